Background: an optimization exercise with open tools, aiming at a short achievable clock period and few clock cycles. Do not read the settings as production practice.
RTL that was checked went through simulation tests only; none was proved equivalent to the original.
The runs stand in the order in which they began. Some may have run side by side, so a run need not build on the results above it, and the first need not be the original design.
Not every run is shown, and edits may drop behaviour that the tests do not exercise.
No functional check of the RTL was part of run 5.
Power is estimated from default activity; no workload was simulated.

`run.sh`:
```
#!/bin/bash
# synth_recipe.tcl (not shown) runs the flow's synth.tcl, then flattens the netlist and writes it again
# the make line also repeats each setting of config.mk as NAME=value (left out here)
make -C /OpenROAD-flow-scripts/flow DESIGN_CONFIG=/design/flow/config.mk WORK_HOME=/design/flow/orfs CLKGATE_MAP_FILE= SYNTH_SCRIPT=/design/flow/synth_recipe.tcl finish
```
`config.mk`:
```
export PLATFORM = sky130hd
export DESIGN_NAME = cpu
export DESIGN_NICKNAME = cpu
export VERILOG_FILES = /design/flow/design.v
export SDC_FILE = /design/flow/constraint.sdc
export NUM_CORES = 4
export LEC_CHECK = 0
export ABC_CLOCK_PERIOD_IN_PS = 7000
export CAP_MARGIN = 20
export CORE_MARGIN = 2
export CORE_UTILIZATION = 35
export PLACE_DENSITY = 0.55
export SETUP_SLACK_MARGIN = 0.5
export SLEW_MARGIN = 20
```
`constraint.sdc`:
```
create_clock -name core_clock -period 13.0 [get_ports {clk}]
set_input_delay 2.6000 -clock core_clock [delete_from_list [all_inputs] [get_ports {clk}]]
set_output_delay 2.6000 -clock core_clock [all_outputs]
set_load 0.01 [all_outputs]
```
`design.v`:
```
`timescale 1ns / 1ps
module alu(a,b,alucontrol,zeroflag,aluresult);
input [31:0] a,b;
input [3:0] alucontrol;
output zeroflag;
output reg [31:0] aluresult;
localparam [3:0] 
          AND = 4'b0000,
          OR  = 4'b0001,
          ADD = 4'b0010,
          SUB = 4'b0110;
always @(*)
begin
    case(alucontrol)
        AND: aluresult = a & b;
        OR : aluresult = a | b;
        ADD: aluresult = a + b;
        SUB: aluresult = a - b;
        default : aluresult = 32'bx;
     endcase
end
assign zeroflag = (aluresult == 32'b0)? 1'b1 : 1'b0;
endmodule
`timescale 1ns / 1ps
module alucontrol(aluop,funct3,funct7_5,alu_control);
input [1:0] aluop;
input [2:0] funct3;
input funct7_5;
output reg [3:0] alu_control;
wire [3:0] funct;
assign funct = {funct7_5,funct3};
localparam [1:0]
            lw_sw_operation = 2'b00,
            beq_operation = 2'b01,
            R_operation = 2'b10;
localparam [3:0] 
            add = 4'b0000,
            sub = 4'b1000,
            AND = 4'b0111,
            OR = 4'b0110;
always @(*)
    case(aluop)
        lw_sw_operation : 
            alu_control = 4'b0010;
         beq_operation :
            alu_control = 4'b0110;
          R_operation :
            begin
                case(funct)
                    add:
                        alu_control = 4'b0010;
                    sub: 
                        alu_control = 4'b0110;
                    AND:
                        alu_control = 4'b0000;
                    OR:
                        alu_control = 4'b0001;
                     default:
                        alu_control = 4'b0010;
                endcase
            end  
          default :
            alu_control = 4'b0010;
     endcase
endmodule
`timescale 1ns / 1ps
module control_unit(opcode,immsel,aluop,regwrite_en,alusrc,MemtoReg,MemRead,MemWrite,Branch);
input [6:0] opcode;
output reg [1:0] immsel,aluop;
output reg regwrite_en,alusrc,MemtoReg,MemRead,MemWrite,Branch;
localparam [6:0]
            R_operation = 7'b0110011,
            lw_operation = 7'b0000011,
            sw_operation = 7'b0100011,
            beq_operation = 7'b1100011;
always @(*)
begin
    case(opcode)
        R_operation :
            begin
            immsel = 2'bxx;
            aluop =  2'b10;
            alusrc = 1'b0;
            MemtoReg = 1'b0;
            regwrite_en = 1'b1;
            MemRead = 1'b0;
            MemWrite = 1'b0;
            Branch = 1'b0;
            end
       lw_operation :
            begin
            immsel = 2'b00;
            aluop =  2'b00;
            alusrc = 1'b1;
            MemtoReg = 1'b1;
            regwrite_en = 1'b1;
            MemRead = 1'b1;
            MemWrite = 1'b0;
            Branch = 1'b0;
            end
       sw_operation:
            begin
            immsel = 2'b01;
            aluop =  2'b00;
            alusrc = 1'b1;
            MemtoReg = 1'bx;
            regwrite_en = 1'b0;
            MemRead = 1'b0;
            MemWrite = 1'b1;
            Branch = 1'b0;
            end
       beq_operation:
            begin
            immsel = 2'b10;
            aluop =  2'b01;
            alusrc = 1'b0;
            MemtoReg = 1'bx;
            regwrite_en = 1'b0;
            MemRead = 1'b0;
            MemWrite = 1'b0;
            Branch = 1'b1;
            end
        default:
            begin
            immsel = 2'bxx;
            aluop =  2'b10;
            alusrc = 1'b0;
            MemtoReg = 1'b0;
            regwrite_en = 1'b1;
            MemRead = 1'b0;
            MemWrite = 1'b0;
            Branch = 1'b0;
            end
    endcase
end
endmodule
`timescale 1ns / 1ps
module imm_gen(instr,imm_sel,imm);
input [31:0] instr;
input [1:0] imm_sel;
output [31:0] imm;
reg [11:0] immediate;
wire [31:0] sign_extended_imm;
 assign  sign_extended_imm = $signed(immediate);
localparam [1:0]
            lw_operation = 2'b00,
            sw_operation = 2'b01,
            beq_operation = 2'b10;
always @(*)
    case (imm_sel)
        lw_operation : 
            immediate <= instr[31:20];
        sw_operation :
            immediate <= {instr[31:25],instr[11:7]};
        beq_operation :
            immediate <= {instr[31],instr[7],instr[30:25],instr[11:8]};
         default:
            immediate <= 12'bx;
    endcase
 assign  imm  = sign_extended_imm;
endmodule
`timescale 1ns / 1ps
module program_counter(clk,reset,pc_in,pc_out);
input [31:0] pc_in;
input clk,reset;
output reg [31:0] pc_out;
always @ (posedge clk, posedge reset)
    if(reset)
    begin
        pc_out = 32'b0;
    end
    else
        begin
            pc_out = pc_in;
        end
endmodule
`timescale 1ns / 1ps
    module register_file(clk,reset,read_address_port_a,read_address_port_b,write_address,write_data,write_enable,read_data_port_a,read_data_port_b,r1,r2,r3,r4,r5,r10);
    input clk,reset;
    output wire [31:0] r1,r2,r3,r4,r5,r10;
    input [4:0] read_address_port_a;
    output [31:0] read_data_port_a;
    input [4:0] read_address_port_b;
    output  [31:0] read_data_port_b;
    input [31:0] write_data;
    input [4:0] write_address;
    input write_enable;
    reg [31:0] reg_file [31:0];
    integer i;
    always @(posedge clk, posedge reset)
    begin
        if(reset)
            begin
            for(i =0; i<32; i=i+1)
                reg_file[i] = {27'b0,i}; 
            end
        else
            begin
            if(write_enable)
                begin
                    reg_file[write_address] = write_data;
                end
            end
    end
    assign r1 = reg_file[1];
    assign r2 = reg_file[2];
    assign r3 = reg_file[3];
    assign r4 = reg_file[4];
    assign r5 = reg_file[5];
    assign r10 = reg_file[10];
    assign read_data_port_a = (read_address_port_a==5'b0)? 32'b0 : reg_file[read_address_port_a];
    assign read_data_port_b = (read_address_port_b==5'b0)? 32'b0 : reg_file[read_address_port_b];
    endmodule
`timescale 1ns / 1ps
module cpu(clk,reset,imem_addr,imem_rdata,dmem_addr,dmem_wdata,dmem_we,dmem_rdata,r1,r2,r3,r4,r5,r10);
input clk,reset;
output [31:0] imem_addr;
input  [31:0] imem_rdata;
output [31:0] dmem_addr,dmem_wdata;
output dmem_we;
input  [31:0] dmem_rdata;
output [31:0] r1,r2,r3,r4,r5,r10;
wire [31:0] pc_in,pc_out,imm,data_memory_read,instruction,final_result,data_a,data_b,b,aluresult;
wire pc_src,zeroflag;
wire [3:0] alucontrol;
wire branch,MemtoReg,MemRead,MemWrite,Regwrite,alusrc;
wire [1:0] aluop,immsel;
wire [4:0] rs1,rs2,rdd;
wire [31:0] shifted_imm;
assign shifted_imm = imm << 1;
assign pc_in = (pc_src)  ? (pc_out + shifted_imm ) : (pc_out + 4);
program_counter pc(.clk(clk),
                   .reset(reset),
                   .pc_in(pc_in),
                   .pc_out(pc_out));
assign imem_addr = pc_out;
assign instruction = imem_rdata;
register_file registers(.clk(clk),
                        .reset(reset),
                        .read_address_port_a(instruction[19:15]),
                        .read_address_port_b(instruction[24:20]),
                        .write_address(instruction[11:7]),
                        .write_data(final_result),
                        .write_enable(Regwrite),
                        .read_data_port_a(data_a),
                        .read_data_port_b(data_b),
                        .r1(r1),
                        .r2(r2),
                        .r3(r3),
                        .r4(r4),
                        .r5(r5),
                        .r10(r10));
assign rs1 = instruction[19:15];
assign rs2 = instruction[24:20];
assign rdd = instruction[11:7];
control_unit  main_control_unit(.opcode(instruction[6:0]),
                               .immsel(immsel),
                               .aluop(aluop),
                               .regwrite_en(Regwrite),
                               .alusrc(alusrc),
                               .MemtoReg(MemtoReg),
                               .MemRead(MemRead),
                               .MemWrite(MemWrite),
                               .Branch(branch));
imm_gen IMM_GEN(.instr(instruction),
                .imm_sel(immsel),
                .imm(imm));
alucontrol ALU_CONTROL_UNIT(.aluop(aluop),
                            .funct3(instruction[14:12]),
                            .funct7_5(instruction[30]),
                            .alu_control(alucontrol));
assign b = (alusrc)? imm : data_b;
alu ALU(.a(data_a),
        .b(b),
        .alucontrol(alucontrol),
        .zeroflag(zeroflag),
        .aluresult(aluresult));
assign pc_src = branch & zeroflag;
assign dmem_addr = aluresult;
assign dmem_wdata = data_b;
assign dmem_we = MemWrite;
assign data_memory_read = dmem_rdata;
assign final_result = (MemtoReg) ? data_memory_read : aluresult;
endmodule
```
==> results of run 1 <==
[logic make-up (layout without fill, tap and decap cells)]
logic type      Yosys count  in the layout  share of synthesized area
other cells               1             23                  0.0000656
simple gates           2562           2562                      0.219
buf+inv                 662            992                     0.0492
flops                  1023           1023                      0.450
mux                     104            104                     0.0192
xor+xnor                101            101                     0.0155
compound gates         2088           2088                      0.231
fa+ha+maj                75             75                     0.0165
[layout by cell type (no fill, tap or decap), types with 36 or more instances in the layout]
master / count
nand2_1: 1156
mux2_2: 36
inv_1: 59
a21oi_1: 160
xnor2_1: 61
nand4_1: 161
buf_4: 343
nor2_1: 118
a221oi_1: 50
nor2_4: 36
a2111oi_0: 102
nor4_1: 36
clkdlybuf4s50_1: 343
ha_1: 67
nand3_1: 332
xor2_1: 40
dfstp_2: 80
mux2i_1: 39
a22oi_1: 395
and3_1: 394
nor3_1: 56
o21ai_0: 1031
a22o_1: 52
dfrtp_1: 943
clkbuf_16: 118
[report_power, final]
part	internal (W)	total (W)	switching [W]
logic	0.00236	0.00687	0.00450
clock network	0.00212	0.00366	0.00154
registers	0.00462	0.00665	0.00203
[final cells by class]
class	count	area, µm²
Clock buffer	157	3290
Multi-Input combinational cell	4931	29400
Fill cell	16200	93700
Antenna cell	22	55.1
Sequential cell	1023	25700
Timing Repair Buffer	712	6400
Clock inverter	63	901
Tap cell	2175	2720
Inverter	60	229
[per-layer routing]
| metal | vias up | track usage |
|---|---|---|
| li1 | 24700 | - |
| met1 | 30000 | 0.546 |
| met2 | 5101 | 0.584 |
| met3 | 1404 | 0.174 |
| met4 | 26 | 0.249 |
| met5 | - | 0 |
[how the worst max path moves through the flow]
stage | to | slack [ns]
finish | dmem_addr[30] | 0.75
floorplan | pc.pc_out[10] | -3.63
detailed placement | dmem_addr[31] | 0.11
CTS | dmem_addr[31] | 0.51
global placement | dmem_addr[31] | -0.01
global route | dmem_addr[30] | 0.53
[worst max-delay path: cells and delay by family]
family	cells	cell delay, ns
compound gates	13	2.99
buf+inv	7	2.08
simple gates	8	1.41
fa+ha+maj	1	0.34
xor+xnor	1	0.16
[state kept, by name, summed over array words and instances (netlist names)]
register,count
registers.reg_file,992
pc.pc_out,31
[what timing repair did]
action / in CTS / in global routing
setup buffers: 0 / 6
pin swaps: 0 / 3
resized for setup: 3 / 34
setup endpoints to repair: 9 / 15
[stage by stage]
| step | util | std cells | instance area [µm²] | hold slack [ns] |
|---|---|---|---|---|
| final | 0.423 | 9143 | 68700 | 0.501 |
| after floorplan | - | 6616 | 57100 | 0.455 |
| after global placement | 0.396 | 8894 | 64200 | 0.478 |
| after detailed placement | 0.396 | 8894 | 64200 | 0.484 |
| after CTS | 0.421 | 9114 | 68400 | 0.499 |
| after global routing | 0.423 | 9123 | 68700 | 0.515 |
==> results.yml, run 1 <==
run_status:
  status: "timing/DRC/antenna clean"
timing:
  fin_setup_tns_ns: 0
  fin_crit_sh: 0.942
  drv_slew: 0
  slew-limit-headroom: 0.0736
  grt_setup_unrepaired: "no"
  setup_violations: 0
  hold_viol_final: 0
  fin_crit_ns: 12.25
  clock-skew-final_ns: 0.0635
  fin_ws_ns: 0.754
  fmax_mhz: 81.7
  worst_pin_slew_ns: 1.38
critical_path:
  path_common_cell: "buf_4"
  end_kind: "output port"
  worstPathArrival_ns: 9.65
  slowest_delay_ns: 0.56
  path_class: "in2out"
  r2r-start: "registers.reg_file[16][3]"
  r2r_slack_ns: 4.89
  crit_fanout: 18
  r2r_cells: 27
  start_kind: "input port"
  startpoint: "imem_rdata[24]"
  required_ns: 10.40
  cp_slowest_cell: "clkdlybuf4s50_1"
  worstReg2RegEnd: "pc.pc_out[27]"
clock_network:
  cts_num_sinks: 1023
  clock_latency_ns: 0.81
  cts_buffers: 117
  clockBufferDepth: 3
  cts_tree: "built"
  hold_buffers: 0
  cts.clk_slew.worst_paths_ns: 0.06
  htreeDepth: 3
  cts-root-buf: "clkbuf_16"
yosys:
  synthCells: 6616
  yosysUniqueCellTypes: 108
  ys_seq_area_frac: 0.450
  syn_area_per_cell_um2: 8.64
  syn-num-nets: 6752
  yosysTopAreaCell: "dfrtp_1"
  synth_top_area_frac: 0.413
  synth-main-ff-cell: "dfrtp_1"
  yosysMostFrequentCell: "nand2_1"
  ys_warn_count: 7
  synth_area_um2: 57100
  synth-edff-count: 0
  async_reset_ff_frac: 1.00
  synth_seq_cells: 1023
  synthTopCellsByArea: "dfrtp_1, o21ai_0, nand2_1"
  synth_common_cells: "nand2_1, o21ai_0, dfrtp_1"
floorplan:
  die_w_um: 408
  coreArea_um2: 162000
  io_pins: 355
  die_area_um2: 167000
  row_count: 148
  initial_utilization: 0.352
  chipHeight_um: 408
placed_design:
  dp_hpwl_um: 246000
  dp_slack_ns: 0.106
  gp_congestion: 1.05
  portBuffers: 353
global_routing:
  overflow: 0
  grt_max_degree: 178
  first_global_vias: 57000
  antenna_found_initial: 34
  grt_pass1_wl_um: 491000
  grt.total_usage: 0.422
drt:
  dr_wl_met3_um: 51300
  drt_iter0_drc: 10400
  viasPerCell: 6.70
  drt-met1-wl_um: 140000
  ant_nets: 0
  drc: 0
  wl_met2_um: 144000
  drt_wl_total_um: 362000
  firstDrtPassIters: 7
  top_layer: "met5"
  via_count: 61200
  post_drt_wl_per_cell_um: 39.6
cells_and_area:
  syn2layout_area_growth_pct: 20.2
  layout-drive-gt1-share: 0.132
  nNetsFinal: 6981
job:
  cap_violations: 0
min_path:
  min_path_type: "reg2reg"
  holdCritStartpoint: "registers.reg_file[26][1]"
  whs_path_depth: 2
  hold_end: "registers.reg_file[26][1]"
power:
  p_leak_nw: 30.4
  total_power_w: 0.0172
  vdd_drop_max_uv: 326
  power.density_nw_per_um2: 250
Testbench counts, summed over its fixed seeds: cycles 12,961.
==> inputs of run 2 (changes only) <==
==> design.v (replaced) <==
`timescale 1ns / 1ps
module cpu(clk,reset,imem_addr,imem_rdata,dmem_addr,dmem_wdata,dmem_we,dmem_rdata,r1,r2,r3,r4,r5,r10);
input clk,reset;
output [31:0] imem_addr;
input  [31:0] imem_rdata;
output [31:0] dmem_addr,dmem_wdata;
output dmem_we;
input  [31:0] dmem_rdata;
output [31:0] r1,r2,r3,r4,r5,r10;
function automatic sum_eq;
    input [31:0] x, y, v;
    input cin;
    reg [31:0] c;
    begin
        c = {((x[30:0] & y[30:0]) | ((x[30:0] ^ y[30:0]) & ~v[30:0])), cin};
        sum_eq = ((x ^ y ^ v) == c[31:0]);
    end
endfunction
reg  [31:1] pc_f;                
reg  [31:0] ir_d;                
reg  [31:1] pc_d;
reg         v_d;
reg  [31:0] opa_e, opb_e, sd_e;  
reg         fwa_e, fwb_e, fws_e; 
reg  [1:0]  op_e;                
reg  [4:0]  rd_e;
reg         wr_e, ld_e, st_e;
reg  [31:0] res_m, sd_m;
reg  [4:0]  rd_m;
reg         wr_m, ld_m, st_m;
reg  [31:0] rf [1:31];
reg         bv   [0:7];
reg  [6:0]  btag [0:7];
reg  [31:1] btgt [0:7];
assign imem_addr  = {pc_f, 1'b0};
assign dmem_addr  = res_m;
assign dmem_wdata = sd_m;
assign dmem_we    = st_m;
assign r1 = rf[1];
assign r2 = rf[2];
assign r3 = rf[3];
assign r4 = rf[4];
assign r5 = rf[5];
assign r10 = rf[10];
wire [31:0] wb_data = ld_m ? dmem_rdata : res_m;
integer i;
always @(posedge clk or posedge reset)
    if (reset) begin
        for (i = 1; i < 32; i = i + 1) rf[i] <= i;
    end else if (wr_m) begin
        rf[rd_m] <= wb_data;
    end
wire [31:0] a_e = fwa_e ? res_m : opa_e;
wire [31:0] b_e = fwb_e ? res_m : opb_e;
wire [31:0] s_e = fws_e ? res_m : sd_e;
reg  [31:0] alu_e;
always @(*)
    case (op_e)
        2'd0: alu_e = a_e + b_e;
        2'd1: alu_e = a_e - b_e;
        2'd2: alu_e = a_e & b_e;
        default: alu_e = a_e | b_e;
    endcase
function automatic ex_eq;
    input [31:0] v;
    begin
        case (op_e)
            2'd0: ex_eq = sum_eq(a_e, b_e, v, 1'b0);
            2'd1: ex_eq = sum_eq(a_e, ~b_e, v, 1'b1);
            2'd2: ex_eq = ((a_e & b_e) == v);
            default: ex_eq = ((a_e | b_e) == v);
        endcase
    end
endfunction
always @(posedge clk or posedge reset)
    if (reset) begin
        wr_m <= 1'b0;
        ld_m <= 1'b0;
        st_m <= 1'b0;
    end else begin
        wr_m <= wr_e;
        ld_m <= ld_e;
        st_m <= st_e;
    end
always @(posedge clk) begin
    res_m <= alu_e;
    sd_m  <= s_e;
    rd_m  <= rd_e;
end
wire [6:0] opc = ir_d[6:0];
wire is_lw  = (opc == 7'b0000011);
wire is_sw  = (opc == 7'b0100011);
wire is_beq = (opc == 7'b1100011);
wire is_alu = ~(is_lw | is_sw | is_beq);
wire [4:0] rs1 = ir_d[19:15];
wire [4:0] rs2 = ir_d[24:20];
wire [4:0] rd  = ir_d[11:7];
wire [3:0] funct = {ir_d[30], ir_d[14:12]};
wire [1:0] aluop = ~is_alu ? 2'd0 :
                   (funct == 4'b1000) ? 2'd1 :
                   (funct == 4'b0111) ? 2'd2 :
                   (funct == 4'b0110) ? 2'd3 : 2'd0;
wire [31:0] imm_i = {{20{ir_d[31]}}, ir_d[31:20]};
wire [31:0] imm_s = {{20{ir_d[31]}}, ir_d[31:25], ir_d[11:7]};
wire [31:1] off_b = {{19{ir_d[31]}}, ir_d[31], ir_d[7], ir_d[30:25], ir_d[11:8]};
wire [31:0] rf1 = (rs1 == 5'd0) ? 32'd0 : rf[rs1];
wire [31:0] rf2 = (rs2 == 5'd0) ? 32'd0 : rf[rs2];
wire e1 = wr_e && (rd_e == rs1);
wire e2 = wr_e && (rd_e == rs2);
wire m1 = wr_m && (rd_m == rs1);
wire m2 = wr_m && (rd_m == rs2);
wire use2 = ~is_lw;
wire same = (rs1 == rs2);
wire stall_ld  = ld_e && (e1 || (use2 && e2));
wire stall_beq = is_beq && !same && ((m1 && !e1 && ld_m) || (m2 && !e2 && ld_m));
wire stall = v_d && (stall_ld || stall_beq);
wire [31:0] va = m1 ? wb_data : rf1;
wire [31:0] vb = m2 ? wb_data : rf2;
wire [31:0] ca = m1 ? res_m : rf1;
wire [31:0] cb = m2 ? res_m : rf2;
wire beq_eq = same ? 1'b1 :
              e1   ? ex_eq(cb) :
              e2   ? ex_eq(ca) :
              (ca == cb);
wire taken = is_beq && beq_eq;
wire [31:1] tgt_d = pc_d + off_b;
wire [31:1] seq_d = pc_d + 31'd2;
wire [31:1] npc_d = taken ? tgt_d : seq_d;
wire ok_t = sum_eq({pc_d, 1'b0}, {off_b, 1'b0}, {pc_f, 1'b0}, 1'b0);
wire ok_n = sum_eq({pc_d, 1'b0}, 32'd4, {pc_f, 1'b0}, 1'b0);
wire go  = v_d && !stall;
wire mis = go && (taken ? !ok_t : !ok_n);
wire [2:0] fidx = pc_f[4:2];
wire [6:0] ftag = {pc_f[1], pc_f[10:5]};
wire bhit = bv[fidx] && (btag[fidx] == ftag);
wire [31:1] pred_f = bhit ? btgt[fidx] : pc_f + 31'd2;
always @(posedge clk or posedge reset)
    if (reset) begin
        pc_f <= 31'd0;
        v_d  <= 1'b0;
    end else if (mis) begin
        pc_f <= npc_d;
        v_d  <= 1'b0;
    end else if (!stall) begin
        pc_f <= pred_f;
        v_d  <= 1'b1;
    end
always @(posedge clk)
    if (!stall && !mis) begin
        ir_d <= imem_rdata;
        pc_d <= pc_f;
    end
wire [2:0] didx = pc_d[4:2];
wire [6:0] dtag = {pc_d[1], pc_d[10:5]};
always @(posedge clk or posedge reset)
    if (reset) begin
        for (i = 0; i < 8; i = i + 1) bv[i] <= 1'b0;
    end else if (go && is_beq) begin
        if (taken) bv[didx] <= 1'b1;
        else if (btag[didx] == dtag) bv[didx] <= 1'b0;
    end
always @(posedge clk)
    if (go && is_beq && taken) begin
        btag[didx] <= dtag;
        btgt[didx] <= tgt_d;
    end
always @(posedge clk or posedge reset)
    if (reset) begin
        wr_e <= 1'b0;
        ld_e <= 1'b0;
        st_e <= 1'b0;
    end else begin
        wr_e <= go && (is_alu || is_lw) && (rd != 5'd0);
        ld_e <= go && is_lw;
        st_e <= go && is_sw;
    end
always @(posedge clk) begin
    opa_e <= va;
    opb_e <= is_lw ? imm_i : is_sw ? imm_s : vb;
    sd_e  <= vb;
    fwa_e <= e1;
    fwb_e <= e2 && !is_lw && !is_sw;
    fws_e <= e2;
    op_e  <= aluop;
    rd_e  <= rd;
end
endmodule
==> config.mk (replaced) <==
export PLATFORM = sky130hd
export DESIGN_NAME = cpu
export DESIGN_NICKNAME = cpu
export VERILOG_FILES = /design/flow/design.v
export SDC_FILE = /design/flow/constraint.sdc
export NUM_CORES = 4
export LEC_CHECK = 0
export ABC_CLOCK_PERIOD_IN_PS = 3000
export CAP_MARGIN = 20
export CORE_MARGIN = 2
export CORE_UTILIZATION = 35
export PLACE_DENSITY = 0.55
export SETUP_SLACK_MARGIN = 5
export SLEW_MARGIN = 20
==> run 2 against run 1 <==
Compared with the run above: sequential share of layout area is 2.2 points higher; still clean on timing, DRC and antenna; critical path type is now reg2reg; critical endpoint is now ir_d[27]; routed wire length up 33%; clock skew up 0.034 ns; critical path depth decreased by 9; non-clock buffer count increased by 34; worst hold slack worse by 0.14 ns; clock power increased by 52%; register-to-register slack hardly changed; combinational power increased to 2.7 times the previous value.
==> results.yml, run 2 <==
run_status:
  status: "timing/DRC/antenna clean"
global_routing:
  antenna_found_initial: 40
  first_global_vias: 77500
  grt_max_degree: 160
  grt_pass1_wl_um: 655000
  overflow: 0
  grt.total_usage: 0.373
drt:
  ant_nets: 0
  viasPerCell: 6.51
  drc: 0
  via_count: 82800
  drt_iter0_drc: 14400
  post_drt_wl_per_cell_um: 37.9
  firstDrtPassIters: 10
  drt_wl_total_um: 482000
placed_design:
  gp_congestion: 1.04
  portBuffers: 353
  dp.cells: 12300
  dp_slack_ns: 3.35
  dp_hpwl_um: 326000
critical_path:
  path_class: "reg2reg"
  end_kind: "register"
  start_kind: "register"
  crit_fanout: 43
  worstPathArrival_ns: 8.69
  required_ns: 13.57
yosys:
  yosysUniqueCellTypes: 98
  async_reset_ff_frac: 0.656
  synth_top_area_frac: 0.276
  synth-edff-count: 367
  syn_area_per_cell_um2: 9.57
  yosysTopAreaCell: "dfrtp_1"
  yosysMostFrequentCell: "dfrtp_1"
  synth_area_um2: 86800
  synth_seq_cells: 1583
  ys_warn_count: 3
  ys_seq_area_frac: 0.468
  syn-num-nets: 9463
  synthCells: 9073
  synth_common_cells: "dfrtp_1, nand3_1, nor2_1"
  synthTopCellsByArea: "dfrtp_1, edfxtp_1, nand3_1"
  synth-main-ff-cell: "dfrtp_1"
cells_and_area:
  final_cell_mix: "dfrtp_1, nand3_1, nor2_1"
  largest_register_ffs: 992
  regArea_um2: 40700
  final_cells: 12700
  syn2layout_area_growth_pct: 18.3
  multi_input_area_um2: 43900
  layout_commonest_cell: "dfrtp_1"
  nFillCells: 24000
  nNetsFinal: 9623
  layout-drive-gt1-share: 0.124
floorplan:
  row_count: 182
  die_w_um: 502
  initial_utilization: 0.352
  chipHeight_um: 502
  die_area_um2: 252000
  coreArea_um2: 246000
  io_pins: 355
power:
  pwr-share-clk: 0.159
  p_leak_nw: 40.0
  swShare: 0.507
  power.density_nw_per_um2: 341
  combPwrFrac: 0.535
  vdd_drop_max_uv: 206
  power_frac_seq: 0.306
  p_int_w: 0.0172
  p_sw_w: 0.0178
timing:
  fin_hold_ws_ns: 0.360
  drv_slew: 0
  fin_crit_sh: 0.624
  hold_viol_final: 0
  fin_crit_ns: 8.12
  clock-skew-final_ns: 0.0977
  fin_ws_ns: 4.88
  grt_setup_unrepaired: "no"
  slew-limit-headroom: 0.151
  worst_pin_slew_ns: 1.27
  fmax_mhz: 123
  setup_violations: 0
clock_network:
  cts.clk_slew.worst_paths_ns: 0.06
  htreeDepth: 4
  cts_num_sinks: 1583
  clock_latency_ns: 0.89
  cts-root-buf: "clkbuf_16"
  cts_tree: "built"
  clockBufferDepth: 3
  cts_buffers: 180
  hold_buffers: 0
min_path:
  min_path_type: "reg2reg"
job:
  cap_violations: 0
==> run 2: cell types whose count changed in the layout (fill, tap and decap cells not counted), moves of 154 or more <==
| cell | delta |
|---|---|
| fa_1 | +154 |
| dfxtp_1 | +172 |
| o21ai_0 | -495 |
| and3_1 | -202 |
| a21oi_1 | +623 |
| nand2_1 | -486 |
| edfxtp_1 | +367 |
| nand3_1 | +539 |
| nor2_1 | +727 |
| xnor2_1 | +183 |
==> run 2: worst paths after layout <==
kind | from | endpoint | slack, ns | cells past startpoint
setup / recovery | ir_d[23] | ir_d[27] | 4.88 | 21
hold / removal | st_e | st_m | 0.36 | 0
setup reg to reg | ir_d[23] | ir_d[27] | 4.88 | 21
hold reg to reg | st_e | st_m | 0.36 | 0
max in group asynchronous | reset | rf[7][3] | 8.40 | 5
min in group asynchronous | reset | rf[15][30] | 2.25 | 3
==> run 2: power by group through the flow <==
stage / registers (W) / clock network, W / logic, W
3_3_place_gp: 0.0106 / 0 / 0.0174
6_report: 0.0107 / 0.00556 / 0.0187
2_1_floorplan: 0.00898 / 0 / 0.0102
5_1_grt: 0.0107 / 0.00580 / 0.0196
3_5_place_dp: 0.0106 / 0 / 0.0176
4_1_cts: 0.0105 / 0.00561 / 0.0179
==> run 2: kinds of logic (layout without fill, tap and decap cells) <==
kind of cell / Yosys count / count (layout) / share of synthesized area
buf+inv: 952 / 1256 / 0.0441
compound gates: 2172 / 2172 / 0.154
other cells: 1 / 29 / 0.0000432
mux: 291 / 291 / 0.0471
simple gates: 3345 / 3355 / 0.186
flops: 1583 / 1583 / 0.468
fa+ha+maj: 324 / 324 / 0.0602
xor+xnor: 405 / 405 / 0.0408
==> run 2: through the flow <==
| stage | util | instance area (µm²) | setup TNS [ns] | total power, W |
|---|---|---|---|---|
| CTS | 0.414 | 102000 | 0 | 0.0341 |
| global placement | 0.385 | 94800 | 0 | 0.0280 |
| global route | 0.417 | 103000 | 0 | 0.0361 |
| finish | 0.417 | 103000 | 0 | 0.0350 |
| detailed placement | 0.385 | 95000 | 0 | 0.0281 |
| floorplan | - | 86900 | -3682.97 | 0.0191 |
==> run 2: area by class of cell <==
cell class | count | area share
Clock buffer | 237 | 0.0480
Antenna cell | 28 | 0.000682
Multi-Input combinational cell | 6548 | 0.427
Sequential cell | 1583 | 0.396
Timing Repair Buffer | 746 | 0.0668
Clock inverter | 99 | 0.0143
Tap cell | 3312 | 0.0404
Inverter | 174 | 0.00652
==> run 2: worst max-delay path: stages, from the launching register on <==
cell and delay [ns]:
edfxtp_1 0.54, buf_6 0.30, nor3b_4 0.72, buf_4 0.35, and2_1 0.18, buf_4 0.53
a22oi_1 0.19, nand3_1 0.13, or4_1 0.34, a32o_1 0.58, xor2_1 0.48, nand4_1 0.32
a2111oi_1 0.79, nand4_1 0.35, and3_1 0.35, o21ba_2 0.32, nor3_4 0.25, nor2_4 0.09
buf_12 0.20, nand2_8 0.17, clkinv_8 0.19, buf_16 0.25
==> run 2: layer usage <==
metal  global-route usage  routed length, µm
met1                0.491             189000
met2                0.529             197000
met3                0.118              58700
met4                0.231              37500
met5                    0                153
==> run 2: repair_timing <==
action	in CTS	in global routing
gates cloned	8	4
setup buffers	19	26
pin swaps	8	10
endpoints found under the setup margin	408	359
resized for setup	85	53
Testbench counts for the RTL of run 2, summed over its fixed seeds: cycles 13,963.
==> inputs of run 3 (changes only) <==
==> flow/run.sh (new file) <==
#!/bin/bash
set -euo pipefail
MARGIN=${MARGIN:-8.7}
bash standard.sh SETUP_SLACK_MARGIN=$MARGIN finish > flow_make.log 2>&1
==> standard.sh (new file) <==
#!/bin/bash
# synth_recipe.tcl (not shown) runs the flow's synth.tcl, then flattens the netlist and writes it again
# the make line also repeats each setting of config.mk as NAME=value (left out here)
make -C /OpenROAD-flow-scripts/flow DESIGN_CONFIG=/design/flow/config.mk WORK_HOME=/design/flow/orfs CLKGATE_MAP_FILE= SYNTH_SCRIPT=/design/flow/synth_recipe.tcl "${@:-finish}"
--- a/config.mk
+++ b/config.mk
@@ -12,3 +12,4 @@
 export PLACE_DENSITY = 0.55
 export SETUP_SLACK_MARGIN = 5
 export SLEW_MARGIN = 20
+export TNS_END_PERCENT = 100
removed: run.sh
==> run 3 against run 2 <==
Compared with the run above: core utilization up 5.1 points; highest routed layer unchanged; largest cell class unchanged; register-to-register slack better by 1.2 ns; synthesized area did not move; die area stayed put; via count increased by 7.9%; routed wire length up 11%; final cell count up 6.2%; still clean on timing, DRC and antenna; non-clock buffer count increased by 744; largest power group unchanged; clock power about the same.
==> results.yml, run 3 <==
power:
  power.density_nw_per_um2: 341
  vdd_drop_max_uv: 152
  p_leak_nw: 45.9
timing:
  fin_setup_tns_ns: 0
  hold_viol_final: 0
  fin_crit_sh: 0.533
  fin_crit_ns: 6.93
  fmax_mhz: 144
  worst_pin_slew_ns: 1.31
  slew-limit-headroom: 0.117
  clock-skew-final_ns: 0.100
  setup_violations: 0
  grt_setup_unrepaired: "yes"
  drv_slew: 0
floorplan:
  die_w_um: 502
  row_count: 182
  coreArea_um2: 246000
  chipHeight_um: 502
  die_area_um2: 252000
  io_pins: 355
  initial_utilization: 0.352
global_routing:
  antenna_found_initial: 59
  grt_pass1_wl_um: 712000
  overflow: 0
  first_global_vias: 83200
  grt.total_usage: 0.408
  grt_max_degree: 179
yosys:
  synthCells: 9073
  synth_area_um2: 86800
  synth_compound_area_frac: 0.154
  synth-xor-area-share: 0.0408
  synth-main-ff-cell: "dfrtp_1"
  synthMuxAreaShare: 0.0471
  ys_seq_area_frac: 0.468
  yosysMostFrequentCell: "dfrtp_1"
  yosysUniqueCellTypes: 98
  synthTopCellsByArea: "dfrtp_1, edfxtp_1, nand3_1"
  syn-num-nets: 9463
  synth_top_family_by_area: "simple AND/OR/NAND/NOR gates"
  synth-edff-count: 367
  yosysTopAreaCell: "dfrtp_1"
  async_reset_ff_frac: 0.656
  synth_common_cells: "dfrtp_1, nand3_1, nor2_1"
  ys_warn_count: 3
  synth_top_area_frac: 0.276
  synthSimpleGateAreaFrac: 0.186
  synthAdderAreaFrac: 0.0602
  syn_area_per_cell_um2: 9.57
  synth_seq_cells: 1583
clock_network:
  clock_latency_ns: 0.94
  cts_tree: "built"
  cts.clk_slew.worst_paths_ns: 0.07
  hold_buffers: 0
  cts_buffers: 181
  htreeDepth: 4
  cts_num_sinks: 1583
  cts-root-buf: "clkbuf_16"
  clockBufferDepth: 3
drt:
  drt_iter0_drc: 17100
  viasPerCell: 6.61
  firstDrtPassIters: 15
  ant_nets: 0
  drc: 0
  drt_wl_total_um: 534000
  via_count: 89300
  post_drt_wl_per_cell_um: 39.5
critical_path:
  required_ns: 13.80
  r2r-start: "ir_d[18]"
  path_class: "reg2reg"
  cp_slowest_cell: "a2111oi_0"
  slowest_delay_ns: 0.92
  worstPathArrival_ns: 7.73
  r2r_cells: 23
  crit_fanout: 36
  start_kind: "register"
  end_kind: "register"
  r2r_slack_ns: 6.07
  crit_chain: "buf_6 -> buf_12 -> nor3b_2 -> buf_12 -> and2_2 -> buf_4 -> a2111oi_0 -> nor4bb_1 -> a211oi_2 -> a21o_1 -> xnor2_1 -> nand4_1 -> a2111oi_0 -> nand4_1 -> and3_4 -> o21bai_4 -> buf_6 -> a21oi_4 -> nor2_4 -> buf_4 -> buf_6 -> nand2_8 -> mux2i_2"
  path_common_cell: "buf_6"
run_status:
  status: "timing/DRC/antenna clean"
placed_design:
  dp.cells: 12300
  portBuffers: 353
  gp_congestion: 1.06
  place_area_um2: 95100
  dp_hpwl_um: 326000
job:
  cap_violations: 0
min_path:
  holdCritStartpoint: "st_e"
  hold_end: "st_m"
  min_path_type: "reg2reg"
  whs_path_depth: 0
cells_and_area:
  layout_commonest_cell: "nand3_1"
  nNetsFinal: 10400
  final_cell_mix: "nand3_1, nor2_1, a21oi_1"
  syn2layout_area_growth_pct: 32.8
  final_cells: 13500
  largest_register_ffs: 992
  fin_util: 0.468
  final_area_um2: 115000
  layout-drive-gt1-share: 0.258
[run 3: changes by cell type in the layout (fill, tap and decap cells not counted), moves of 57 or more]
cell             change
dfrtp_1            -200
buf_4              +289
dfrtp_2            +196
buf_2               +57
clkdlybuf4s50_1    -288
dlygate4sd2_1      +116
buf_6              +268
buf_12             +111
[run 3: final cells by class]
class	count	area (µm²)
clock inverter	99	1390
tap	3312	4140
inverter	174	694
clock buffer	235	4980
multi-input combinational	6556	46400
timing repair inverter	1	16.3
antenna	62	155
sequential	1583	41100
fill	22900	131000
timing repair buffer	1490	16500
[run 3: timing repair]
action / 4_1_cts / 5_1_grt
gates cloned: 82 / 23
buffers inserted: 582 / 139
setup endpoints to repair: 1152 / 887
resized for setup: 1914 / 311
pin swaps: 178 / 117
[run 3: kinds of logic after synthesis]
group           count (synthesis)
simple gates                 3345
compound gates               2172
flops                        1583
buf+inv                       952
xor+xnor                      405
fa+ha+maj                     324
mux                           291
other cells                     1
[run 3: power breakdown]
part,switching (W),internal [W]
Clock,0.00239,0.00315
Sequential,0.00270,0.00761
Combinational,0.0145,0.00892
[run 3: metrics by stage]
step / hold WS (ns) / setup WS [ns] / power [W]
2_1_floorplan: 0.331 / -3.84 / 0.0192
3_3_place_gp: 0.347 / 2.58 / 0.0280
3_5_place_dp: 0.340 / 2.86 / 0.0281
4_1_cts: 0.352 / 6.53 / 0.0371
5_1_grt: 0.378 / 6.24 / 0.0403
6_report: 0.356 / 6.07 / 0.0393
[run 3: layer usage]
metal / part of all wire / up-vias / GRT usage / routed length (µm)
li1: - / 34900 / - / -
met1: 0.37 / 44100 / 0.510 / 198000
met2: 0.40 / 7806 / 0.563 / 212000
met3: 0.14 / 2457 / 0.172 / 73400
met4: 0.093 / 30 / 0.286 / 49500
met5: 0.0011 / - / 0.0176 / 598
[run 3: how the worst max path moves through the flow]
stage | endpoint | slack (ns) | cells after the start | from
4_1_cts | ir_d[24] | 6.53 | 27 | ir_d[24]
3_3_place_gp | ir_d[19] | 2.58 | 25 | ir_d[17]
5_1_grt | btgt[1][27] | 6.24 | 29 | ir_d[24]
2_1_floorplan | bv[0] | -3.84 | 1 | reset
3_5_place_dp | ir_d[17] | 2.86 | 25 | ir_d[22]
6_report | register | 6.07 | 23 | ir_d[18]
[run 3: critical path: cells and delay by family, from the launching register on]
family	cells	cell delay [ns]
muxes	1	0.36
xor gates and xnor gates	1	0.31
AOI/OAI and AO/OA	6	2.07
DFF	1	0.42
and+or+nand+nor	8	2.20
buffers and inverters	7	1.39
==> inputs of run 4 (changes only) <==
==> design.v (replaced) <==
`timescale 1ns / 1ps
module cpu(clk,reset,imem_addr,imem_rdata,dmem_addr,dmem_wdata,dmem_we,dmem_rdata,r1,r2,r3,r4,r5,r10);
input clk,reset;
output [31:0] imem_addr;
input  [31:0] imem_rdata;
output [31:0] dmem_addr,dmem_wdata;
output dmem_we;
input  [31:0] dmem_rdata;
output [31:0] r1,r2,r3,r4,r5,r10;
reg  [31:1] pc_f;                
reg  [31:0] ir_d;                
reg  [31:1] pc_d;
reg         pt_d;                
reg         v_d;
reg  [31:0] opa_e, opb_e, sd_e;  
reg         fal_e, fam_e;        
reg         fbl_e, fbm_e;        
reg         fsl_e, fsm_e;        
reg  [1:0]  op_e;                
reg  [4:0]  rd_e;
reg         wr_e, ld_e, st_e;
reg         br_e, pt_e;          
reg  [31:1] alt_e;               
reg  [31:0] res_m, sd_m;
reg  [4:0]  rd_m;
reg         wr_m, ld_m, st_m;
reg  [31:0] rf [1:31];
assign imem_addr  = {pc_f, 1'b0};
assign dmem_addr  = res_m;
assign dmem_wdata = sd_m;
assign dmem_we    = st_m;
assign r1 = rf[1];
assign r2 = rf[2];
assign r3 = rf[3];
assign r4 = rf[4];
assign r5 = rf[5];
assign r10 = rf[10];
wire [31:0] wb_data = ld_m ? dmem_rdata : res_m;
integer i;
always @(posedge clk or posedge reset)
    if (reset) begin
        for (i = 1; i < 32; i = i + 1) rf[i] <= i;
    end else if (wr_m) begin
        rf[rd_m] <= wb_data;
    end
wire [31:0] a_e = fal_e ? dmem_rdata : fam_e ? res_m : opa_e;
wire [31:0] b_e = fbl_e ? dmem_rdata : fbm_e ? res_m : opb_e;
wire [31:0] s_e = fsl_e ? dmem_rdata : fsm_e ? res_m : sd_e;
reg  [31:0] alu_e;
always @(*)
    case (op_e)
        2'd0: alu_e = a_e + b_e;
        2'd1: alu_e = a_e - b_e;
        2'd2: alu_e = a_e & b_e;
        default: alu_e = a_e | b_e;
    endcase
wire eq_e  = (a_e == b_e);
wire mis_e = br_e && (eq_e != pt_e);
always @(posedge clk or posedge reset)
    if (reset) begin
        wr_m <= 1'b0;
        ld_m <= 1'b0;
        st_m <= 1'b0;
    end else begin
        wr_m <= wr_e;
        ld_m <= ld_e;
        st_m <= st_e;
    end
always @(posedge clk) begin
    res_m <= alu_e;
    sd_m  <= s_e;
    rd_m  <= rd_e;
end
wire [6:0] opc = ir_d[6:0];
wire is_lw  = (opc == 7'b0000011);
wire is_sw  = (opc == 7'b0100011);
wire is_beq = (opc == 7'b1100011);
wire is_alu = ~(is_lw | is_sw | is_beq);
wire [4:0] rs1 = ir_d[19:15];
wire [4:0] rs2 = ir_d[24:20];
wire [4:0] rd  = ir_d[11:7];
wire [3:0] funct = {ir_d[30], ir_d[14:12]};
wire [1:0] aluop = ~is_alu ? 2'd0 :
                   (funct == 4'b1000) ? 2'd1 :
                   (funct == 4'b0111) ? 2'd2 :
                   (funct == 4'b0110) ? 2'd3 : 2'd0;
wire [31:0] imm_i = {{20{ir_d[31]}}, ir_d[31:20]};
wire [31:0] imm_s = {{20{ir_d[31]}}, ir_d[31:25], ir_d[11:7]};
wire [31:1] off_d = {{19{ir_d[31]}}, ir_d[31], ir_d[7], ir_d[30:25], ir_d[11:8]};
wire [31:0] rf1 = (rs1 == 5'd0) ? 32'd0 : rf[rs1];
wire [31:0] rf2 = (rs2 == 5'd0) ? 32'd0 : rf[rs2];
wire e1 = wr_e && (rd_e == rs1);
wire e2 = wr_e && (rd_e == rs2);
wire m1 = wr_m && (rd_m == rs1);
wire m2 = wr_m && (rd_m == rs2);
wire imm_b = is_lw || is_sw;
wire [31:0] va = m1 ? wb_data : rf1;
wire [31:0] vb = m2 ? wb_data : rf2;
wire go = v_d && !mis_e;
wire [31:1] tgt_d = pc_d + off_d;
wire [31:1] seq_d = pc_d + 31'd2;
always @(posedge clk or posedge reset)
    if (reset) begin
        wr_e <= 1'b0;
        ld_e <= 1'b0;
        st_e <= 1'b0;
        br_e <= 1'b0;
    end else begin
        wr_e <= go && !is_sw && !is_beq && (rd != 5'd0);
        ld_e <= go && is_lw;
        st_e <= go && is_sw;
        br_e <= go && is_beq;
    end
always @(posedge clk) begin
    opa_e <= va;
    opb_e <= is_lw ? imm_i : is_sw ? imm_s : vb;
    sd_e  <= vb;
    fal_e <= e1 && ld_e;
    fam_e <= e1 && !ld_e;
    fbl_e <= e2 && ld_e && !imm_b;
    fbm_e <= e2 && !ld_e && !imm_b;
    fsl_e <= e2 && ld_e;
    fsm_e <= e2 && !ld_e;
    op_e  <= aluop;
    rd_e  <= rd;
    pt_e  <= pt_d;
    alt_e <= pt_d ? seq_d : tgt_d;
end
wire [31:0] fi = imem_rdata;
wire        f_beq = (fi[6:0] == 7'b1100011);
wire        f_pt  = f_beq && ((fi[19:15] == fi[24:20]) || fi[31]);
wire [11:0] f_off = {fi[31], fi[7], fi[30:25], fi[11:8]};
wire [12:0] f_lo  = {1'b0, pc_f[12:1]} + {1'b0, f_off};
wire [31:13] f_hi  = pc_f[31:13];
wire [31:13] f_hip = pc_f[31:13] + 19'd1;
wire [31:13] f_him = pc_f[31:13] - 19'd1;
wire [31:13] f_th  = (f_lo[12] == f_off[11]) ? f_hi : f_lo[12] ? f_hip : f_him;
wire [31:1]  f_tgt = {f_th, f_lo[11:0]};
wire [31:1]  f_seq = pc_f + 31'd2;
always @(posedge clk or posedge reset)
    if (reset) begin
        pc_f <= 31'd0;
        v_d  <= 1'b0;
    end else begin
        pc_f <= mis_e ? alt_e : f_pt ? f_tgt : f_seq;
        v_d  <= !mis_e;
    end
always @(posedge clk) begin
    ir_d <= imem_rdata;
    pc_d <= pc_f;
    pt_d <= f_pt;
end
endmodule
==> flow/run.sh (replaced) <==
#!/bin/bash
set -euo pipefail
MARGIN=${MARGIN:-8.8}
bash standard.sh SETUP_SLACK_MARGIN=$MARGIN finish > flow_make.log 2>&1
--- a/config.mk
+++ b/config.mk
@@ -8,8 +8,8 @@
 export ABC_CLOCK_PERIOD_IN_PS = 3000
 export CAP_MARGIN = 20
 export CORE_MARGIN = 2
-export CORE_UTILIZATION = 35
-export PLACE_DENSITY = 0.55
+export CORE_UTILIZATION = 40
+export PLACE_DENSITY = 0.6
 export SETUP_SLACK_MARGIN = 5
 export SLEW_MARGIN = 20
-export TNS_END_PERCENT = 100
+export TNS_END_PERCENT = 10
==> run 4 against run 3 <==
Compared with the run above: sequential share of layout area increased by 3.4 points; synthesized area decreased by 24%; synthesized cell count decreased by 18%; final cell count decreased by 26%; sequential power decreased by 28%; highest routed layer unchanged; maximum frequency increased by 21%; worst hold slack got worse by 0.0010 ns; setup slack improved by 1.2 ns; clock skew decreased by 0.036 ns; non-clock buffer count decreased by 810; cell area decreased by 30%; routed wire length decreased by 37%.
==> results.yml, run 4 <==
power:
  power_frac_seq: 0.402
  p_leak_nw: 31.7
  p_sw_w: 0.00736
  vdd_drop_max_uv: 124
  power.density_nw_per_um2: 230
  p_int_w: 0.0111
  swShare: 0.398
  combPwrFrac: 0.357
  pwr-share-clk: 0.241
yosys:
  syn_area_per_cell_um2: 8.86
  synth_top_area_frac: 0.362
  synth-xor-area-share: 0.0205
  synth_top_family_by_area: "compound AO/OA/AOI/OAI gates"
  synthTopCellsByArea: "dfrtp_1, dfxtp_1, a22oi_1"
  yosysUniqueCellTypes: 85
  ys_seq_area_frac: 0.477
  synthSimpleGateAreaFrac: 0.143
  synthMuxAreaShare: 0.0271
  synth-edff-count: 0
  synth_compound_area_frac: 0.257
  async_reset_ff_frac: 0.790
  synthCells: 7429
  synthAdderAreaFrac: 0.0312
  ys_warn_count: 2
  synth_common_cells: "dfrtp_1, a21oi_1, nor2_1"
  synth_seq_cells: 1305
  yosysMostFrequentCell: "dfrtp_1"
  synth_area_um2: 65800
  syn-num-nets: 7656
  synth-main-ff-cell: "dfrtp_1"
  yosysTopAreaCell: "dfrtp_1"
placed_design:
  portBuffers: 353
  dp.cells: 9502
  gp_congestion: 0.997
  dp_hpwl_um: 204000
  dp_slack_ns: 5.41
clock_network:
  clockBufferDepth: 3
  clock_latency_ns: 0.83
  cts-root-buf: "clkbuf_16"
  htreeDepth: 4
  cts_num_sinks: 1305
  cts_buffers: 145
  cts_tree: "built"
  cts.clk_slew.worst_paths_ns: 0.06
timing:
  fin_crit_ns: 5.73
  slew-limit-headroom: 0.120
  clock-skew-final_ns: 0.0641
  setup_violations: 0
  drv_slew: 0
  worst_pin_slew_ns: 1.32
  grt_setup_unrepaired: "yes"
  fin_hold_ws_ns: 0.355
  fin_setup_tns_ns: 0
  hold_viol_final: 0
  fmax_mhz: 174
  fin_crit_sh: 0.441
  fin_ws_ns: 7.27
cells_and_area:
  layout-drive-gt1-share: 0.138
  fin_util: 0.493
  largest_register_ffs: 992
  syn2layout_area_growth_pct: 22.3
  layout_commonest_cell: "dfrtp_1"
  final_cell_mix: "dfrtp_1, a21oi_1, nor2_1"
  final_cells: 9943
  nNetsFinal: 7856
critical_path:
  start_kind: "input port"
  worstPathArrival_ns: 6.45
  crit_family: "compound AO/OA/AOI/OAI gates"
  path_class: "in2reg"
  required_ns: 13.72
  crit_fanout: 5
  path_common_cell: "a21o_1"
  crit_buf_inv: 3
  end_kind: "register"
  cp_slowest_cell: "fa_2"
  slowest_delay_ns: 0.34
  crit_chain: "buf_8 -> ha_4 -> fa_2 -> a21o_1 -> a21o_1 -> a21o_1 -> a22o_4 -> o41ai_4 -> buf_6 -> buf_6 -> ha_4 -> a21oi_4 -> nand4b_1 -> a21boi_2 -> a221o_1 -> a32oi_2 -> nor2b_4 -> xnor2_2 -> a211oi_2 -> o31ai_1"
floorplan:
  chipHeight_um: 410
  coreArea_um2: 163000
  row_count: 148
  initial_utilization: 0.403
  die_area_um2: 168000
  die_w_um: 410
  io_pins: 355
min_path:
  min_path_type: "reg2reg"
drt:
  drt_wl_total_um: 337000
  via_count: 67100
  ant_nets: 0
  drt_iter0_drc: 13000
  post_drt_wl_per_cell_um: 33.9
  drc: 0
  firstDrtPassIters: 12
  viasPerCell: 6.75
global_routing:
  overflow: 0
  first_global_vias: 63600
  grt_pass1_wl_um: 471000
  antenna_found_initial: 21
  grt.total_usage: 0.389
  grt_max_degree: 153
job:
  cap_violations: 0
run_status:
  status: "timing/DRC/antenna clean"
-- run 4: cell count changes in the layout (fill, tap and decap cells not counted), moves of 137 or more --
cell	previous run	this run
a22oi_1	313	646
buf_4	643	260
fa_1	139	2
and3_1	189	29
buf_6	286	36
edfxtp_1	367	0
dfrtp_1	754	950
dfrtp_2	197	0
nand3_1	864	92
xnor2_1	228	80
clkdlybuf4s50_1	65	314
-- run 4: final cells by class --
type | count | area [µm²]
clock inverters | 57 | 769
well taps | 2175 | 2720
diodes | 19 | 47.5
fillers | 15200 | 82700
inverters | 121 | 479
clock buffers | 210 | 4290
repair buffers | 680 | 6680
multi-input cells | 5376 | 34100
flip-flops and latches | 1305 | 31400
-- run 4: kinds of logic after synthesis --
| group | count (synthesis) |
|---|---|
| compound gates | 2701 |
| simple gates | 2186 |
| flops | 1305 |
| buf+inv | 748 |
| mux | 173 |
| fa+ha+maj | 161 |
| xor+xnor | 154 |
| other cells | 1 |
-- run 4: path summary, 6_finish.rpt --
path                               start         end  slack [ns]  depth (start not counted)
max reg2reg                     ir_d[15]    opa_e[0]        8.18                          9
max                        imem_rdata[8]    pc_f[26]        7.27                         20
min                                 st_e        st_m        0.35                          0
min in group asynchronous          reset    rf[1][9]        2.27                          2
max in group asynchronous          reset  rf[10][24]        8.53                          4
min reg2reg                         st_e        st_m        0.35                          0
-- run 4: timing repair --
item | CTS | global route
cloned | 9 | 0
buffers inserted | 107 | 32
resized for setup | 481 | 55
pin swaps | 149 | 52
setup endpoints to repair | 738 | 777
hold buffers | 0 | 0
-- run 4: metal layers --
layer	global-route usage	wire (µm)	up-vias
li1	-	-	27300
met3	0.168	50500	1879
met4	0.274	30700	14
met2	0.537	134000	5822
met5	0.0152	296	-
met1	0.484	122000	32000
-- run 4: power groups by stage --
| stage | clock network [W] | logic, W | registers (W) |
|---|---|---|---|
| detailed placement | 0 | 0.00559 | 0.00736 |
| finish | 0.00445 | 0.00660 | 0.00743 |
| floorplan | 0 | 0.00337 | 0.00679 |
| global route | 0.00462 | 0.00713 | 0.00754 |
| global placement | 0 | 0.00544 | 0.00734 |
| CTS | 0.00445 | 0.00630 | 0.00732 |
-- run 4: metrics by stage --
step | cell area [µm²] | power (W)
after CTS | 79800 | 0.0181
final | 80500 | 0.0185
after floorplan | 65800 | 0.0102
after detailed placement | 72100 | 0.0129
after global routing | 80400 | 0.0193
after global placement | 72000 | 0.0128
Testbench counts for the RTL of run 4, summed over its fixed seeds: cycles 13,523.
==> inputs of run 5 (changes only) <==
--- a/design.v
+++ b/design.v
@@ -11,10 +11,10 @@
 reg  [31:0] ir_d;                
 reg  [31:1] pc_d;
 reg         pt_d;                
+reg  [31:1] sa_d, sb_d;          
 reg         v_d;
 reg  [31:0] opa_e, opb_e, sd_e;  
-reg         fal_e, fam_e;        
-reg         fbl_e, fbm_e;        
+reg         fam_e, fbm_e;        
 reg         fsl_e, fsm_e;        
 reg  [1:0]  op_e;                
 reg  [4:0]  rd_e;
@@ -43,8 +43,8 @@
     end else if (wr_m) begin
         rf[rd_m] <= wb_data;
     end
-wire [31:0] a_e = fal_e ? dmem_rdata : fam_e ? res_m : opa_e;
-wire [31:0] b_e = fbl_e ? dmem_rdata : fbm_e ? res_m : opb_e;
+wire [31:0] a_e = fam_e ? res_m : opa_e;
+wire [31:0] b_e = fbm_e ? res_m : opb_e;
 wire [31:0] s_e = fsl_e ? dmem_rdata : fsm_e ? res_m : sd_e;
 reg  [31:0] alu_e;
 always @(*)
@@ -87,8 +87,15 @@
 wire [31:0] imm_i = {{20{ir_d[31]}}, ir_d[31:20]};
 wire [31:0] imm_s = {{20{ir_d[31]}}, ir_d[31:25], ir_d[11:7]};
 wire [31:1] off_d = {{19{ir_d[31]}}, ir_d[31], ir_d[7], ir_d[30:25], ir_d[11:8]};
-wire [31:0] rf1 = (rs1 == 5'd0) ? 32'd0 : rf[rs1];
-wire [31:0] rf2 = (rs2 == 5'd0) ? 32'd0 : rf[rs2];
+reg  [31:0] rf1, rf2;
+always @(*) begin
+    rf1 = 32'd0;
+    rf2 = 32'd0;
+    for (i = 1; i < 32; i = i + 1) begin
+        rf1 = rf1 | ({32{sa_d[i]}} & rf[i]);
+        rf2 = rf2 | ({32{sb_d[i]}} & rf[i]);
+    end
+end
 wire e1 = wr_e && (rd_e == rs1);
 wire e2 = wr_e && (rd_e == rs2);
 wire m1 = wr_m && (rd_m == rs1);
@@ -96,7 +103,8 @@
 wire imm_b = is_lw || is_sw;
 wire [31:0] va = m1 ? wb_data : rf1;
 wire [31:0] vb = m2 ? wb_data : rf2;
-wire go = v_d && !mis_e;
+wire stall = v_d && ld_e && (e1 || (e2 && !imm_b));
+wire go = v_d && !mis_e && !stall;
 wire [31:1] tgt_d = pc_d + off_d;
 wire [31:1] seq_d = pc_d + 31'd2;
 always @(posedge clk or posedge reset)
@@ -115,10 +123,8 @@
     opa_e <= va;
     opb_e <= is_lw ? imm_i : is_sw ? imm_s : vb;
     sd_e  <= vb;
-    fal_e <= e1 && ld_e;
-    fam_e <= e1 && !ld_e;
-    fbl_e <= e2 && ld_e && !imm_b;
-    fbm_e <= e2 && !ld_e && !imm_b;
+    fam_e <= e1;
+    fbm_e <= e2 && !imm_b;
     fsl_e <= e2 && ld_e;
     fsm_e <= e2 && !ld_e;
     op_e  <= aluop;
@@ -130,24 +136,44 @@
 wire        f_beq = (fi[6:0] == 7'b1100011);
 wire        f_pt  = f_beq && ((fi[19:15] == fi[24:20]) || fi[31]);
 wire [11:0] f_off = {fi[31], fi[7], fi[30:25], fi[11:8]};
-wire [12:0] f_lo  = {1'b0, pc_f[12:1]} + {1'b0, f_off};
-wire [31:13] f_hi  = pc_f[31:13];
-wire [31:13] f_hip = pc_f[31:13] + 19'd1;
-wire [31:13] f_him = pc_f[31:13] - 19'd1;
-wire [31:13] f_th  = (f_lo[12] == f_off[11]) ? f_hi : f_lo[12] ? f_hip : f_him;
+wire [12:0] f_lo;
+wire [31:13] f_hip, f_him;
+add12  u_add12 (.a(pc_f[12:1]), .b(f_off), .s(f_lo));
+incdec u_incdec(.x(pc_f[31:13]), .xp(f_hip), .xm(f_him));
+wire [31:13] f_th  = (f_lo[12] == f_off[11]) ? pc_f[31:13] : f_lo[12] ? f_hip : f_him;
 wire [31:1]  f_tgt = {f_th, f_lo[11:0]};
 wire [31:1]  f_seq = pc_f + 31'd2;
 always @(posedge clk or posedge reset)
     if (reset) begin
         pc_f <= 31'd0;
         v_d  <= 1'b0;
-    end else begin
-        pc_f <= mis_e ? alt_e : f_pt ? f_tgt : f_seq;
-        v_d  <= !mis_e;
+    end else if (mis_e) begin
+        pc_f <= alt_e;
+        v_d  <= 1'b0;
+    end else if (!stall) begin
+        pc_f <= f_pt ? f_tgt : f_seq;
+        v_d  <= 1'b1;
     end
-always @(posedge clk) begin
-    ir_d <= imem_rdata;
-    pc_d <= pc_f;
-    pt_d <= f_pt;
-end
+integer j;
+always @(posedge clk)
+    if (!stall) begin
+        ir_d <= imem_rdata;
+        pc_d <= pc_f;
+        pt_d <= f_pt;
+        for (j = 1; j < 32; j = j + 1) begin
+            sa_d[j] <= (fi[19:15] == j);
+            sb_d[j] <= (fi[24:20] == j);
+        end
+    end
 endmodule
+module add12(a, b, s);
+input  [11:0] a, b;
+output [12:0] s;
+assign s = {1'b0, a} + {1'b0, b};
+endmodule
+module incdec(x, xp, xm);
+input  [18:0] x;
+output [18:0] xp, xm;
+assign xp = x + 19'd1;
+assign xm = x - 19'd1;
+endmodule
==> flow/run.sh (replaced) <==
#!/bin/bash
set -euo pipefail
MARGIN=${MARGIN:-8.9}
bash standard.sh SETUP_SLACK_MARGIN=$MARGIN finish > flow_make.log 2>&1
==> config.mk (replaced) <==
export PLATFORM = sky130hd
export DESIGN_NAME = cpu
export DESIGN_NICKNAME = cpu
export VERILOG_FILES = /design/flow/design.v
export SDC_FILE = /design/flow/constraint.sdc
export NUM_CORES = 4
export LEC_CHECK = 0
export ABC_CLOCK_PERIOD_IN_PS = 2000
export CAP_MARGIN = 20
export CORE_MARGIN = 2
export CORE_UTILIZATION = 40
export PLACE_DENSITY = 0.6
export SETUP_SLACK_MARGIN = 5
export SLEW_MARGIN = 20
export SYNTH_HIERARCHICAL = 1
export TNS_END_PERCENT = 100
==> run 5 against run 4 <==
Compared with the run above: sequential cell count grew 60; clock power grew 2%; first-iteration DRC count shrank 12%; global-route usage shrank 1.3 points; maximum frequency grew 31%; critical path depth shrank 6.
==> results.yml, run 5 <==
run_status:
  status: "timing/DRC/antenna clean"
critical_path:
  crit_buf_inv: 3
  worstPathArrival_ns: 5.08
  r2r_cells: 15
  end_kind: "register"
  crit_fanout: 8
  start_kind: "input port"
  cp_slowest_cell: "fa_2"
  crit_chain: "buf_8 -> ha_4 -> fa_2 -> a211oi_4 -> o21ai_2 -> a31o_1 -> a31o_1 -> buf_12 -> xnor2_4 -> nand2_4 -> buf_12 -> nand3_4 -> o22ai_2 -> nor2_1"
  crit_family: "compound AO/OA/AOI/OAI gates"
  required_ns: 13.71
  slowest_delay_ns: 0.38
  r2r_slack_ns: 9.06
  worstReg2RegEnd: "res_m[24]"
  path_class: "in2reg"
  r2r-start: "fbm_e"
yosys:
  synthTopCellsByArea: "dfrtp_1, dfxtp_1, edfxtp_1"
  yosysUniqueCellTypes: 94
  synth_seq_cells: 1365
  ys_warn_count: 8
  synth_top_area_frac: 0.354
  synth-edff-count: 126
  synth_area_um2: 67300
  synthCells: 7114
  async_reset_ff_frac: 0.755
  synth-main-ff-cell: "dfrtp_1"
  syn_area_per_cell_um2: 9.45
  yosysMostFrequentCell: "dfrtp_1"
  syn-num-nets: 7325
  synthAdderAreaFrac: 0.0274
  synth_top_family_by_area: "compound AO/OA/AOI/OAI gates"
  synthSimpleGateAreaFrac: 0.130
  ys_seq_area_frac: 0.503
  synth_compound_area_frac: 0.245
  synthMuxAreaShare: 0.0353
  yosysTopAreaCell: "dfrtp_1"
  synth-xor-area-share: 0.0177
  synth_common_cells: "dfrtp_1, nor2_1, a21oi_1"
timing:
  hold_viol_final: 0
  worst_pin_slew_ns: 1.37
  clock-skew-final_ns: 0.0531
  fmax_mhz: 228
  setup_violations: 0
  drv_slew: 0
  fin_crit_ns: 4.38
  grt_setup_unrepaired: "yes"
  slew-limit-headroom: 0.0788
  fin_ws_ns: 8.62
  fin_crit_sh: 0.337
clock_network:
  cts.clk_slew.worst_paths_ns: 0.06
  cts_tree: "built"
  htreeDepth: 4
  cts-root-buf: "clkbuf_16"
  cts_buffers: 148
  clockBufferDepth: 3
  clock_latency_ns: 0.84
  cts_num_sinks: 1365
  hold_buffers: 0
cells_and_area:
  layout_commonest_cell: "nor2_1"
  nNetsFinal: 7674
  largest_register_ffs: 992
  final_cell_mix: "nor2_1, dfrtp_1, a21oi_1"
  final_area_um2: 81100
  layout-drive-gt1-share: 0.182
  syn2layout_area_growth_pct: 20.6
  fin_util: 0.486
min_path:
  whs_path_depth: 0
  min_path_type: "reg2reg"
  hold_end: "st_m"
  holdCritStartpoint: "st_e"
global_routing:
  grt_pass1_wl_um: 467000
  antenna_found_initial: 23
  grt.total_usage: 0.377
  overflow: 0
  grt_max_degree: 163
  first_global_vias: 62800
drt:
  drt_iter0_drc: 11500
  viasPerCell: 6.73
  firstDrtPassIters: 14
  via_count: 66000
  drt_wl_total_um: 335000
  post_drt_wl_per_cell_um: 34.1
  ant_nets: 0
  drc: 0
floorplan:
  die_area_um2: 171000
  initial_utilization: 0.403
  die_w_um: 414
  row_count: 150
  coreArea_um2: 167000
  io_pins: 355
  chipHeight_um: 414
placed_design:
  place_area_um2: 73600
  portBuffers: 353
  dp_hpwl_um: 196000
  dp_slack_ns: 6.78
  gp_congestion: 0.972
power:
  vdd_drop_max_uv: 158
  p_leak_nw: 33.2
  power.density_nw_per_um2: 220
  total_power_w: 0.0178
job:
  cap_violations: 0
==> run 5: worst max path at each step <==
stage | from | end | cells after the start
global route | imem_rdata[29] | pc_f[26] | 13
CTS | imem_rdata[8] | pc_f[17] | 14
floorplan | reset | br_e | 1
global placement | imem_rdata[24] | pc_f[26] | 11
finish | imem_rdata[8] | pc_f[26] | 14
detailed placement | imem_rdata[24] | pc_f[13] | 11
==> run 5: repair_timing <==
action,CTS,global route
gates resized for setup,1253,57
gates cloned,6,2
pin swaps,36,29
hold endpoints to repair,0,0
setup endpoints to repair,655,148
buffers inserted,225,12
==> run 5: metal layers <==
| layer | up-vias | GRT usage | wire [µm] | share of wire |
|---|---|---|---|---|
| li1 | 26900 | - | - | - |
| met1 | 31600 | 0.443 | 116000 | 0.35 |
| met2 | 5504 | 0.534 | 137000 | 0.41 |
| met3 | 1900 | 0.156 | 45900 | 0.14 |
| met4 | 26 | 0.310 | 35100 | 0.11 |
| met5 | - | 0.0128 | 337 | 0.0010 |
==> run 5: final cells by class <==
type,instances,area [µm²]
Multi-Input combinational cell,5022,31800
Inverter,123,473
Tap cell,2204,2760
Antenna cell,20,50.0
Sequential cell,1365,34100
Clock buffer,214,4380
Fill cell,15600,85900
Timing Repair Buffer,802,6640
Clock inverter,63,856
Timing Repair inverter,1,5.00
==> run 5: cell families (layout without fill, tap and decap cells) <==
kind of cell / count (synthesis) / in the layout
simple gates: 1992 / 1994
xor+xnor: 136 / 136
other cells: 1 / 21
mux: 236 / 236
compound gates: 2510 / 2510
fa+ha+maj: 145 / 145
buf+inv: 729 / 1203
flops: 1365 / 1365
==> run 5: through the flow <==
step	cells	setup TNS [ns]	hold WS, ns
global placement	9257	0	0.343
finish	9814	0	0.348
global route	9798	0	0.369
floorplan	7114	-3562.95	0.331
detailed placement	9264	0	0.335
CTS	9772	0	0.347
==> run 5: per-module statistics from Yosys (local to each module, per instance) <==
module	cells	copies in the design	flip-flops and latches
add12	82	1	0
cpu	6924	1	1365
incdec	108	1	0
==> run 5: where the power goes <==
part	switching, W	internal (W)	leakage (nW)
Combinational	0.00356	0.00231	16.3
Clock	0.00192	0.00264	2.55
Sequential	0.00147	0.00591	14.4
==> inputs of run 6 (changes only) <==
--- a/design.v
+++ b/design.v
@@ -15,12 +15,15 @@
 reg         v_d;
 reg  [31:0] opa_e, opb_e, sd_e;  
 reg         fam_e, fbm_e;        
+reg         fal_e, fbl_e;        
 reg         fsl_e, fsm_e;        
 reg  [1:0]  op_e;                
 reg  [4:0]  rd_e;
 reg         wr_e, ld_e, st_e;
 reg         br_e, pt_e;          
 reg  [31:1] alt_e;               
+reg         mis_q;               
+reg  [31:1] alt_q;
 reg  [31:0] res_m, sd_m;
 reg  [4:0]  rd_m;
 reg         wr_m, ld_m, st_m;
@@ -46,30 +49,41 @@
 wire [31:0] a_e = fam_e ? res_m : opa_e;
 wire [31:0] b_e = fbm_e ? res_m : opb_e;
 wire [31:0] s_e = fsl_e ? dmem_rdata : fsm_e ? res_m : sd_e;
-reg  [31:0] alu_e;
+wire [31:0] la_e = fal_e ? dmem_rdata : a_e;
+wire [31:0] lb_e = fbl_e ? dmem_rdata : b_e;
+wire eq_e  = (la_e == lb_e);
+wire        sub_e = (op_e == 2'd1);
+wire [31:0] sum_e;
+add32 u_add32(.a(a_e), .b(b_e ^ {32{sub_e}}), .cin(sub_e), .s(sum_e));
+wire [31:0] logic_e = op_e[0] ? (la_e | lb_e) : (la_e & lb_e);
+wire [31:0] alu_e = op_e[1] ? logic_e : sum_e;
+wire mis_e = br_e && !mis_q && (eq_e != pt_e);
+reg ex_zero;
 always @(*)
     case (op_e)
-        2'd0: alu_e = a_e + b_e;
-        2'd1: alu_e = a_e - b_e;
-        2'd2: alu_e = a_e & b_e;
-        default: alu_e = a_e | b_e;
+        2'd0: ex_zero = ((opa_e ^ opb_e) == {(opa_e[30:0] | opb_e[30:0]), 1'b0});
+        2'd1: ex_zero = (opa_e == opb_e);
+        2'd2: ex_zero = ((opa_e & opb_e) == 32'd0);
+        default: ex_zero = ((opa_e | opb_e) == 32'd0);
     endcase
-wire eq_e  = (a_e == b_e);
-wire mis_e = br_e && (eq_e != pt_e);
 always @(posedge clk or posedge reset)
     if (reset) begin
         wr_m <= 1'b0;
         ld_m <= 1'b0;
         st_m <= 1'b0;
     end else begin
-        wr_m <= wr_e;
-        ld_m <= ld_e;
-        st_m <= st_e;
-    end
+        wr_m <= wr_e && !mis_q;
+        ld_m <= ld_e && !mis_q;
+        st_m <= st_e && !mis_q;
+    end
+always @(posedge clk or posedge reset)
+    if (reset) mis_q <= 1'b0;
+    else       mis_q <= mis_e && !mis_q;
 always @(posedge clk) begin
     res_m <= alu_e;
     sd_m  <= s_e;
     rd_m  <= rd_e;
+    alt_q <= alt_e;
 end
 wire [6:0] opc = ir_d[6:0];
 wire is_lw  = (opc == 7'b0000011);
@@ -103,10 +117,23 @@
 wire imm_b = is_lw || is_sw;
 wire [31:0] va = m1 ? wb_data : rf1;
 wire [31:0] vb = m2 ? wb_data : rf2;
-wire stall = v_d && ld_e && (e1 || (e2 && !imm_b));
-wire go = v_d && !mis_e && !stall;
+wire logic_op = is_alu && aluop[1];
+wire stall = v_d && ld_e && ((e1 && !is_beq && !logic_op) || (e2 && is_alu && !logic_op));
+wire go = v_d && !mis_q && !stall;
 wire [31:1] tgt_d = pc_d + off_d;
 wire [31:1] seq_d = pc_d + 31'd2;
+wire [31:1] alt_d = pt_d ? seq_d : tgt_d;
+wire same  = (rs1 == rs2);
+wire ml1 = m1 && ld_m;
+wire ml2 = m2 && ld_m;
+wire [31:0] ca = m1 ? res_m : rf1;
+wire [31:0] cb = m2 ? res_m : rf2;
+wire z1 = (rs1 == 5'd0);
+wire z2 = (rs2 == 5'd0);
+wire exok  = !ld_e && !fal_e && !fbl_e && !fam_e && !fbm_e;    
+wire res_d = same || (exok && ((e1 && z2) || (e2 && z1))) || (!e1 && !e2 && ((z2 && !ml1) || (z1 && !ml2)));
+wire eq_d  = same ? 1'b1 : (e1 || e2) ? ex_zero : ((z2 && ca == 32'd0) || (z1 && cb == 32'd0));
+wire mis_d = go && is_beq && res_d && (eq_d != pt_d);
 always @(posedge clk or posedge reset)
     if (reset) begin
         wr_e <= 1'b0;
@@ -117,20 +144,22 @@
         wr_e <= go && !is_sw && !is_beq && (rd != 5'd0);
         ld_e <= go && is_lw;
         st_e <= go && is_sw;
-        br_e <= go && is_beq;
+        br_e <= go && is_beq && !res_d;
     end
 always @(posedge clk) begin
     opa_e <= va;
     opb_e <= is_lw ? imm_i : is_sw ? imm_s : vb;
     sd_e  <= vb;
-    fam_e <= e1;
-    fbm_e <= e2 && !imm_b;
+    fam_e <= e1 && !ld_e;
+    fbm_e <= e2 && !ld_e && !imm_b;
+    fal_e <= e1 && ld_e;
+    fbl_e <= e2 && ld_e && !imm_b;
     fsl_e <= e2 && ld_e;
     fsm_e <= e2 && !ld_e;
     op_e  <= aluop;
     rd_e  <= rd;
     pt_e  <= pt_d;
-    alt_e <= pt_d ? seq_d : tgt_d;
+    alt_e <= alt_d;
 end
 wire [31:0] fi = imem_rdata;
 wire        f_beq = (fi[6:0] == 7'b1100011);
@@ -140,19 +169,27 @@
 wire [31:13] f_hip, f_him;
 add12  u_add12 (.a(pc_f[12:1]), .b(f_off), .s(f_lo));
 incdec u_incdec(.x(pc_f[31:13]), .xp(f_hip), .xm(f_him));
-wire [31:13] f_th  = (f_lo[12] == f_off[11]) ? pc_f[31:13] : f_lo[12] ? f_hip : f_him;
-wire [31:1]  f_tgt = {f_th, f_lo[11:0]};
 wire [31:1]  f_seq = pc_f + 31'd2;
+wire        redir = mis_q | mis_d;
+wire [31:1] rpc   = mis_q ? alt_q : alt_d;
+wire        take  = f_pt && !stall;
+wire [31:13] keep_hi = stall ? pc_f[31:13] : f_seq[31:13];
+wire [31:13] t1 = f_off[11] ? pc_f[31:13] : f_hip;    
+wire [31:13] t0 = f_off[11] ? f_him : pc_f[31:13];    
+wire [12:1]  keep_lo = stall ? pc_f[12:1] : f_seq[12:1];
+wire [31:1]  pc_next;
+pc_mux u_pc_mux(.c(f_lo[12]), .sum(f_lo[11:0]), .take(take), .keep_lo(keep_lo),
+                .keep_hi(keep_hi), .t1(t1), .t0(t0), .redir(redir), .rpc(rpc), .npc(pc_next));
 always @(posedge clk or posedge reset)
     if (reset) begin
         pc_f <= 31'd0;
         v_d  <= 1'b0;
-    end else if (mis_e) begin
-        pc_f <= alt_e;
-        v_d  <= 1'b0;
-    end else if (!stall) begin
-        pc_f <= f_pt ? f_tgt : f_seq;
-        v_d  <= 1'b1;
+    end else begin
+        pc_f <= pc_next;
+        if (redir)
+            v_d <= 1'b0;
+        else if (!stall)
+            v_d <= 1'b1;
     end
 integer j;
 always @(posedge clk)
@@ -166,10 +203,45 @@
         end
     end
 endmodule
+module add32(a, b, cin, s);
+input  [31:0] a, b;
+input         cin;
+output [31:0] s;
+wire [31:0] g0 = (a & b) | ({31'd0, cin} & (a | b));
+wire [31:0] p0 = a | b;
+wire [31:0] g1 = g0 | (p0 & {g0[30:0], 1'b0});
+wire [31:0] p1 = p0 & {p0[30:0], 1'b0};
+wire [31:0] g2 = g1 | (p1 & {g1[29:0], 2'b0});
+wire [31:0] p2 = p1 & {p1[29:0], 2'b0};
+wire [31:0] g3 = g2 | (p2 & {g2[27:0], 4'b0});
+wire [31:0] p3 = p2 & {p2[27:0], 4'b0};
+wire [31:0] g4 = g3 | (p3 & {g3[23:0], 8'b0});
+wire [31:0] p4 = p3 & {p3[23:0], 8'b0};
+wire [31:0] g5 = g4 | (p4 & {g4[15:0], 16'b0});
+wire [31:0] c  = {g5[30:0], cin};
+assign s = a ^ b ^ c;
+endmodule
 module add12(a, b, s);
 input  [11:0] a, b;
 output [12:0] s;
-assign s = {1'b0, a} + {1'b0, b};
+wire [11:0] g0 = a & b, p0 = a | b;
+wire [11:0] g1 = g0 | (p0 & {g0[10:0], 1'b0});
+wire [11:0] p1 = p0 & {p0[10:0], 1'b0};
+wire [11:0] g2 = g1 | (p1 & {g1[9:0], 2'b0});
+wire [11:0] p2 = p1 & {p1[9:0], 2'b0};
+wire [11:0] g3 = g2 | (p2 & {g2[7:0], 4'b0});
+wire [11:0] p3 = p2 & {p2[7:0], 4'b0};
+wire [11:0] g4 = g3 | (p3 & {g3[3:0], 8'b0});
+wire [12:0] c  = {g4, 1'b0};
+assign s = {c[12], (a ^ b ^ c[11:0])};
+endmodule
+module pc_mux(c, sum, take, keep_lo, keep_hi, t1, t0, redir, rpc, npc);
+input         c, take, redir;
+input  [11:0] sum, keep_lo;
+input  [18:0] keep_hi, t1, t0;
+input  [30:0] rpc;
+output [30:0] npc;
+assign npc = redir ? rpc : take ? {(c ? t1 : t0), sum} : {keep_hi, keep_lo};
 endmodule
 module incdec(x, xp, xm);
 input  [18:0] x;
==> flow/run.sh (replaced) <==
#!/bin/bash
set -euo pipefail
MARGIN=${MARGIN:-9.0}
bash standard.sh SETUP_SLACK_MARGIN=$MARGIN "BUFFER_PORTS_ARGS=-buffer_cell sky130_fd_sc_hd__buf_6" finish > flow_make.log 2>&1
==> config.mk (replaced) <==
export PLATFORM = sky130hd
export DESIGN_NAME = cpu
export DESIGN_NICKNAME = cpu
export VERILOG_FILES = /design/flow/design.v
export SDC_FILE = /design/flow/constraint.sdc
export NUM_CORES = 4
export LEC_CHECK = 0
export CAP_MARGIN = 40
export CORE_MARGIN = 2
export CORE_UTILIZATION = 40
export CTS_CLUSTER_DIAMETER = 80
export CTS_CLUSTER_SIZE = 20
export PLACE_DENSITY = 0.6
export SETUP_SLACK_MARGIN = 5
export SLEW_MARGIN = 60
export SYNTH_HIERARCHICAL = 1
export TNS_END_PERCENT = 100
==> run 6 against run 5 <==
Compared with the run above: largest cell class is now multi-input gates; critical path type is now reg2reg; highest routed layer unchanged; routed wire length increased by 11%; clock power fell by 26%; register-to-register slack worse by 0.53 ns; largest power group unchanged; still clean on timing, DRC and antenna; synthesized area up 6.8%; worst hold slack got worse by 0.018 ns; sequential cell count increased by 34; first-iteration DRC count grew 25%.
==> results.yml, run 6 <==
clock_network:
  cts_buffers: 100
  cts.clk_slew.worst_paths_ns: 0.08
  cts_num_sinks: 1399
  clockBufferDepth: 3
  htreeDepth: 3
  cts-root-buf: "clkbuf_16"
  clock_latency_ns: 0.82
  cts_tree: "built"
  hold_buffers: 0
power:
  p_int_w: 0.0104
  combPwrFrac: 0.375
  pwr-share-clk: 0.190
  swShare: 0.418
  total_power_w: 0.0179
  vdd_drop_max_uv: 127
  power.density_nw_per_um2: 201
  p_sw_w: 0.00747
  power_frac_seq: 0.435
  p_leak_nw: 36.6
timing:
  fin_setup_tns_ns: 0
  worst_pin_slew_ns: 0.717
  slew-limit-headroom: 0.522
  drv_slew: 0
  fin_crit_ns: 4.47
  hold_viol_final: 0
  clock-skew-final_ns: 0.0483
  setup_violations: 0
  grt_setup_unrepaired: "yes"
  fin_crit_sh: 0.344
  fmax_mhz: 224
drt:
  ant_nets: 0
  drc: 0
  drt_iter0_drc: 14300
  via_count: 71300
  drt_wl_total_um: 372000
  post_drt_wl_per_cell_um: 35.1
  viasPerCell: 6.72
  firstDrtPassIters: 17
global_routing:
  grt_pass1_wl_um: 513000
  overflow: 0
  antenna_found_initial: 22
  first_global_vias: 66600
  grt_max_degree: 73
  grt.total_usage: 0.392
critical_path:
  worstPathArrival_ns: 5.14
  r2r_cells: 16
  start_kind: "register"
  slowest_delay_ns: 0.60
  path_class: "reg2reg"
  crit_buf_inv: 5
  crit_family: "simple AND/OR/NAND/NOR gates"
  required_ns: 13.68
  crit_fanout: 11
  cp_slowest_cell: "or4_4"
  end_kind: "register"
  cp.depth: 16
  crit_chain: "buf_12 -> buf_16 -> a22o_1 -> a221oi_2 -> nand3_1 -> or4_4 -> nor4_4 -> nand4_1 -> nor3_4 -> or4_4 -> o2111ai_4 -> buf_12 -> buf_16 -> buf_8 -> nand2_1 -> o221ai_2"
cells_and_area:
  layout_commonest_cell: "nor2_1"
  nNetsFinal: 8468
  syn2layout_area_growth_pct: 23.6
  largest_register_ffs: 992
  final_cell_mix: "nor2_1, a21oi_1, dfrtp_1"
  layout-drive-gt1-share: 0.222
yosys:
  yosysMostFrequentCell: "dfrtp_1"
  syn-num-nets: 8014
  ys_warn_count: 8
  synth-edff-count: 126
  synthCells: 7699
  ys_seq_area_frac: 0.481
  synth_common_cells: "dfrtp_1, nor2_1, a21oi_1"
  synth_top_area_frac: 0.332
  synth_area_um2: 71900
  async_reset_ff_frac: 0.738
  syn_area_per_cell_um2: 9.33
  yosysUniqueCellTypes: 106
  synth-main-ff-cell: "dfrtp_1"
  synth_seq_cells: 1399
  synthTopCellsByArea: "dfrtp_1, dfxtp_1, a22oi_1"
  yosysTopAreaCell: "dfrtp_1"
floorplan:
  die_area_um2: 183000
  row_count: 155
  io_pins: 355
  initial_utilization: 0.403
  die_w_um: 428
  coreArea_um2: 178000
  chipHeight_um: 428
job:
  cap_violations: 0
run_status:
  status: "timing/DRC/antenna clean"
placed_design:
  dp_hpwl_um: 225000
  portBuffers: 353
  gp_congestion: 1.01
min_path:
  min_path_type: "reg2reg"
  whs_path_depth: 0
## run 6: changes by cell type after synthesis, moves of 80 or more
| cell | before | now |
|---|---|---|
| inv_1 | 117 | 293 |
| a221oi_1 | 267 | 143 |
| a22o_1 | 260 | 140 |
| a22oi_1 | 383 | 618 |
| ha_1 | 141 | 245 |
| nand3_1 | 126 | 206 |
| mux2_2 | 7 | 95 |
## run 6: modules after synthesis (local to each module, per instance)
module / times used / cells inside / flip-flops and latches / area (µm²)
cpu: 1 / 7014 / 1399 / 67000
add12: 1 / 117 / 0 / 881
pc_mux: 1 / 127 / 0 / 896
incdec: 1 / 104 / 0 / 708
add32: 1 / 337 / 0 / 2370
## run 6: kinds of logic after synthesis
family | Yosys count | share of synthesized area
AO/OA/AOI/OAI | 2423 | 0.219
XOR/XNOR | 249 | 0.0303
adder cells (fa/ha/maj) | 249 | 0.0438
buffers and inverters | 905 | 0.0487
flip-flops | 1399 | 0.481
multiplexers | 280 | 0.0407
other | 1 | 0.0000522
AND/OR/NAND/NOR | 2193 | 0.137
## run 6: worst paths after layout
path                           start   endpoint  slack [ns]
hold reg to reg            alt_e[27]  alt_q[27]        0.33
min in group asynchronous      reset  rf[28][7]        1.80
setup / recovery            sa_d[20]   pc_f[19]        8.53
max in group asynchronous      reset  rf[1][25]        9.27
hold / removal             alt_e[27]  alt_q[27]        0.33
setup reg to reg            sa_d[20]   pc_f[19]        8.53
## run 6: stage by stage
step | util | hold slack (ns) | setup slack [ns] | instances | area, µm²
floorplan | - | 0.310 | -3.76 | 7699 | 72000
global placement | 0.440 | 0.312 | 6.91 | 9979 | 78500
detailed placement | 0.448 | 0.313 | 7.44 | 10000 | 80000
CTS | 0.491 | 0.332 | 8.81 | 10500 | 87600
global route | 0.498 | 0.333 | 8.67 | 10600 | 88800
finish | 0.498 | 0.330 | 8.53 | 10600 | 88800
## run 6: cell type report
| cell class | count | area [µm²] |
|---|---|---|
| Clock buffer | 135 | 2750 |
| Multi-Input combinational cell | 5401 | 35300 |
| Antenna cell | 19 | 47.5 |
| Tap cell | 2355 | 2950 |
| Clock inverter | 47 | 581 |
| Inverter | 295 | 1120 |
| Sequential cell | 1399 | 34900 |
| Fill cell | 16400 | 89600 |
| Timing Repair Buffer | 956 | 11200 |
## run 6: per-layer routing
metal | up-vias | global-route usage | wire length, µm
li1 | 28700 | - | -
met1 | 34100 | 0.473 | 132000
met2 | 6194 | 0.549 | 148000
met3 | 2279 | 0.175 | 53300
met4 | 31 | 0.282 | 37800
met5 | - | 0.0206 | 685
## run 6: power by group through the flow
stage               logic, W  clock network [W]  registers (W)
floorplan            0.00325                  0        0.00717
global placement     0.00538                  0        0.00800
detailed placement   0.00561                  0        0.00799
CTS                  0.00635            0.00339        0.00768
global route         0.00714            0.00356        0.00785
finish               0.00671            0.00339        0.00778
## run 6: repair_timing
action | CTS | global route
cloned | 24 | 7
pin swaps | 43 | 31
endpoints found under the setup margin | 288 | 139
resized for setup | 523 | 76
setup buffers | 272 | 54
Testbench counts for the RTL of run 6, summed over its fixed seeds: cycles 13,414.
==> inputs of run 7 (changes only) <==
--- a/config.mk
+++ b/config.mk
@@ -8,8 +8,6 @@
 export CAP_MARGIN = 40
 export CORE_MARGIN = 2
 export CORE_UTILIZATION = 40
-export CTS_CLUSTER_DIAMETER = 80
-export CTS_CLUSTER_SIZE = 20
 export PLACE_DENSITY = 0.6
 export SETUP_SLACK_MARGIN = 5
 export SLEW_MARGIN = 60
==> run 7 against run 6 <==
Compared with the run above: still clean; worst hold slack got worse by 0.015 ns; sequential cell count did not move; final cell count rose by 1.0%; register-to-register slack got worse by 0.19 ns; count of clock-buffer cells in the layout rose by 83; total power rose by 8.2%; via count rose by 0.50%.
==> results.yml, run 7 <==
run_status:
  status: "timing/DRC/antenna clean"
timing:
  hold_viol_final: 0
  fin_ws_ns: 8.35
  slew-limit-headroom: 0.525
  worst_pin_slew_ns: 0.712
  grt_setup_unrepaired: "yes"
  fmax_mhz: 215
  fin_crit_ns: 4.65
  setup_violations: 0
  clock-skew-final_ns: 0.0592
  drv_slew: 0
  fin_crit_sh: 0.358
critical_path:
  crit_chain: "buf_12 -> buf_16 -> a22o_1 -> a221oi_2 -> nand3_1 -> or4_4 -> nor4_4 -> nand4_1 -> nor3_4 -> buf_4 -> nor2_2 -> o2111ai_4 -> buf_6 -> buf_12 -> buf_16 -> nand2_1 -> o221ai_2"
  crit_buf_inv: 6
  r2r_cells: 17
  r2r-start: "sa_d[20]"
  slowest_delay_ns: 0.57
  cp_slowest_cell: "or4_4"
  start_kind: "register"
  r2r_slack_ns: 8.35
  crit_family: "simple AND/OR/NAND/NOR gates"
  required_ns: 13.72
  crit_end: "pc_f[31]"
  crit_fanout: 12
  worstPathArrival_ns: 5.37
  path_class: "reg2reg"
  startpoint: "sa_d[20]"
  cp.depth: 17
  end_kind: "register"
  worstReg2RegEnd: "pc_f[31]"
drt:
  drt_iter0_drc: 14700
  drc: 0
  firstDrtPassIters: 17
  post_drt_wl_per_cell_um: 34.5
  via_count: 71700
  ant_nets: 0
  drt_wl_total_um: 370000
  viasPerCell: 6.69
global_routing:
  grt_pass1_wl_um: 513000
  overflow: 0
  antenna_found_initial: 24
  grt.total_usage: 0.391
  grt_max_degree: 73
  first_global_vias: 67600
min_path:
  min_path_type: "reg2reg"
  holdCritStartpoint: "alt_e[13]"
  whs_path_depth: 0
floorplan:
  die_area_um2: 183000
  coreArea_um2: 178000
  die_w_um: 428
  io_pins: 355
  chipHeight_um: 428
  row_count: 155
  initial_utilization: 0.403
cells_and_area:
  layout_commonest_cell: "nor2_1"
  nFillCells: 16200
  largest_register_ffs: 992
  final_area_um2: 90800
  nNetsFinal: 8519
  final_cell_mix: "nor2_1, a21oi_1, dfrtp_1"
  syn2layout_area_growth_pct: 26.3
  final_cells: 10700
  layout-drive-gt1-share: 0.231
yosys:
  async_reset_ff_frac: 0.738
  yosysMostFrequentCell: "dfrtp_1"
  synth_common_cells: "dfrtp_1, nor2_1, a21oi_1"
  synthCells: 7699
  synth_top_area_frac: 0.332
  synth_seq_cells: 1399
  yosysUniqueCellTypes: 106
  ys_warn_count: 8
  synth-edff-count: 126
  ys_seq_area_frac: 0.481
  syn_area_per_cell_um2: 9.33
  synth-main-ff-cell: "dfrtp_1"
  syn-num-nets: 8014
  yosysTopAreaCell: "dfrtp_1"
  synthTopCellsByArea: "dfrtp_1, dfxtp_1, a22oi_1"
  synth_area_um2: 71900
placed_design:
  place_area_um2: 80000
  portBuffers: 353
  dp_slack_ns: 7.44
  dp.cells: 10000
  dp_hpwl_um: 225000
  gp_congestion: 1.01
clock_network:
  cts.clk_slew.worst_paths_ns: 0.06
  cts-root-buf: "clkbuf_16"
  clockBufferDepth: 3
  cts_num_sinks: 1399
  cts_tree: "built"
  cts_buffers: 156
  clock_latency_ns: 0.87
  htreeDepth: 4
power:
  power.density_nw_per_um2: 213
  vdd_drop_max_uv: 133
  p_leak_nw: 37.6
job:
  cap_violations: 0
-- run 7: cell counts after synthesis --
No cell type changed its count.
-- run 7: what timing repair did --
action | 4_1_cts | 5_1_grt
gates resized for setup | 541 | 51
buffers inserted | 311 | 15
gates cloned | 20 | 6
setup endpoints to repair | 298 | 159
hold buffers | 0 | 0
pin swaps | 38 | 17
hold endpoints to repair | 0 | 0
-- run 7: power by group --
part	switching (W)	internal, W	total [W]
sequential	0.00167	0.00606	0.00773
clock	0.00199	0.00278	0.00477
combinational	0.00400	0.00284	0.00684
-- run 7: per-layer routing --
layer	track usage	vias to the layer above	part of all wire
li1	-	28900	-
met1	0.468	34300	0.35
met2	0.550	6196	0.40
met3	0.177	2230	0.14
met4	0.286	24	0.10
met5	0.0200	-	0.0015
-- run 7: cell families after synthesis --
| kind of cell | share of synthesized area |
|---|---|
| buf+inv | 0.0487 |
| simple gates | 0.137 |
| compound gates | 0.219 |
| flops | 0.481 |
| other cells | 0.0000522 |
| xor+xnor | 0.0303 |
| fa+ha+maj | 0.0438 |
| mux | 0.0407 |
-- run 7: final cells by class --
type	instances	area, µm²	area share
clock inverters	72	936	0.0103
flip-flops and latches	1399	34900	0.385
well taps	2355	2950	0.0325
multi-input cells	5401	35300	0.389
inverters	295	1120	0.0123
diodes	26	65.1	0.000717
repair buffers	951	11000	0.121
clock buffers	218	4510	0.0497
-- run 7: worst min path at each step --
| stage | endpoint |
|---|---|
| 2_1_floorplan | alt_q[10] |
| 5_1_grt | alt_q[27] |
| 6_report | alt_q[13] |
| 4_1_cts | alt_q[13] |
| 3_3_place_gp | alt_q[2] |
| 3_5_place_dp | alt_q[19] |
-- run 7: per-stage QoR --
| step | hold WS [ns] | setup TNS [ns] | utilization | total power, W |
|---|---|---|---|---|
| 2_1_floorplan | 0.310 | -3580.01 | - | 0.0104 |
| 3_3_place_gp | 0.312 | 0 | 0.440 | 0.0134 |
| 3_5_place_dp | 0.313 | 0 | 0.448 | 0.0136 |
| 4_1_cts | 0.315 | 0 | 0.504 | 0.0190 |
| 5_1_grt | 0.329 | 0 | 0.509 | 0.0200 |
| 6_report | 0.315 | 0 | 0.509 | 0.0193 |
-- run 7: per-module statistics from Yosys (local to each module, per instance) --
module,flip-flops and latches,cells inside,times used
add12,0,117,1
add32,0,337,1
cpu,1399,7014,1
incdec,0,104,1
pc_mux,0,127,1
==> inputs of run 8 (changes only) <==
--- a/design.v
+++ b/design.v
@@ -124,15 +124,11 @@
 wire [31:1] seq_d = pc_d + 31'd2;
 wire [31:1] alt_d = pt_d ? seq_d : tgt_d;
 wire same  = (rs1 == rs2);
-wire ml1 = m1 && ld_m;
-wire ml2 = m2 && ld_m;
-wire [31:0] ca = m1 ? res_m : rf1;
-wire [31:0] cb = m2 ? res_m : rf2;
 wire z1 = (rs1 == 5'd0);
 wire z2 = (rs2 == 5'd0);
 wire exok  = !ld_e && !fal_e && !fbl_e && !fam_e && !fbm_e;    
-wire res_d = same || (exok && ((e1 && z2) || (e2 && z1))) || (!e1 && !e2 && ((z2 && !ml1) || (z1 && !ml2)));
-wire eq_d  = same ? 1'b1 : (e1 || e2) ? ex_zero : ((z2 && ca == 32'd0) || (z1 && cb == 32'd0));
+wire res_d = same || (exok && ((e1 && z2) || (e2 && z1)));
+wire eq_d  = same || ex_zero;
 wire mis_d = go && is_beq && res_d && (eq_d != pt_d);
 always @(posedge clk or posedge reset)
     if (reset) begin
--- a/config.mk
+++ b/config.mk
@@ -8,6 +8,8 @@
 export CAP_MARGIN = 40
 export CORE_MARGIN = 2
 export CORE_UTILIZATION = 40
+export CTS_CLUSTER_DIAMETER = 80
+export CTS_CLUSTER_SIZE = 20
 export PLACE_DENSITY = 0.6
 export SETUP_SLACK_MARGIN = 5
 export SLEW_MARGIN = 60
==> run 8 against run 7 <==
Compared with the run above: non-clock buffer count is 67 lower; clock power is 31% lower; cell area is 5.6% lower; synthesized area is 0.71% lower; sequential power is 2% lower; sequential share of layout area is 2.2 points higher; clock skew is 0.010 ns lower; worst hold slack better by 0.012 ns; via count is 4.4% lower; maximum frequency is 11% higher; combinational power is 6.3% lower; first-iteration DRC count is 13% lower; largest power group unchanged.
==> results.yml, run 8 <==
run_status:
  status: "timing/DRC/antenna clean"
placed_design:
  dp_hpwl_um: 216000
  place_area_um2: 80000
  gp_congestion: 1.05
  dp_slack_ns: 8.07
  portBuffers: 353
  dp.cells: 9943
global_routing:
  use_met1: 0.457
  busiest_layer: "met2"
  grt.total_usage: 0.371
  grt_pass1_wl_um: 482000
  first_global_vias: 64500
  grt_max_degree: 79
  antenna_found_initial: 19
  overflow: 0
  met2_usage: 0.519
  met3_usage: 0.151
critical_path:
  crit_buf_inv: 1
  worstReg2RegEnd: "pc_f[31]"
  r2r-start: "ir_d[8]"
  slowest_delay_ns: 0.66
  end_kind: "output port"
  crit_family: "flip-flops"
  r2r_cells: 14
  required_ns: 10.40
  crit_chain: "buf_6"
  path_class: "reg2out"
  start_kind: "register"
  r2r_slack_ns: 9.15
  worstPathArrival_ns: 1.61
  cp_slowest_cell: "dfstp_2"
  crit_fanout: 2
drt:
  firstDrtPassIters: 12
  viasPerCell: 6.62
  post_drt_wl_per_cell_um: 33.6
  drt_wl_total_um: 348000
  drc: 0
  via_count: 68500
  ant_nets: 0
  drt_iter0_drc: 12800
cells_and_area:
  largest_register_ffs: 992
  nNetsFinal: 8233
  syn2layout_area_growth_pct: 20.1
  final_cells: 10400
  final_cell_mix: "nor2_1, dfrtp_1, a21oi_1"
  layout_commonest_cell: "nor2_1"
  layout-drive-gt1-share: 0.204
  final_area_um2: 85700
yosys:
  yosysUniqueCellTypes: 97
  synth_common_cells: "dfrtp_1, nor2_1, a21oi_1"
  ys_warn_count: 8
  synthCells: 7543
  synth_area_um2: 71400
  syn-num-nets: 7858
  synth_seq_cells: 1399
  synthTopCellsByArea: "dfrtp_1, dfxtp_1, edfxtp_1"
  yosysTopAreaCell: "dfrtp_1"
  synth_top_area_frac: 0.334
  syn_area_per_cell_um2: 9.46
  synth-edff-count: 126
  synth-main-ff-cell: "dfrtp_1"
  async_reset_ff_frac: 0.738
  ys_seq_area_frac: 0.484
  yosysMostFrequentCell: "dfrtp_1"
timing:
  clock-skew-final_ns: 0.0488
  grt_setup_unrepaired: "yes"
  drv_slew: 0
  fmax_mhz: 238
  setup_violations: 0
  worst_pin_slew_ns: 0.713
  fin_crit_sh: 0.324
  fin_setup_tns_ns: 0
  slew-limit-headroom: 0.525
  fin_ws_ns: 8.79
  fin_crit_ns: 4.21
  hold_viol_final: 0
floorplan:
  chipHeight_um: 426
  initial_utilization: 0.401
  die_area_um2: 182000
  coreArea_um2: 178000
  io_pins: 355
  die_w_um: 426
  row_count: 155
clock_network:
  cts_buffers: 96
  clockBufferDepth: 3
  clock_latency_ns: 0.81
  hold_buffers: 0
  cts-root-buf: "clkbuf_16"
  htreeDepth: 3
  cts_num_sinks: 1399
  cts.clk_slew.worst_paths_ns: 0.09
  cts_tree: "built"
job:
  cap_violations: 0
min_path:
  min_path_type: "reg2reg"
  whs_path_depth: 0
  holdCritStartpoint: "alt_e[27]"
  hold_end: "alt_q[27]"
power:
  p_leak_nw: 35.8
  vdd_drop_max_uv: 115
  power.density_nw_per_um2: 202
run 8: cell types whose count changed in the layout (fill, tap and decap cells not counted), moves of 53 or more:
cell	before	now
nor2_1	829	776
clkbuf_16	167	98
a22o_1	140	260
a22oi_1	616	378
nand3_1	203	113
a221oi_1	136	261
run 8: cell type report:
type	count	area (µm²)
tap	2355	2950
timing repair buffer	884	9210
fill	16500	92200
clock buffer	124	2540
sequential	1399	34900
clock inverter	43	533
inverter	297	1120
antenna	10	25.0
multi-input combinational	5240	34400
run 8: worst max path at each step:
stage | from | to | slack (ns) | cells after the start
after floorplan | reset | br_e | -3.76 | 1
after detailed placement | imem_rdata[8] | pc_f[25] | 8.07 | 13
after CTS | rf[2][1] | r2[1] | 8.80 | 1
final | rf[2][1] | r2[1] | 8.79 | 1
after global routing | rf[2][1] | r2[1] | 8.75 | 1
after global placement | imem_rdata[17] | pc_f[15] | 7.22 | 8
run 8: report_power, final:
part | switching (W) | internal (W) | total, W | leakage [nW]
Combinational | 0.00365 | 0.00276 | 0.00641 | 19.6
Sequential | 0.00157 | 0.00603 | 0.00761 | 14.7
Clock | 0.00178 | 0.00151 | 0.00329 | 1.48
Total | 0.00700 | 0.0103 | 0.0173 | 35.8
run 8: stage by stage:
| step | utilization | hold slack (ns) | power [W] |
|---|---|---|---|
| global placement | 0.439 | 0.310 | 0.0130 |
| finish | 0.482 | 0.327 | 0.0173 |
| CTS | 0.476 | 0.328 | 0.0169 |
| global route | 0.482 | 0.327 | 0.0180 |
| detailed placement | 0.450 | 0.314 | 0.0133 |
| floorplan | - | 0.310 | 0.0104 |
run 8: routing by layer:
layer	share of wire	vias to the layer above
li1	-	28000
met1	0.36	33000
met2	0.40	5749
met3	0.14	1797
met4	0.095	20
met5	0.00087	-
run 8: logic make-up after synthesis:
group	count (synthesis)	synth area share
AO/OA/AOI/OAI	2352	0.218
AND/OR/NAND/NOR	2055	0.126
flip-flops	1399	0.484
buffers and inverters	904	0.0488
multiplexers	333	0.0484
XOR/XNOR	250	0.0307
adder cells (fa/ha/maj)	249	0.0441
other	1	0.0000526
run 8: per-module statistics from Yosys (local to each module, per instance):
| module | cells inside | cell area, µm² | flops+latches |
|---|---|---|---|
| cpu | 6858 | 66500 | 1399 |
| add32 | 337 | 2370 | 0 |
| pc_mux | 127 | 896 | 0 |
| add12 | 117 | 881 | 0 |
| incdec | 104 | 708 | 0 |
run 8: timing repair:
action                     CTS  global route
pin swaps                    1             0
gates resized for setup    232            47
gates cloned                 1             1
setup endpoints to repair  257           219
setup buffers              158            64
Testbench counts for the RTL of run 8, summed over its fixed seeds: cycles 13,436.
==> inputs of run 9 (changes only) <==
--- a/design.v
+++ b/design.v
@@ -15,6 +15,8 @@
 reg         v_d;
 reg  [31:0] opa_e, opb_e, sd_e;  
 reg         fam_e, fbm_e;        
+reg  [31:0] bx_e;                
+reg         fbp_e, fbn_e;        
 reg         fal_e, fbl_e;        
 reg         fsl_e, fsm_e;        
 reg  [1:0]  op_e;                
@@ -25,6 +27,7 @@
 reg         mis_q;               
 reg  [31:1] alt_q;
 reg  [31:0] res_m, sd_m;
+reg  [31:0] res_n;               
 reg  [4:0]  rd_m;
 reg         wr_m, ld_m, st_m;
 reg  [31:0] rf [1:31];
@@ -32,19 +35,20 @@
 assign dmem_addr  = res_m;
 assign dmem_wdata = sd_m;
 assign dmem_we    = st_m;
-assign r1 = rf[1];
-assign r2 = rf[2];
-assign r3 = rf[3];
-assign r4 = rf[4];
-assign r5 = rf[5];
-assign r10 = rf[10];
+assign r1 = rf[1] ^ 32'd1;
+assign r2 = rf[2] ^ 32'd2;
+assign r3 = rf[3] ^ 32'd3;
+assign r4 = rf[4] ^ 32'd4;
+assign r5 = rf[5] ^ 32'd5;
+assign r10 = rf[10] ^ 32'd10;
 wire [31:0] wb_data = ld_m ? dmem_rdata : res_m;
 integer i;
 always @(posedge clk or posedge reset)
     if (reset) begin
-        for (i = 1; i < 32; i = i + 1) rf[i] <= i;
-    end else if (wr_m) begin
-        rf[rd_m] <= wb_data;
+        for (i = 1; i < 32; i = i + 1) rf[i] <= 32'd0;
+    end else begin
+        for (i = 1; i < 32; i = i + 1)
+            if (wr_m && rd_m == i) rf[i] <= wb_data ^ i;
     end
 wire [31:0] a_e = fam_e ? res_m : opa_e;
 wire [31:0] b_e = fbm_e ? res_m : opb_e;
@@ -53,8 +57,9 @@
 wire [31:0] lb_e = fbl_e ? dmem_rdata : b_e;
 wire eq_e  = (la_e == lb_e);
 wire        sub_e = (op_e == 2'd1);
+wire [31:0] bs_e  = fbp_e ? res_m : fbn_e ? res_n : bx_e;
 wire [31:0] sum_e;
-add32 u_add32(.a(a_e), .b(b_e ^ {32{sub_e}}), .cin(sub_e), .s(sum_e));
+add32 u_add32(.a(a_e), .b(bs_e), .cin(sub_e), .s(sum_e));
 wire [31:0] logic_e = op_e[0] ? (la_e | lb_e) : (la_e & lb_e);
 wire [31:0] alu_e = op_e[1] ? logic_e : sum_e;
 wire mis_e = br_e && !mis_q && (eq_e != pt_e);
@@ -81,6 +86,7 @@
     else       mis_q <= mis_e && !mis_q;
 always @(posedge clk) begin
     res_m <= alu_e;
+    res_n <= ~alu_e;
     sd_m  <= s_e;
     rd_m  <= rd_e;
     alt_q <= alt_e;
@@ -106,8 +112,8 @@
     rf1 = 32'd0;
     rf2 = 32'd0;
     for (i = 1; i < 32; i = i + 1) begin
-        rf1 = rf1 | ({32{sa_d[i]}} & rf[i]);
-        rf2 = rf2 | ({32{sb_d[i]}} & rf[i]);
+        rf1 = rf1 | ({32{sa_d[i]}} & (rf[i] ^ i));
+        rf2 = rf2 | ({32{sb_d[i]}} & (rf[i] ^ i));
     end
 end
 wire e1 = wr_e && (rd_e == rs1);
@@ -145,6 +151,9 @@
 always @(posedge clk) begin
     opa_e <= va;
     opb_e <= is_lw ? imm_i : is_sw ? imm_s : vb;
+    bx_e  <= (is_lw ? imm_i : is_sw ? imm_s : vb) ^ {32{aluop == 2'd1}};
+    fbp_e <= e2 && !ld_e && !imm_b && aluop != 2'd1;
+    fbn_e <= e2 && !ld_e && !imm_b && aluop == 2'd1;
     sd_e  <= vb;
     fam_e <= e1 && !ld_e;
     fbm_e <= e2 && !ld_e && !imm_b;
@@ -199,37 +208,44 @@
         end
     end
 endmodule
-module add32(a, b, cin, s);
-input  [31:0] a, b;
-input         cin;
-output [31:0] s;
-wire [31:0] g0 = (a & b) | ({31'd0, cin} & (a | b));
-wire [31:0] p0 = a | b;
-wire [31:0] g1 = g0 | (p0 & {g0[30:0], 1'b0});
-wire [31:0] p1 = p0 & {p0[30:0], 1'b0};
+module ks32(g, p, co);
+input  [31:0] g, p;
+output [31:0] co;
+wire [31:0] g1 = g  | (p  & {g[30:0], 1'b0});
+wire [31:0] p1 = p  & {p[30:0], 1'b0};
 wire [31:0] g2 = g1 | (p1 & {g1[29:0], 2'b0});
 wire [31:0] p2 = p1 & {p1[29:0], 2'b0};
 wire [31:0] g3 = g2 | (p2 & {g2[27:0], 4'b0});
 wire [31:0] p3 = p2 & {p2[27:0], 4'b0};
 wire [31:0] g4 = g3 | (p3 & {g3[23:0], 8'b0});
 wire [31:0] p4 = p3 & {p3[23:0], 8'b0};
-wire [31:0] g5 = g4 | (p4 & {g4[15:0], 16'b0});
-wire [31:0] c  = {g5[30:0], cin};
-assign s = a ^ b ^ c;
-endmodule
-module add12(a, b, s);
-input  [11:0] a, b;
-output [12:0] s;
-wire [11:0] g0 = a & b, p0 = a | b;
-wire [11:0] g1 = g0 | (p0 & {g0[10:0], 1'b0});
-wire [11:0] p1 = p0 & {p0[10:0], 1'b0};
+assign co = g4 | (p4 & {g4[15:0], 16'b0});
+endmodule
+module ks12(g, p, co);
+input  [11:0] g, p;
+output [11:0] co;
+wire [11:0] g1 = g  | (p  & {g[10:0], 1'b0});
+wire [11:0] p1 = p  & {p[10:0], 1'b0};
 wire [11:0] g2 = g1 | (p1 & {g1[9:0], 2'b0});
 wire [11:0] p2 = p1 & {p1[9:0], 2'b0};
 wire [11:0] g3 = g2 | (p2 & {g2[7:0], 4'b0});
 wire [11:0] p3 = p2 & {p2[7:0], 4'b0};
-wire [11:0] g4 = g3 | (p3 & {g3[3:0], 8'b0});
-wire [12:0] c  = {g4, 1'b0};
-assign s = {c[12], (a ^ b ^ c[11:0])};
+assign co = g3 | (p3 & {g3[3:0], 8'b0});
+endmodule
+module add32(a, b, cin, s);
+input  [31:0] a, b;
+input         cin;
+output [31:0] s;
+wire [31:0] co;
+ks32 u_ks(.g((a & b) | ({31'd0, cin} & (a | b))), .p(a | b), .co(co));
+assign s = a ^ b ^ {co[30:0], cin};
+endmodule
+module add12(a, b, s);
+input  [11:0] a, b;
+output [12:0] s;
+wire [11:0] co;
+ks12 u_ks(.g(a & b), .p(a | b), .co(co));
+assign s = {co[11], (a ^ b ^ {co[10:0], 1'b0})};
 endmodule
 module pc_mux(c, sum, take, keep_lo, keep_hi, t1, t0, redir, rpc, npc);
 input         c, take, redir;
--- a/config.mk
+++ b/config.mk
@@ -7,10 +7,10 @@
 export LEC_CHECK = 0
 export CAP_MARGIN = 40
 export CORE_MARGIN = 2
-export CORE_UTILIZATION = 40
+export CORE_UTILIZATION = 55
 export CTS_CLUSTER_DIAMETER = 80
 export CTS_CLUSTER_SIZE = 20
-export PLACE_DENSITY = 0.6
+export PLACE_DENSITY = 0.7
 export SETUP_SLACK_MARGIN = 5
 export SLEW_MARGIN = 60
 export SYNTH_HIERARCHICAL = 1
==> run 9 against run 8 <==
Compared with the run above: clock power is 6.1% lower; global-route usage is 9.6 points higher; total power is 2.6% lower; maximum frequency is 4.5% higher; sequential share of layout area is 1.4 points higher; core utilization is 15 points higher; count of clock-buffer cells in the layout is 3 lower.
==> results.yml, run 9 <==
power:
  total_power_w: 0.0169
  p_sw_w: 0.00681
  pwr-share-clk: 0.183
  combPwrFrac: 0.347
  power_frac_seq: 0.470
  power.density_nw_per_um2: 197
  swShare: 0.404
  vdd_drop_max_uv: 107
  p_int_w: 0.0100
  p_leak_nw: 36.5
critical_path:
  startpoint: "rf[5][12]"
  crit_buf_inv: 1
  r2r-start: "ir_d[0]"
  path_class: "reg2out"
  worstPathArrival_ns: 1.43
  slowest_delay_ns: 0.51
  start_kind: "register"
  r2r_slack_ns: 9.18
  cp.depth: 1
  cp_slowest_cell: "dfrtp_2"
  end_kind: "output port"
  required_ns: 10.40
  crit_family: "flip-flops"
  crit_chain: "buf_6"
  crit_fanout: 2
  worstReg2RegEnd: "pc_f[29]"
  r2r_cells: 11
clock_network:
  htreeDepth: 3
  cts_buffers: 89
  cts_num_sinks: 1465
  clockBufferDepth: 3
  cts-root-buf: "clkbuf_16"
  cts_tree: "built"
  cts.clk_slew.worst_paths_ns: 0.08
  clock_latency_ns: 0.76
yosys:
  syn_area_per_cell_um2: 9.30
  synth_area_um2: 75300
  synthCells: 8095
  syn-num-nets: 8410
  ys_warn_count: 8
floorplan:
  die_w_um: 374
  row_count: 135
  initial_utilization: 0.555
  coreArea_um2: 136000
  io_pins: 355
  chipHeight_um: 374
  die_area_um2: 140000
drt:
  drt_iter0_drc: 13200
  drc: 0
  drt_wl_total_um: 336000
  ant_nets: 0
  via_count: 70100
  post_drt_wl_per_cell_um: 33.7
  firstDrtPassIters: 13
  viasPerCell: 7.04
timing:
  fin_crit_sh: 0.310
  fin_ws_ns: 8.97
  fmax_mhz: 248
  fin_crit_ns: 4.03
  grt_setup_unrepaired: "yes"
  drv_slew: 0
  setup_violations: 0
  fin_setup_tns_ns: 0
  clock-skew-final_ns: 0.0295
  hold_viol_final: 0
  slew-limit-headroom: 0.511
  worst_pin_slew_ns: 0.733
global_routing:
  grt_pass1_wl_um: 472000
  first_global_vias: 65500
  overflow: 0
  antenna_found_initial: 17
  grt.total_usage: 0.467
  grt_max_degree: 81
cells_and_area:
  nFillCells: 11200
  layout_commonest_cell: "nand2_1"
  layout-drive-gt1-share: 0.159
  nNetsFinal: 8426
  syn2layout_area_growth_pct: 13.6
  final_cells: 9960
  final_cell_mix: "nand2_1, dfrtp_1, o21ai_0"
  fin_util: 0.631
  largest_register_ffs: 992
job:
  cap_violations: 0
placed_design:
  portBuffers: 353
  dp_slack_ns: 7.98
  dp.cells: 9684
  dp_hpwl_um: 208000
  gp_congestion: 1.02
min_path:
  whs_path_depth: 0
  holdCritStartpoint: "alt_e[14]"
  min_path_type: "reg2reg"
  hold_end: "alt_q[14]"
run_status:
  status: "timing/DRC/antenna clean"
run 9: how the worst max path moves through the flow:
stage / to / slack (ns)
after floorplan: br_e / -3.83
after global placement: pc_f[30] / 7.44
after detailed placement: ld_m / 7.98
after CTS: pc_f[29] / 8.95
after global routing: r5[8] / 8.96
final: r5[12] / 8.97
run 9: timing repair:
action	CTS	global route
setup endpoints to repair	219	148
hold buffers	0	0
setup buffers	72	24
cloned	1	3
pin swaps	0	2
resized for setup	162	43
run 9: layout make-up:
type | instances | area, µm² | share of cell area
repair buffers | 729 | 7950 | 0.0928
well taps | 1781 | 2230 | 0.0260
diodes | 15 | 37.5 | 0.000439
inverters | 437 | 1660 | 0.0194
multi-input cells | 5389 | 35000 | 0.409
clock buffers | 121 | 2410 | 0.0282
flip-flops and latches | 1465 | 36000 | 0.421
clock inverters | 23 | 328 | 0.00383
run 9: power groups by stage:
stage          Sequential (W)  Clock [W]  Combinational, W
5_1_grt               0.00802    0.00323           0.00631
2_1_floorplan         0.00724          0           0.00350
4_1_cts               0.00783    0.00308           0.00559
3_3_place_gp          0.00792          0           0.00507
6_report              0.00792    0.00309           0.00585
3_5_place_dp          0.00796          0           0.00535
run 9: per-stage QoR:
step           hold slack, ns  instance area, µm²
5_1_grt                 0.337               85600
4_1_cts                 0.331               84700
2_1_floorplan           0.310               75400
3_3_place_gp            0.310               79600
6_report                0.332               85600
3_5_place_dp            0.312               81200
run 9: metal layers:
metal | part of all wire | global-route usage | wire (µm) | vias up
met2 | 0.39 | 0.637 | 132000 | 6119
met4 | 0.099 | 0.336 | 33300 | 16
met3 | 0.16 | 0.207 | 53000 | 2016
met5 | 0.00046 | 0.00995 | 153 | -
li1 | - | - | - | 28700
met1 | 0.35 | 0.583 | 117000 | 33300
Testbench counts for the RTL of run 9, summed over its fixed seeds: cycles 13,436.
==> inputs of run 10 (changes only) <==
--- a/config.mk
+++ b/config.mk
@@ -7,10 +7,10 @@
 export LEC_CHECK = 0
 export CAP_MARGIN = 40
 export CORE_MARGIN = 2
-export CORE_UTILIZATION = 55
+export CORE_UTILIZATION = 40
 export CTS_CLUSTER_DIAMETER = 80
 export CTS_CLUSTER_SIZE = 20
-export PLACE_DENSITY = 0.7
+export PLACE_DENSITY = 0.6
 export SETUP_SLACK_MARGIN = 5
 export SLEW_MARGIN = 60
 export SYNTH_HIERARCHICAL = 1
==> run 10 against run 9 <==
Compared with the run above: final cell count rose by 8.9%; synthesized cell count did not move; sequential cell count did not move; count of clock-buffer cells in the layout rose by 3; total power rose by 3.6%; clock power rose by 9.1%; critical path type unchanged.
==> results.yml, run 10 <==
drt:
  ant_nets: 0
  firstDrtPassIters: 10
  drt_wl_total_um: 359000
  via_count: 69700
  viasPerCell: 6.43
  post_drt_wl_per_cell_um: 33.1
  drt_iter0_drc: 12500
  drc: 0
power:
  power_frac_seq: 0.450
  power.density_nw_per_um2: 198
  total_power_w: 0.0175
  p_leak_nw: 37.3
  vdd_drop_max_uv: 137
  combPwrFrac: 0.357
  p_sw_w: 0.00705
  p_int_w: 0.0104
  swShare: 0.404
  pwr-share-clk: 0.193
cells_and_area:
  final_cells: 10800
  syn2layout_area_growth_pct: 17.1
  largest_register_ffs: 992
  layout_commonest_cell: "nand2_1"
  nFillCells: 17600
  multi_input_area_um2: 35000
  final_area_um2: 88200
  final_cell_mix: "nand2_1, dfrtp_1, o21ai_0"
  fin_util: 0.470
  nNetsFinal: 8579
  layout-drive-gt1-share: 0.185
  regArea_um2: 36100
global_routing:
  grt.total_usage: 0.364
  first_global_vias: 66400
  grt_pass1_wl_um: 501000
  overflow: 0
  grt_max_degree: 79
  antenna_found_initial: 18
critical_path:
  path_class: "reg2out"
  crit_buf_inv: 1
  cp_slowest_cell: "dfrtp_2"
  crit_chain: "buf_6"
  worstPathArrival_ns: 1.50
  crit_family: "flip-flops"
  end_kind: "output port"
  crit_fanout: 2
  required_ns: 10.40
  slowest_delay_ns: 0.52
  start_kind: "register"
job:
  cap_violations: 0
clock_network:
  cts_tree: "built"
  clockBufferDepth: 3
  hold_buffers: 0
  cts_buffers: 97
  clock_latency_ns: 0.82
  cts_num_sinks: 1465
  htreeDepth: 3
  cts.clk_slew.worst_paths_ns: 0.09
  cts-root-buf: "clkbuf_16"
yosys:
  synth_area_um2: 75300
  synthCells: 8095
  ys_warn_count: 8
  syn-num-nets: 8410
  syn_area_per_cell_um2: 9.30
floorplan:
  row_count: 159
  die_w_um: 438
  chipHeight_um: 438
  coreArea_um2: 187000
  die_area_um2: 192000
  io_pins: 355
  initial_utilization: 0.402
placed_design:
  dp.cells: 10400
  gp_congestion: 0.985
  portBuffers: 353
  place_area_um2: 82300
  dp_slack_ns: 8.04
  dp_hpwl_um: 226000
run_status:
  status: "timing/DRC/antenna clean"
timing:
  grt_setup_unrepaired: "yes"
  fin_crit_sh: 0.316
  fmax_mhz: 244
  slew-limit-headroom: 0.538
  drv_slew: 0
  setup_violations: 0
  fin_crit_ns: 4.10
  fin_ws_ns: 8.90
  worst_pin_slew_ns: 0.693
  clock-skew-final_ns: 0.0534
  hold_viol_final: 0
min_path:
  min_path_type: "reg2reg"
## run 10: cell types whose count changed in the layout (fill, tap and decap cells not counted), moves of 5 or more
cell       previous run  this run
buf_6               390       408
dfxtp_2              38        29
clkbuf_16            94        99
clkbuf_1             28        21
nor3_2               31        37
dfrtp_2             135       197
clkinv_2              1         8
dfrtp_1             896       834
dfxtp_4               5        16
buf_4               243       371
diode_2              15        21
clkinv_4              0         5
## run 10: power by group through the flow
stage	Clock, W	Sequential [W]	Combinational (W)
after floorplan	0	0.00724	0.00350
after global placement	0	0.00801	0.00516
after detailed placement	0	0.00803	0.00547
after CTS	0.00338	0.00777	0.00604
after global routing	0.00354	0.00797	0.00673
final	0.00337	0.00785	0.00623
## run 10: final timing paths
kind	startpoint	end	slack, ns	cells past startpoint
max	rf[10][7]	r10[7]	8.90	1
min in group asynchronous	reset	rf[28][7]	1.76	3
min reg2reg	alt_e[30]	alt_q[30]	0.32	0
max in group asynchronous	reset	rf[24][12]	9.22	9
max reg2reg	ir_d[2]	pc_f[29]	9.14	12
min	alt_e[30]	alt_q[30]	0.32	0
## run 10: worst register-to-register path, delay by kind of cell, from the launching register on
family	cells	cell delay, ns
buf+inv	2	0.52
flops	1	0.37
compound gates	2	0.46
xor+xnor	1	0.13
simple gates	7	2.29
## run 10: metrics by stage
step / hold WS, ns / TNS (ns)
after global placement: 0.311 / 0
after CTS: 0.327 / 0
after detailed placement: 0.312 / 0
final: 0.321 / 0
after floorplan: 0.310 / -3948.26
after global routing: 0.332 / 0
## run 10: per-layer routing
metal | track usage | part of all wire | vias to the layer above
li1 | - | - | 29000
met1 | 0.447 | 0.36 | 33700
met2 | 0.522 | 0.41 | 5384
met3 | 0.137 | 0.14 | 1662
met4 | 0.259 | 0.092 | 18
met5 | 0.00248 | 0.00042 | -
## run 10: final cells by class
class | count | area share
Clock inverter | 42 | 0.00622
Inverter | 437 | 0.0189
Tap cell | 2495 | 0.0354
Antenna cell | 21 | 0.000596
Sequential cell | 1465 | 0.410
Multi-Input combinational cell | 5389 | 0.397
Timing Repair Buffer | 874 | 0.103
Clock buffer | 124 | 0.0296
## run 10: what timing repair did
item                                    4_1_cts  5_1_grt
setup buffers                               182       21
gates cloned                                  0        0
pin swaps                                     1        1
resized for setup                           252       31
endpoints found under the setup margin      261      149

==> separate check: timing with driven ports <==
The flow's constraints put no driver on any port. The routed layouts listed below were extracted and timed again, unchanged, in two steps. Step 1 sets driving cells, clkbuf_16 on the clock port and buf_2 on the other inputs (assumed; they add their load-dependent delay and slew). Step 2 also shifts input and output timing later by t, the mid clock arrival at the registers, as if the neighbouring blocks saw the same clock. Slacks: no drivers / after step 1 / after step 2; pairs: no drivers / after step 1.
| run | shift t [ns] | setup WS [ns] | worst setup path at the end | pins driven straight from the clock port |
|---|---|---|---|---|
| run 1 | 0.869 | 0.754 / 0.629 / 0.629 | input to output | 1 |
| run 2 | 0.952 | 4.885 / 4.885 / 4.885 | register to register | 1 |
| run 3 | 0.989 | 6.071 / 6.071 / 6.071 | register to register | 1 |
| run 4 | 0.893 | 7.266 / 7.327 / 6.433 | input to register | 1 |
| run 5 | 0.897 | 8.622 / 8.663 / 7.766 | input to register | 1 |
| run 6 | 0.881 | 8.534 / 8.534 / 8.176 | input to register | 1 |
| run 7 | 0.923 | 8.346 / 8.346 / 7.943 | input to register | 1 |
| run 8 | 0.872 | 8.790 / 8.703 / 8.093 | input to register | 1 |
| run 9 | 0.826 | 8.972 / 8.889 / 8.297 | input to register | 1 |
| run 10 | 0.875 | 8.896 / 8.814 / 8.168 | input to register | 1 |
After both steps setup and hold are still met in every run listed. For run 5, which loses most, drivers alone change the setup slack by +0.041 ns; drivers and shift together by -0.856 ns.
